This design comes from an exercise in tuning for small area on the open sky130 flow, not from production work.
Only simulation tests tie the RTL to the original design; equivalence was not proved.
Order is by start time. A run may have started before the one above it ended, and the first run may already hold edits.
Some runs may be left out. An edit can pass the tests and still lose a function that they never use.
No activity file was given, so power comes from the tool's default toggle rates.

## design/flow/run.sh

```bash
#!/bin/bash
# synth_recipe.tcl (not shown) runs the flow's synth.tcl, then flattens the netlist and writes it again
# the make line also repeats each setting of config.mk as NAME=value (left out here)
make -C /OpenROAD-flow-scripts/flow DESIGN_CONFIG=/design/flow/config.mk WORK_HOME=/design/flow/orfs CLKGATE_MAP_FILE= SYNTH_SCRIPT=/design/flow/synth_recipe.tcl finish
```

## design/flow/config.mk

```make
export PLATFORM = sky130hd
export DESIGN_NAME = test_adt7420_driver
export DESIGN_NICKNAME = test_adt7420_driver
export VERILOG_FILES = /design/flow/design.v
export SDC_FILE = /design/flow/constraint.sdc
export NUM_CORES = 4
export LEC_CHECK = 0
export CAP_MARGIN = 20
export CORE_MARGIN = 2
export CORE_UTILIZATION = 40
export SLEW_MARGIN = 20
```

## design/flow/constraint.sdc

```tcl
create_clock -name core_clock -period 13.0 [get_ports {CLK100MHZ}]
set_input_delay 2.6000 -clock core_clock [delete_from_list [all_inputs] [get_ports {CLK100MHZ}]]
set_output_delay 2.6000 -clock core_clock [all_outputs]
set_load 0.01 [all_outputs]
```

## design/flow/design.v

```verilog
`timescale 1ns / 1ps
module clock_generator_200khz (
    input logic clk_100MHz,
    input logic rst,
    output logic clk_200kHz,
    output logic tick_200kHz
);
    logic [7:0] clk_200kHz_counter;
    logic clk_200kHz_reg;
    always_ff @(posedge clk_100MHz) begin
        if (rst) begin
            clk_200kHz_counter <= 8'd0;
            clk_200kHz_reg <= 1'b1;
        end else begin
            clk_200kHz_reg <= clk_200kHz_reg;
            if (clk_200kHz_counter == 249) begin
                clk_200kHz_counter <= 8'd0;
                clk_200kHz_reg <= ~clk_200kHz_reg;
            end else begin
                clk_200kHz_counter <= clk_200kHz_counter + 1;
            end
        end
    end
    assign clk_200kHz = clk_200kHz_reg;
    assign tick_200kHz = (clk_200kHz_counter == 249) && !clk_200kHz_reg;
endmodule
`timescale 1ns / 1ps
module clock_generator_10khz (
    input logic clk_100MHz,
    input logic rst,
    input logic tick_200kHz,
    output logic clk_10kHz
);
    logic [3:0] clk_10kHz_counter;
    logic clk_10kHz_reg;
    always_ff @(posedge clk_100MHz) begin
        if (rst) begin
            clk_10kHz_counter <= 4'd0;
            clk_10kHz_reg <= 1'b1;
        end else if (tick_200kHz) begin
            clk_10kHz_reg <= clk_10kHz_reg;
            if (clk_10kHz_counter == 9) begin
                clk_10kHz_counter <= 4'd0;
                clk_10kHz_reg <= ~clk_10kHz_reg;
            end else begin
                clk_10kHz_counter <= clk_10kHz_counter + 1;
            end
        end
    end
    assign clk_10kHz = clk_10kHz_reg;
endmodule
`timescale 1ns / 1ps
module adt7420_clock_generator (
    input logic clk_100MHz,
    input logic rst,
    output logic tick_200kHz,
    output logic clk_10kHz
);
    logic clk_200kHz;
    clock_generator_200khz clock_generator_200khz (
        .clk_100MHz(clk_100MHz),
        .rst(rst),
        .clk_200kHz(clk_200kHz),
        .tick_200kHz(tick_200kHz)
    );
    clock_generator_10khz clock_generator_10khz (
        .clk_100MHz(clk_100MHz),
        .rst(rst),
        .tick_200kHz(tick_200kHz),
        .clk_10kHz(clk_10kHz)
    );
endmodule
`timescale 1ns / 1ps
module adt7420_i2c_master #(
    parameter [11:0] POWER_UP_TIME = 12'd0
)(
    input logic clk_100MHz,
    input logic rst,
    input logic tick_200kHz,
    input logic sda_i,
    output logic sda_o,
    output logic sda_oe,
    output logic [7:0] temperature  
);
    localparam [7:0] SENSOR_ADDR = 7'h4B;  
    localparam RW = 1'b1;  
    localparam SENSOR_ADDR_PLUS_RW = {SENSOR_ADDR[6:0], RW};  
    localparam [4:0] S_POWER_UP      = 5'd0;
    localparam [4:0] S_START         = 5'd1;
    localparam [4:0] S_SEND_ADDR6    = 5'd2;
    localparam [4:0] S_SEND_ADDR5    = 5'd3;
    localparam [4:0] S_SEND_ADDR4    = 5'd4;
    localparam [4:0] S_SEND_ADDR3    = 5'd5;
    localparam [4:0] S_SEND_ADDR2    = 5'd6;
    localparam [4:0] S_SEND_ADDR1    = 5'd7;
    localparam [4:0] S_SEND_ADDR0    = 5'd8;
    localparam [4:0] S_SEND_RW       = 5'd9;
    localparam [4:0] S_RECEIVE_ACK   = 5'd10;
    localparam [4:0] S_RECEIVE_MSB7  = 5'd11;
    localparam [4:0] S_RECEIVE_MSB6  = 5'd12;
    localparam [4:0] S_RECEIVE_MSB5  = 5'd13;
    localparam [4:0] S_RECEIVE_MSB4  = 5'd14;
    localparam [4:0] S_RECEIVE_MSB3  = 5'd15;
    localparam [4:0] S_RECEIVE_MSB2  = 5'd16;
    localparam [4:0] S_RECEIVE_MSB1  = 5'd17;
    localparam [4:0] S_RECEIVE_MSB0  = 5'd18;
    localparam [4:0] S_SEND_ACK      = 5'd19;
    localparam [4:0] S_RECEIVE_LSB7  = 5'd20;
    localparam [4:0] S_RECEIVE_LSB6  = 5'd21;
    localparam [4:0] S_RECEIVE_LSB5  = 5'd22;
    localparam [4:0] S_RECEIVE_LSB4  = 5'd23;
    localparam [4:0] S_RECEIVE_LSB3  = 5'd24;
    localparam [4:0] S_RECEIVE_LSB2  = 5'd25;
    localparam [4:0] S_RECEIVE_LSB1  = 5'd26;
    localparam [4:0] S_RECEIVE_LSB0  = 5'd27;
    localparam [4:0] S_SEND_NACK     = 5'd28;
    logic [4:0] CS;
    logic [4:0] NS;
    logic [7:0] msb_reg;
    logic [7:0] lsb_reg;
    logic [7:0] temperature_reg;
    logic sda_out_reg;
    logic sda_in_reg;
    logic sda_direction;
    logic [11:0] clk_200kHz_counter;
    always_ff @(posedge clk_100MHz) begin
      if (rst) begin
        CS <= S_POWER_UP;
        msb_reg <= 8'b0;
        lsb_reg <= 8'b0;
        sda_out_reg <= 1'b1;
        clk_200kHz_counter <= 12'd0;
        temperature_reg <= 8'b0;
      end else if (tick_200kHz) begin
        NS = CS;
        msb_reg <= msb_reg;
        lsb_reg <= lsb_reg;
        sda_out_reg <= sda_out_reg;
        clk_200kHz_counter <= clk_200kHz_counter + 1;
        temperature_reg <= temperature_reg;
        CS <= CS;
        if (CS == S_SEND_NACK)
            temperature_reg <= {msb_reg[6:0], lsb_reg[7]};
        case (CS)
            S_POWER_UP: begin
                if (clk_200kHz_counter == (12'd1999 - POWER_UP_TIME)) 
                    NS = S_START;
            end
            S_START: begin
                if (clk_200kHz_counter == (12'd2004 - POWER_UP_TIME))
                    sda_out_reg <= 1'b0;
                if (clk_200kHz_counter == (12'd2013 - POWER_UP_TIME)) 
                    NS = S_SEND_ADDR6;
            end
            S_SEND_ADDR6: begin
                sda_out_reg <= SENSOR_ADDR_PLUS_RW[7];
                if (clk_200kHz_counter == (12'd2033 - POWER_UP_TIME)) 
                    NS = S_SEND_ADDR5;
            end
            S_SEND_ADDR5: begin
                sda_out_reg <= SENSOR_ADDR_PLUS_RW[6];
                if (clk_200kHz_counter == (12'd2053 - POWER_UP_TIME)) 
                    NS = S_SEND_ADDR4;
            end
            S_SEND_ADDR4: begin
                sda_out_reg <= SENSOR_ADDR_PLUS_RW[5];
                if (clk_200kHz_counter == (12'd2073 - POWER_UP_TIME)) 
                    NS = S_SEND_ADDR3;
            end
            S_SEND_ADDR3: begin
                sda_out_reg <= SENSOR_ADDR_PLUS_RW[4];
                if (clk_200kHz_counter == (12'd2093 - POWER_UP_TIME)) 
                    NS = S_SEND_ADDR2;
            end
            S_SEND_ADDR2: begin
                sda_out_reg <= SENSOR_ADDR_PLUS_RW[3];
                if (clk_200kHz_counter == (12'd2113 - POWER_UP_TIME)) 
                    NS = S_SEND_ADDR1;
            end
            S_SEND_ADDR1: begin
                sda_out_reg <= SENSOR_ADDR_PLUS_RW[2];
                if (clk_200kHz_counter == (12'd2133 - POWER_UP_TIME)) 
                    NS = S_SEND_ADDR0;
            end
            S_SEND_ADDR0: begin
                sda_out_reg <= SENSOR_ADDR_PLUS_RW[1];
                if (clk_200kHz_counter == (12'd2153 - POWER_UP_TIME)) 
                    NS = S_SEND_RW;
            end
            S_SEND_RW: begin
                sda_out_reg <= SENSOR_ADDR_PLUS_RW[0];
                if (clk_200kHz_counter == (12'd2169 - POWER_UP_TIME)) 
                    NS = S_RECEIVE_ACK;
            end
            S_RECEIVE_ACK: begin
                if (clk_200kHz_counter == (12'd2189 - POWER_UP_TIME))
                    NS = S_RECEIVE_MSB7;
            end
            S_RECEIVE_MSB7: begin
                if (clk_200kHz_counter == (12'd2209 - POWER_UP_TIME))
                    NS = S_RECEIVE_MSB6;
                else
                    msb_reg[7] <= sda_in_reg;    
            end
            S_RECEIVE_MSB6: begin
                if (clk_200kHz_counter == (12'd2229 - POWER_UP_TIME))
                    NS = S_RECEIVE_MSB5;
                else 
                    msb_reg[6] <= sda_in_reg;
            end
            S_RECEIVE_MSB5: begin
                if (clk_200kHz_counter == (12'd2249 - POWER_UP_TIME))
                    NS = S_RECEIVE_MSB4;
                else
                    msb_reg[5] <= sda_in_reg;
            end
            S_RECEIVE_MSB4: begin
                if (clk_200kHz_counter == (12'd2269 - POWER_UP_TIME))
                    NS = S_RECEIVE_MSB3;
                else
                    msb_reg[4] <= sda_in_reg;
            end
            S_RECEIVE_MSB3: begin
                if (clk_200kHz_counter == (12'd2289 - POWER_UP_TIME))
                    NS = S_RECEIVE_MSB2;
                else
                    msb_reg[3] <= sda_in_reg;
            end
            S_RECEIVE_MSB2: begin
                if (clk_200kHz_counter == (12'd2309 - POWER_UP_TIME))
                    NS = S_RECEIVE_MSB1;
                else
                    msb_reg[2] <= sda_in_reg;
            end
            S_RECEIVE_MSB1: begin
                if (clk_200kHz_counter == (12'd2329 - POWER_UP_TIME))
                    NS = S_RECEIVE_MSB0;
                else
                    msb_reg[1] <= sda_in_reg;
            end
            S_RECEIVE_MSB0: begin
                sda_out_reg <= 1'b0;
                if (clk_200kHz_counter == (12'd2349 - POWER_UP_TIME)) 
                    NS = S_SEND_ACK;
                else
                    msb_reg[0] <= sda_in_reg;
            end
            S_SEND_ACK: begin
                if (clk_200kHz_counter == (12'd2369 - POWER_UP_TIME)) 
                    NS = S_RECEIVE_LSB7;
            end
            S_RECEIVE_LSB7: begin
                if (clk_200kHz_counter == (12'd2389 - POWER_UP_TIME))
                    NS = S_RECEIVE_LSB6;
                else
                    lsb_reg[7] <= sda_in_reg;
            end
            S_RECEIVE_LSB6: begin
                if (clk_200kHz_counter == (12'd2409 - POWER_UP_TIME))
                    NS = S_RECEIVE_LSB5;
                else
                    lsb_reg[6] <= sda_in_reg;
            end
            S_RECEIVE_LSB5: begin
                if (clk_200kHz_counter == (12'd2429 - POWER_UP_TIME))
                    NS = S_RECEIVE_LSB4;
                else
                    lsb_reg[5] <= sda_in_reg;
            end
            S_RECEIVE_LSB4: begin
                if (clk_200kHz_counter == (12'd2449 - POWER_UP_TIME))
                    NS = S_RECEIVE_LSB3;
                else 
                    lsb_reg[4] <= sda_in_reg;
            end
            S_RECEIVE_LSB3: begin
                if (clk_200kHz_counter == (12'd2469 - POWER_UP_TIME))
                    NS = S_RECEIVE_LSB2;
                else
                    lsb_reg[3] <= sda_in_reg;
            end
            S_RECEIVE_LSB2: begin
                if (clk_200kHz_counter == (12'd2489 - POWER_UP_TIME))
                    NS = S_RECEIVE_LSB1;
                else
                    lsb_reg[2] <= sda_in_reg;
            end
            S_RECEIVE_LSB1: begin
                if (clk_200kHz_counter == (12'd2509 - POWER_UP_TIME))
                    NS = S_RECEIVE_LSB0;
                else
                    lsb_reg[1] <= sda_in_reg;
            end
            S_RECEIVE_LSB0: begin
                sda_out_reg <= 1'b1;
                if (clk_200kHz_counter == (12'd2529 - POWER_UP_TIME)) 
                    NS = S_SEND_NACK;
                else
                    lsb_reg[0] <= sda_in_reg;
            end
            S_SEND_NACK: begin
                if (clk_200kHz_counter == (12'd2559 - POWER_UP_TIME)) begin
                    clk_200kHz_counter <= (12'd2000 - POWER_UP_TIME);
                    NS = S_START;
                end
            end
            default: ;
        endcase
        CS <= NS;
      end
    end
    assign sda_in_reg = sda_i;
    assign sda_direction = (
        CS == S_POWER_UP || CS == S_START || 
        CS == S_SEND_ADDR6 || CS == S_SEND_ADDR5 || 
        CS == S_SEND_ADDR4 || CS == S_SEND_ADDR3 || 
        CS == S_SEND_ADDR2 || CS == S_SEND_ADDR1 || 
        CS == S_SEND_ADDR0 || CS == S_SEND_RW || 
        CS == S_SEND_ACK || CS == S_SEND_NACK
    ) ? 1'b1 : 1'b0;
    assign sda_o = sda_out_reg;
    assign sda_oe = sda_direction;
    assign temperature = temperature_reg;
endmodule
`timescale 1ns / 1ps
module temp_converter (
    input logic [7:0] temp_c,
    output logic [7:0] temp_f
);
    logic [15:0] temp_f_reg;
    always_comb begin
        temp_f_reg = temp_c * 9;
        temp_f_reg = temp_f_reg / 5;
        temp_f_reg = temp_f_reg + 32;
        temp_f = temp_f_reg[7:0];
    end
endmodule
`timescale 1ns / 1ps
module seg7_driver(
    input logic clk_100MHz,                
    input logic rst,                       
    input logic [7:0] c_data,              
    input logic [7:0] f_data,              
    output logic [6:0] seg,            
    output logic [7:0] an              
);
    logic [3:0] c_tens, c_ones;
    assign c_tens = c_data / 10;            
    assign c_ones = c_data % 10;            
    logic [3:0] f_tens, f_ones;
    assign f_tens = f_data / 10;            
    assign f_ones = f_data % 10;            
    localparam ZERO  = 7'b000_0001;   
    localparam ONE   = 7'b100_1111;   
    localparam TWO   = 7'b001_0010;   
    localparam THREE = 7'b000_0110;   
    localparam FOUR  = 7'b100_1100;   
    localparam FIVE  = 7'b010_0100;   
    localparam SIX   = 7'b010_0000;   
    localparam SEVEN = 7'b000_1111;   
    localparam EIGHT = 7'b000_0000;   
    localparam NINE  = 7'b000_0100;   
    localparam DEG   = 7'b001_1100;   
    localparam C     = 7'b011_0001;   
    localparam F     = 7'b011_1000;   
    localparam BLANK = 7'b111_1111;   
    logic [2:0] anode_select;          
    logic [16:0] anode_timer;          
    always @(posedge clk_100MHz) begin
        if(rst) begin
            anode_timer <= 0;
            anode_select <= 0;
        end
        else if(anode_timer == 99_999) begin          
            anode_timer <= 0;                    
            anode_select <=  anode_select + 1;
        end
        else
            anode_timer <=  anode_timer + 1;
    end
    always @(anode_select) begin
        case(anode_select) 
            3'o0 : an = 8'b1111_1110;
            3'o1 : an = 8'b1111_1101;
            3'o2 : an = 8'b1111_1011;
            3'o3 : an = 8'b1111_0111;
            3'o4 : an = 8'b1110_1111;
            3'o5 : an = 8'b1101_1111;
            3'o6 : an = 8'b1011_1111;
            3'o7 : an = 8'b0111_1111;
        endcase
    end
    always @*
        case(anode_select)
            3'o0 : seg = C;     
            3'o1 : seg = DEG;   
            3'o2 : begin        
                        case(c_ones)
                            4'b0000 : seg = ZERO;
                            4'b0001 : seg = ONE;
                            4'b0010 : seg = TWO;
                            4'b0011 : seg = THREE;
                            4'b0100 : seg = FOUR;
                            4'b0101 : seg = FIVE;
                            4'b0110 : seg = SIX;
                            4'b0111 : seg = SEVEN;
                            4'b1000 : seg = EIGHT;
                            4'b1001 : seg = NINE;
                            default : seg = BLANK;
                        endcase
                    end
            3'o3 : begin        
                        case(c_tens)
                            4'b0000 : seg = ZERO;
                            4'b0001 : seg = ONE;
                            4'b0010 : seg = TWO;
                            4'b0011 : seg = THREE;
                            4'b0100 : seg = FOUR;
                            4'b0101 : seg = FIVE;
                            4'b0110 : seg = SIX;
                            4'b0111 : seg = SEVEN;
                            4'b1000 : seg = EIGHT;
                            4'b1001 : seg = NINE;
                            default : seg = BLANK;
                        endcase
                    end
            3'o4 : seg = F;     
            3'o5 : seg = DEG;   
            3'o6 : begin        
                        case(f_ones)
                            4'b0000 : seg = ZERO;
                            4'b0001 : seg = ONE;
                            4'b0010 : seg = TWO;
                            4'b0011 : seg = THREE;
                            4'b0100 : seg = FOUR;
                            4'b0101 : seg = FIVE;
                            4'b0110 : seg = SIX;
                            4'b0111 : seg = SEVEN;
                            4'b1000 : seg = EIGHT;
                            4'b1001 : seg = NINE;
                            default : seg = BLANK;
                        endcase
                    end
            3'o7 : begin        
                        case(f_tens)
                            4'b0000 : seg = ZERO;
                            4'b0001 : seg = ONE;
                            4'b0010 : seg = TWO;
                            4'b0011 : seg = THREE;
                            4'b0100 : seg = FOUR;
                            4'b0101 : seg = FIVE;
                            4'b0110 : seg = SIX;
                            4'b0111 : seg = SEVEN;
                            4'b1000 : seg = EIGHT;
                            4'b1001 : seg = NINE;
                            default : seg = BLANK;
                        endcase
                    end             
        endcase  
endmodule
`timescale 1ns / 1ps
module test_adt7420_driver (
    input logic CLK100MHZ,
    input logic RST,
    input logic TMP_SDA_I,
    output logic TMP_SDA_O,
    output logic TMP_SDA_OE,
    output logic TMP_SCL,
    output logic [6:0] SEG,
    output logic [7:0] AN,
    output logic [15:0] LED
);
    localparam [11:0] POWER_UP_TIME = 12'd0;  
    logic tick_200kHz;
    logic [7:0] temperature_c_reg;
    logic [7:0] temperature_f_reg;
    adt7420_clock_generator clock_wizard (
        .clk_100MHz(CLK100MHZ),
        .rst(RST),
        .tick_200kHz(tick_200kHz),
        .clk_10kHz(TMP_SCL)
    );
    adt7420_i2c_master #(
        .POWER_UP_TIME(POWER_UP_TIME) 
    ) i2c_master (
        .clk_100MHz(CLK100MHZ),
        .rst(RST),
        .tick_200kHz(tick_200kHz),
        .sda_i(TMP_SDA_I),
        .sda_o(TMP_SDA_O),
        .sda_oe(TMP_SDA_OE),
        .temperature(temperature_c_reg)
    );
    temp_converter c2f (
        .temp_c(temperature_c_reg),
        .temp_f(temperature_f_reg)
    );
    seg7_driver seg7 (
        .clk_100MHz(CLK100MHZ),
        .rst(RST),
        .c_data(temperature_c_reg),
        .f_data(temperature_f_reg),
        .seg(SEG),
        .an(AN)
    );
    assign LED = {temperature_f_reg, temperature_c_reg};
endmodule
```

==> summary.txt, run 1 <==
Port Buffer Count 36; minimum setup slack among reg-to-reg paths approximately 9.4 ns; cell chosen for the clock root sky130_fd_sc_hd__clkbuf_16; net count after synthesis approximately 1,200; WHS Path Cells 2; flip-flop count of the largest register, all copies and words added 17; arrival time of data at the critical path endpoint about 9.9 ns; routed wire length ~22,000 um; part of the Yosys area used for sequential elements 18.5%; kind of cell adding the most delay to the critical path compound AO/OA/AOI/OAI gates; count of standard-cell rows 52; antenna cell count 0; # DRC 0; hold_buf cts 0; run status complete, no violations; Worst Path Class, Setup reg -> out; clock slew seen by the registers of the worst setup and hold paths roughly 0.05 ns; max_cap viols 0; most used flip-flop cell after synthesis sky130_fd_sc_hd__dfxtp_1; number of buffers added by the clock tree synthesis step 9; total overflow reported by the global router 0; Most flops, register seg7.anode_timer; Slew Viols, Final 0; critical path capture point type output port; CP dominant cell by count sky130_fd_sc_hd__ha_1; average wire per standard cell roughly 15 um; number of H-tree levels 3; number of global-route vias before repair approximately 7,600; wire length of the first global-routing pass approximately 36,000 um; Worst Skew 0.00663 ns; violation count after the first detailed-routing iteration about 700; Netlist cell types 100; final-stage net count 1,231; maximum cell stage delay along the critical path 0.55 ns; capture endpoint of the worst hold path i2c_master.temperature_reg[7]; fmax about 80 MHz; worst-case clock buffer depth 2; class of the tightest hold or removal check reg -> reg; maximum number of pins on one net before global-route repair 50; area of the core region a little over 0.02 mm2; asr flop ratio synth 0%; Post-Route Utilization a little under half; reg2reg end i2c_master.CS[3]; ratio of cells with drive above 1 in the final layout ~11%; total number of yosys warnings 5; library cell occupying the most area in the post-synthesis netlist sky130_fd_sc_hd__dfxtp_1; Detailed Routing Iterations Pass 1 6; top cells by area in the synthesized netlist sky130_fd_sc_hd__dfxtp_1, sky130_fd_sc_hd__ha_1, sky130_fd_sc_hd__nand2_1; worst reg2reg path startpoint i2c_master.clk_200kHz_counter[0]; Starting Density between 40% and 50%; via count approximately 8,500; Post-DP Area 0.00888 mm2; Synth top area share between 10% and 20%; total global-route track usage between 10% and 20%; R2R depth 11; number of synthesized flops with an enable pin 0; Die Y-Extent 148 um; # clock sinks 76; CTS tree yes; Seq cells post-synth between 70 and 80; Worst Min Path Start i2c_master.msb_reg[6]; layout overhead on the synthesized area 14.1%; estimated wirelength of the detail-placed design between 15,000 and 20,000 um; slowest library cell on the worst path sky130_fd_sc_hd__clkdlybuf4s50_1; Relative slew margins between 20% and 30%; worst-path fanout max 8; antenna viol nets, final 0; Largest regs seg7.anode_timer x17, i2c_master.clk_200kHz_counter x12; RePlAce Congestion ~0.94; clock period minus worst slack between 10 and 15 ns; Synth Instances approximately 1,100; antenna violations before repair 0; CP required ~10 ns; die outline area approximately 0.022 mm2; latest clock arrival within the worst-skew pair 0.33 ns; I/O pin count 37; final standard cell area without fillers ~0.0094 mm2; die width ~150 um; Setup violations, final 0; detail-routed via count per cell 5.89; crit share post-route 96.5%; number of hold violations in the final report 0; Startpoint Class register; combined area of all synthesized cells between 0.008 and 0.009 mm2; transition time at the pin with the least slew margin 1.10 ns; CP Buf/Inv Count 5; Syn Area/Cell 7.18 um2
-- cell families after synthesis --
logic type,Yosys count,synth area share (%)
fa+ha+maj,60,9.08
compound gates,349,30.5
flops,76,18.5
mux,12,1.53
buf+inv,110,5.41
xor+xnor,59,6.54
simple gates,481,28.4
-- per-stage QoR --
step / hold slack [ns] / instances / worst slack [ns] / setup TNS [ns]
global placement: 0.441 / 1419 / 0.555 / 0
global route: 0.475 / 1445 / -0.0496 / -0.140
CTS: 0.456 / 1433 / 0.0873 / 0
floorplan: 0.428 / 1147 / 0.913 / 0
detailed placement: 0.444 / 1419 / 0.374 / 0
finish: 0.455 / 1445 / 0.460 / 0
-- cell usage in the layout (no fill, tap or decap), types with 10 or more instances in the layout --
cell type | netlist | routed
sky130_fd_sc_hd__nand2_1 | 138 | 137
sky130_fd_sc_hd__nor2_1 | 117 | 117
sky130_fd_sc_hd__a21oi_1 | 82 | 81
sky130_fd_sc_hd__dfxtp_1 | 76 | 75
sky130_fd_sc_hd__o21ai_0 | 56 | 55
sky130_fd_sc_hd__ha_1 | 55 | 53
sky130_fd_sc_hd__nand3_1 | 51 | 51
sky130_fd_sc_hd__inv_1 | 47 | 47
sky130_fd_sc_hd__buf_4 | 1 | 39
sky130_fd_sc_hd__nor3_1 | 38 | 36
sky130_fd_sc_hd__clkdlybuf4s50_1 | 0 | 35
sky130_fd_sc_hd__xnor2_1 | 31 | 29
sky130_fd_sc_hd__xor2_1 | 25 | 25
sky130_fd_sc_hd__o211ai_1 | 17 | 17
sky130_fd_sc_hd__nand4_1 | 16 | 16
sky130_fd_sc_hd__a31oi_1 | 16 | 16
sky130_fd_sc_hd__nor4_1 | 18 | 16
sky130_fd_sc_hd__and3_1 | 16 | 15
sky130_fd_sc_hd__and2_1 | 14 | 14
sky130_fd_sc_hd__a211oi_1 | 12 | 11
sky130_fd_sc_hd__nand2b_1 | 11 | 11
sky130_fd_sc_hd__a21o_1 | 10 | 10
sky130_fd_sc_hd__o211a_1 | 10 | 10
sky130_fd_sc_hd__o21ai_1 | 10 | 10
-- layer usage --
layer  track usage, %  vias to the layer above  wire [um]
li1                 -                     4298          -
met2             31.6                      258      10200
met4             6.01                        0        355
met1             27.0                     3920      10400
met3             2.31                       36       1080
met5                0                        -          0
-- synth_stat cells (7+ instances only) --
library cell / n
sky130_fd_sc_hd__a211o_1: 8
sky130_fd_sc_hd__a211oi_1: 12
sky130_fd_sc_hd__a21o_1: 10
sky130_fd_sc_hd__a21oi_1: 82
sky130_fd_sc_hd__a221oi_1: 10
sky130_fd_sc_hd__a31oi_1: 16
sky130_fd_sc_hd__and2_1: 14
sky130_fd_sc_hd__and3_1: 16
sky130_fd_sc_hd__clkbuf_1: 47
sky130_fd_sc_hd__dfxtp_1: 76
sky130_fd_sc_hd__ha_1: 55
sky130_fd_sc_hd__inv_1: 47
sky130_fd_sc_hd__mux2i_1: 10
sky130_fd_sc_hd__nand2_1: 138
sky130_fd_sc_hd__nand2b_1: 11
sky130_fd_sc_hd__nand3_1: 51
sky130_fd_sc_hd__nand4_1: 16
sky130_fd_sc_hd__nor2_1: 117
sky130_fd_sc_hd__nor2b_1: 8
sky130_fd_sc_hd__nor3_1: 38
sky130_fd_sc_hd__nor4_1: 18
sky130_fd_sc_hd__o211a_1: 10
sky130_fd_sc_hd__o211ai_1: 17
sky130_fd_sc_hd__o21a_1: 7
sky130_fd_sc_hd__o21ai_0: 56
sky130_fd_sc_hd__o21ai_1: 10
sky130_fd_sc_hd__o22ai_1: 7
sky130_fd_sc_hd__o31ai_1: 9
sky130_fd_sc_hd__or2_2: 8
sky130_fd_sc_hd__or3_1: 9
sky130_fd_sc_hd__xnor2_1: 31
sky130_fd_sc_hd__xor2_1: 25
-- how the worst max path moves through the flow --
stage	end	slack (ns)	from	depth (start not counted)
detailed placement	SEG[0]	0.37	i2c_master.temperature_reg[4]	41
global placement	SEG[0]	0.55	i2c_master.temperature_reg[4]	40
global route	SEG[0]	-0.05	i2c_master.temperature_reg[1]	43
floorplan	SEG[2]	0.91	i2c_master.temperature_reg[1]	43
finish	SEG[5]	0.46	i2c_master.temperature_reg[1]	38
CTS	SEG[0]	0.09	i2c_master.temperature_reg[4]	40
-- worst register-to-register path, cell delays in order, from the launching register on --
cell	delay, ns
sky130_fd_sc_hd__dfxtp_1	0.42
sky130_fd_sc_hd__ha_1	0.24
sky130_fd_sc_hd__nor3b_1	0.61
sky130_fd_sc_hd__nand2_1	0.20
sky130_fd_sc_hd__o2111ai_1	0.35
sky130_fd_sc_hd__nand2_1	0.11
sky130_fd_sc_hd__a31oi_1	0.20
sky130_fd_sc_hd__nand4_1	0.14
sky130_fd_sc_hd__nor4_2	0.67
sky130_fd_sc_hd__nand2_1	0.13
sky130_fd_sc_hd__or3_1	0.33
sky130_fd_sc_hd__a21oi_1	0.14
-- what timing repair did --
| item | CTS | global route |
|---|---|---|
| pin swaps | 0 | 7 |
| buffers inserted | 0 | 12 |
| resized for setup | 1 | 27 |
| setup endpoints to repair | 1 | 7 |
-- final cells by class --
class	count	area [um2]
clock inverter	4	51.3
clock buffer	10	239
inverter	49	184
tap	270	338
fill	2043	10800
multi-input combinational	961	6420
timing repair buffer	75	648
sequential	76	1520
Power of run 1 is not shown: the default activity estimate is doubtful for this run.
==> inputs of run 2 (changes only) <==
==> design/flow/design.v (replaced) <==
`timescale 1ns / 1ps
module test_adt7420_driver (
    input  logic CLK100MHZ,
    input  logic RST,
    input  logic TMP_SDA_I,
    output logic TMP_SDA_O,
    output logic TMP_SDA_OE,
    output logic TMP_SCL,
    output logic [6:0] SEG,
    output logic [7:0] AN,
    output logic [15:0] LED
);
    logic [8:0] pre;
    logic [4:0] jc;                                
    logic       scl;
    logic [4:0] slot;
    logic [2:0] a5;
    logic [2:0] sel;
    logic       powered;
    logic [7:0] shreg;
    logic [7:0] temp_c;
    wire tick     = (pre == 9'd499);
    wire b10_wrap = jc[4] & ~jc[3];                
    wire b10_8    = jc[3] & ~jc[2];                
    wire b10_0    = ~jc[4] & ~jc[0];               
    wire b10_ge5  = jc[4];                         
    wire slot_end = b10_wrap & ~scl;               
    wire blk_end  = slot_end & slot[0];            
    wire a5_wrap  = (a5 == 3'd4);
    wire shift_slot = (slot <= 5'd17) | (slot == 5'd19) | (slot == 5'd27);
    wire sample     = scl & b10_8 & shift_slot;
    wire load       = powered & (slot == 5'd26) & ~scl & b10_0;
    always_ff @(posedge CLK100MHZ) begin
        if (RST) begin
            pre     <= 9'd0;
            jc      <= 5'd0;
            scl     <= 1'b1;
            slot    <= 5'd12;
            a5      <= 3'd0;
            sel     <= 3'd0;
            powered <= 1'b0;
            temp_c  <= 8'd0;
        end else begin
            pre <= tick ? 9'd0 : pre + 9'd1;
            if ((slot == 5'd0) & (sel == 3'd2))
                powered <= 1'b1;
            if (tick) begin
                jc <= {jc[3:0], ~jc[4]};
                if (b10_wrap)
                    scl <= ~scl;
                if (slot_end)
                    slot <= (slot == 5'd27) ? 5'd0 : slot + 5'd1;
                if (blk_end) begin
                    a5 <= a5_wrap ? 3'd0 : a5 + 3'd1;
                    if (a5_wrap)
                        sel <= sel + 3'd1;
                end
                if (load)
                    temp_c <= shreg;
            end
        end
    end
    always_ff @(posedge CLK100MHZ)
        if (tick & sample)
            shreg <= {shreg[6:0], TMP_SDA_I};
    wire late = ~scl & b10_ge5;                    
    logic oe_u, o_u;
    always_comb begin
        oe_u = 1'b0;
        o_u  = 1'b1;
        case (slot)
            5'd0:  begin oe_u = 1'b1; o_u = late | (scl & ~b10_ge5); end
            5'd1:  begin oe_u = 1'b1; o_u = ~late; end
            5'd2:  begin oe_u = 1'b1; o_u = 1'b0; end
            5'd3:  begin oe_u = 1'b1; o_u = late; end
            5'd4:  begin oe_u = 1'b1; o_u = ~late; end
            5'd5:  begin oe_u = 1'b1; o_u = late; end
            5'd6:  begin oe_u = 1'b1; o_u = 1'b1; end
            5'd7:  begin oe_u = 1'b1; o_u = 1'b1; end
            5'd8:  begin oe_u = scl;  o_u = 1'b1; end
            5'd17: begin oe_u = ~scl; o_u = 1'b0; end
            5'd18: begin oe_u = scl;  o_u = 1'b0; end
            5'd26: begin oe_u = ~scl; o_u = 1'b1; end
            5'd27: begin oe_u = 1'b1; o_u = 1'b1; end
            default: ;
        endcase
    end
    assign TMP_SDA_OE = ~powered | oe_u;
    assign TMP_SDA_O  = ~powered | o_u;
    assign TMP_SCL    = scl;
    logic [2:0] r5 [0:10];
    logic [9:0] q5;
    wire  [9:0] c4 = {temp_c, 2'b00};
    assign r5[0] = 3'd0;
    for (genvar i = 0; i < 10; i++) begin : g_div5
        always_comb begin
            case ({r5[i], c4[9-i]})
                4'd0: {q5[9-i], r5[i+1]} = {1'b0, 3'd0};
                4'd1: {q5[9-i], r5[i+1]} = {1'b0, 3'd1};
                4'd2: {q5[9-i], r5[i+1]} = {1'b0, 3'd2};
                4'd3: {q5[9-i], r5[i+1]} = {1'b0, 3'd3};
                4'd4: {q5[9-i], r5[i+1]} = {1'b0, 3'd4};
                4'd5: {q5[9-i], r5[i+1]} = {1'b1, 3'd0};
                4'd6: {q5[9-i], r5[i+1]} = {1'b1, 3'd1};
                4'd7: {q5[9-i], r5[i+1]} = {1'b1, 3'd2};
                4'd8: {q5[9-i], r5[i+1]} = {1'b1, 3'd3};
                4'd9: {q5[9-i], r5[i+1]} = {1'b1, 3'd4};
                default: {q5[9-i], r5[i+1]} = 4'bxxxx;
            endcase
        end
    end
    wire [7:0] temp_f = temp_c + q5[7:0] + 8'd32;
    assign LED = {temp_f, temp_c};
    wire [7:0] v     = sel[2] ? temp_f : temp_c;
    logic [3:0] r10 [0:8];
    logic [7:0] tens8;
    assign r10[0] = 4'd0;
    for (genvar i = 0; i < 8; i++) begin : g_div10
        wire [3:0] t = {r10[i][2:0], v[7-i]};
        assign tens8[7-i] = (r10[i] > 4'd4);
        assign r10[i+1]   = tens8[7-i] ? t - 4'd10 : t;
    end
    wire [3:0] ones = r10[8];
    wire [3:0] digit = sel[0] ? tens8[3:0] : ones;
    logic [6:0] dseg;
    always_comb begin
        case (digit)
            4'd0: dseg = 7'b000_0001;
            4'd1: dseg = 7'b100_1111;
            4'd2: dseg = 7'b001_0010;
            4'd3: dseg = 7'b000_0110;
            4'd4: dseg = 7'b100_1100;
            4'd5: dseg = 7'b010_0100;
            4'd6: dseg = 7'b010_0000;
            4'd7: dseg = 7'b000_1111;
            4'd8: dseg = 7'b000_0000;
            4'd9: dseg = 7'b000_0100;
            default: dseg = 7'b111_1111;
        endcase
    end
    always_comb begin
        if (sel[1])
            SEG = dseg;
        else if (sel[0])
            SEG = 7'b001_1100;                     
        else if (sel[2])
            SEG = 7'b011_1000;                     
        else
            SEG = 7'b011_0001;                     
    end
    assign AN = ~(8'd1 << sel);
endmodule
--- a/design/flow/config.mk
+++ b/design/flow/config.mk
@@ -5,7 +5,9 @@
 export SDC_FILE = /design/flow/constraint.sdc
 export NUM_CORES = 4
 export LEC_CHECK = 0
+export ABC_AREA = 1
 export CAP_MARGIN = 20
 export CORE_MARGIN = 2
-export CORE_UTILIZATION = 40
+export CORE_UTILIZATION = 60
+export CTS_BUF_LIST = sky130_fd_sc_hd__clkbuf_2 sky130_fd_sc_hd__clkbuf_4
 export SLEW_MARGIN = 20
==> run 2 against run 1 <==
Against the previous run: die area shrank 69%; worst setup slack gained 0.69 ns; routed wire length shrank 67%; highest routed layer unchanged.
==> summary.txt, run 2 <==
cell chosen for the clock root sky130_fd_sc_hd__clkbuf_4; kind of cell adding the most delay to the critical path simple AND/OR/NAND/NOR gates; worst-case clock buffer depth 2; library cell occupying the most area in the post-synthesis netlist sky130_fd_sc_hd__dfxtp_1; Worst Skew about 0.009 ns; Starting Density between 60% and 70%; Relative slew margins 55.4%; most common cell in the synthesized netlist sky130_fd_sc_hd__inv_1; number of synthesized flops with an enable pin 8; antenna cell count 0; die width between 80 and 90 um; most used flip-flop cell after synthesis sky130_fd_sc_hd__dfxtp_1; max_cap viols 0; clock period minus worst slack between 10 and 15 ns; synth cell count leaders sky130_fd_sc_hd__inv_1, sky130_fd_sc_hd__nand2_1, sky130_fd_sc_hd__nor2_1; estimated wirelength of the detail-placed design 5990 um; worst hold-check slack around 0.46 ns; ratio of cells with drive above 1 in the final layout about a tenth; asr flop ratio synth 0%; # DRC 0; Seq cells post-synth between 40 and 50; total number of yosys warnings 3; critical path capture point type output port; number of buffers added by the clock tree synthesis step 5; wire length of the first global-routing pass between 10,000 and 15,000 um; number of H-tree levels 2; CP Buf/Inv Count 13; total global-route track usage 22.7%; class of the tightest hold or removal check reg -> reg; Synth top area share 19.0%; most frequent cells in the layout sky130_fd_sc_hd__inv_1, sky130_fd_sc_hd__nand2_1, sky130_fd_sc_hd__nor2_1; latest clock arrival within the worst-skew pair roughly 0.34 ns; fmax ~84 MHz; crit share post-route between 90% and 100%; Post-Route Utilization 70.7%; # clock sinks between 40 and 50; post-CTS setup repair buffer count 0; clock slew seen by the registers of the worst setup and hold paths between 0.1 and 0.15 ns; Slew Viols, Final 0; Startpoint Class register; count of filler cells inserted in the layout roughly 520; top cells by area in the synthesized netlist sky130_fd_sc_hd__dfxtp_1, sky130_fd_sc_hd__ha_1, sky130_fd_sc_hd__inv_1; number of global-route vias before repair just under 3,000; via count ~3,400; count of standard-cell rows 28; Largest regs pre x9, shreg x8, temp_c x8; transition time at the pin with the least slew margin between 0.6 and 0.7 ns; final standard cell area without fillers around 0.0042 mm2; arrival time of data at the critical path endpoint slightly above 9 ns; Die Y-Extent 82.4 um; I/O pin count 37; final-stage net count slightly above 600; Port Buffer Count 36; net count after synthesis ~570; routed wire length 7380 um; antenna violations before repair 0; Syn Area/Cell ~7.0 um2; setup total negative slack 0 ns; Detailed Routing Iterations Pass 1 4; violation count after the first detailed-routing iteration 97; RePlAce Congestion slightly below 0.9; Post-DP Area 0.00411 mm2; most common cell after layout, fill and taps aside sky130_fd_sc_hd__inv_1; combined area of all synthesized cells around 0.0037 mm2; maximum number of pins on one net before global-route repair 21; average wire per standard cell around 12 um; slowest library cell on the worst path sky130_fd_sc_hd__clkdlybuf4s50_1; part of the Yosys area used for sequential elements about 26%; flip-flop count of the largest register, all copies and words added 9; CP dominant cell by count sky130_fd_sc_hd__nand2_1; antenna viol nets, final 0; area of the core region just under 0.006 mm2; detail-routed via count per cell 5.26; Setup violations, final 0; Worst Path Class, Setup reg -> out; Netlist cell types 45; layout overhead on the synthesized area 13.5%; Synth Instances approximately 530; number of hold violations in the final report 0; total overflow reported by the global router 0; CP required about 10 ns; CTS tree yes; Most flops, register pre; maximum cell stage delay along the critical path ~0.54 ns; worst-path fanout max 6; die outline area roughly 0.0068 mm2; unrepaired setup endpoints after global routing no; run status complete, no violations
[run 2: cell types whose count changed after synthesis, moves of 27 or more]
cell | previous run | this run
sky130_fd_sc_hd__dfxtp_1 | 76 | 35
sky130_fd_sc_hd__nand2_1 | 138 | 86
sky130_fd_sc_hd__xnor2_1 | 31 | 4
sky130_fd_sc_hd__nor2_1 | 117 | 50
sky130_fd_sc_hd__nor3_1 | 38 | 9
sky130_fd_sc_hd__a21oi_1 | 82 | 32
sky130_fd_sc_hd__clkbuf_1 | 47 | 5
sky130_fd_sc_hd__inv_1 | 47 | 96
[run 2: area by class of cell]
cell class / count / area [um2] / area share, %
Multi-Input combinational cell: 375 / 2340 / 56.0
Clock inverter: 2 / 12.5 / 0.299
Tap cell: 75 / 93.8 / 2.24
Clock buffer: 6 / 45.0 / 1.08
Timing Repair Buffer: 37 / 368 / 8.78
Inverter: 102 / 383 / 9.14
Sequential cell: 43 / 941 / 22.5
[run 2: worst paths after layout]
path | slack [ns] | start | endpoint | cells after the start
worst max-delay path | 1.15 | temp_c[7] | SEG[0] | 67
worst min-delay path | 0.46 | pre[0] | pre[0] | 1
worst max register to register | 10.22 | pre[0] | sel[1] | 14
worst min register to register | 0.46 | pre[0] | pre[0] | 1
[run 2: metrics by stage]
stage               std cells  setup WS [ns]
detailed placement        632           1.53
finish                    640           1.15
CTS                       640           1.12
floorplan                 527           2.82
global route              640         0.0224
global placement          632           1.92
[run 2: per-layer routing]
metal	GRT usage, %	routed length, um
met1	27.7	3340
met4	5.50	63
met3	3.15	203
met2	41.8	3770
met5	0	0
[run 2: logic make-up (layout without fill, tap and decap cells)]
kind of cell	after synthesis	after routing	share of synthesized area [%]
buf+inv	109	147	11.6
compound gates	97	97	15.4
flops	43	43	25.5
fa+ha+maj	43	43	14.8
simple gates	227	227	30.8
xor+xnor	8	8	1.90
[run 2: repair_timing]
action,CTS,global route
endpoints found under the hold margin,0,0
setup endpoints to repair,0,1
hold buffers,0,0
resized for setup,0,3
Power of run 2 is not shown: the default activity estimate is doubtful for this run.
==> inputs of run 3 (changes only) <==
--- a/design/flow/design.v
+++ b/design/flow/design.v
@@ -19,20 +19,19 @@
     logic       powered;
     logic [7:0] shreg;
     logic [7:0] temp_c;
-    wire tick     = (pre == 9'd499);
+    wire tick     = ~|{pre[8:6], pre[4:2], pre[0]};
     wire b10_wrap = jc[4] & ~jc[3];                
     wire b10_8    = jc[3] & ~jc[2];                
-    wire b10_0    = ~jc[4] & ~jc[0];               
     wire b10_ge5  = jc[4];                         
     wire slot_end = b10_wrap & ~scl;               
     wire blk_end  = slot_end & slot[0];            
     wire a5_wrap  = (a5 == 3'd4);
     wire shift_slot = (slot <= 5'd17) | (slot == 5'd19) | (slot == 5'd27);
     wire sample     = scl & b10_8 & shift_slot;
-    wire load       = powered & (slot == 5'd26) & ~scl & b10_0;
+    wire load       = powered & (slot == 5'd26) & ~scl;
     always_ff @(posedge CLK100MHZ) begin
         if (RST) begin
-            pre     <= 9'd0;
+            pre     <= 9'h010;
             jc      <= 5'd0;
             scl     <= 1'b1;
             slot    <= 5'd12;
@@ -41,7 +40,7 @@
             powered <= 1'b0;
             temp_c  <= 8'd0;
         end else begin
-            pre <= tick ? 9'd0 : pre + 9'd1;
+            pre <= tick ? 9'h010 : {pre[7:0], pre[8] ^ pre[4]};
             if ((slot == 5'd0) & (sel == 3'd2))
                 powered <= 1'b1;
             if (tick) begin
@@ -93,21 +92,9 @@
     wire  [9:0] c4 = {temp_c, 2'b00};
     assign r5[0] = 3'd0;
     for (genvar i = 0; i < 10; i++) begin : g_div5
-        always_comb begin
-            case ({r5[i], c4[9-i]})
-                4'd0: {q5[9-i], r5[i+1]} = {1'b0, 3'd0};
-                4'd1: {q5[9-i], r5[i+1]} = {1'b0, 3'd1};
-                4'd2: {q5[9-i], r5[i+1]} = {1'b0, 3'd2};
-                4'd3: {q5[9-i], r5[i+1]} = {1'b0, 3'd3};
-                4'd4: {q5[9-i], r5[i+1]} = {1'b0, 3'd4};
-                4'd5: {q5[9-i], r5[i+1]} = {1'b1, 3'd0};
-                4'd6: {q5[9-i], r5[i+1]} = {1'b1, 3'd1};
-                4'd7: {q5[9-i], r5[i+1]} = {1'b1, 3'd2};
-                4'd8: {q5[9-i], r5[i+1]} = {1'b1, 3'd3};
-                4'd9: {q5[9-i], r5[i+1]} = {1'b1, 3'd4};
-                default: {q5[9-i], r5[i+1]} = 4'bxxxx;
-            endcase
-        end
+        wire [3:0] t = {r5[i], c4[9-i]};
+        assign q5[9-i]  = (t >= 4'd5);
+        assign r5[i+1]  = q5[9-i] ? 3'(t - 4'd5) : t[2:0];
     end
     wire [7:0] temp_f = temp_c + q5[7:0] + 8'd32;
     assign LED = {temp_f, temp_c};
@@ -116,9 +103,9 @@
     logic [7:0] tens8;
     assign r10[0] = 4'd0;
     for (genvar i = 0; i < 8; i++) begin : g_div10
-        wire [3:0] t = {r10[i][2:0], v[7-i]};
-        assign tens8[7-i] = (r10[i] > 4'd4);
-        assign r10[i+1]   = tens8[7-i] ? t - 4'd10 : t;
+        wire [4:0] t = {r10[i], v[7-i]};
+        assign tens8[7-i] = (t >= 5'd10);
+        assign r10[i+1]   = tens8[7-i] ? 4'(t - 5'd10) : t[3:0];
     end
     wire [3:0] ones = r10[8];
     wire [3:0] digit = sel[0] ? tens8[3:0] : ones;
==> design/flow/flow/run.sh (new file) <==
#!/bin/bash
# Own layout flow: the standard flow, except that
#  - synthesis is the standard synthesis (synth_recipe.tcl) with a stronger,
#    area-oriented ABC script for the combinational logic (flow/area.abc) and no
#    separate adder mapping; registers are mapped exactly as in the standard run;
#  - port buffers are the smallest buffer cell.
set -euo pipefail
W=$(pwd)
F=$W/flow
cat > "$W/own_synth.tcl" <<EOS
proc abc {args} {
  set i [lsearch -exact \$args -script]
  if {\$i >= 0} { set args [lreplace \$args \$i [expr {\$i + 1}] -script $F/area.abc] }
  yosys abc {*}\$args
}
source $W/synth_recipe.tcl
EOS
sed -e "s#SYNTH_SCRIPT=[^ ]*#SYNTH_SCRIPT=$W/own_synth.tcl ADDER_MAP_FILE= 'BUFFER_PORTS_ARGS=-buffer_cell sky130_fd_sc_hd__buf_1'#" standard.sh > "$W/own.sh"
bash "$W/own.sh" synth > "$W/synth.log" 2>&1
bash "$W/own.sh" finish > "$W/layout.log" 2>&1
==> design/flow/flow/area.abc (new file) <==
strash
dc2
&get -n
&deepsyn -T 15
&put
dch -f
amap
strash
&get -n
&deepsyn -T 15
&put
dch -f
amap
strash
&get -n
&deepsyn -T 15
&put
dch -f
amap
topo
==> design/flow/standard.sh (new file) <==
#!/bin/bash
# synth_recipe.tcl (not shown) runs the flow's synth.tcl, then flattens the netlist and writes it again
# the make line also repeats each setting of config.mk as NAME=value (left out here)
make -C /OpenROAD-flow-scripts/flow DESIGN_CONFIG=/design/flow/config.mk WORK_HOME=/design/flow/orfs CLKGATE_MAP_FILE= SYNTH_SCRIPT=/design/flow/synth_recipe.tcl "${@:-finish}"
==> design/flow/config.mk (replaced) <==
export PLATFORM = sky130hd
export DESIGN_NAME = test_adt7420_driver
export DESIGN_NICKNAME = test_adt7420_driver
export VERILOG_FILES = /design/flow/design.v
export SDC_FILE = /design/flow/constraint.sdc
export NUM_CORES = 4
export LEC_CHECK = 0
export CAP_MARGIN = 20
export CORE_MARGIN = 2
export CORE_UTILIZATION = 60
export CTS_BUF_LIST = sky130_fd_sc_hd__clkbuf_4 sky130_fd_sc_hd__clkbuf_8
export SLEW_MARGIN = 20
removed: design/flow/run.sh
==> run 3 against run 2 <==
Against the previous run: synthesized cell count decreased by 40%; fmax decreased by 0.10%; die area decreased by 35%; still clean on timing, DRC and antenna.
==> summary.txt, run 3 <==
total number of yosys warnings 3; antenna cell count 0; Worst Path Class, Setup reg -> out; count of standard-cell rows 22; Worst IR Drop VDD approximately 0.095 mV; worst hold-check slack about 0.43 ns; die width about 67 um; routed wire length 5630 um; net count after synthesis 320; maximum cell stage delay along the critical path ~0.44 ns; transition time at the pin with the least slew margin between 1 and 1.5 ns; Startpoint Class register; Relative slew margins a little under a third; proportion of power drawn by the clock network between 40% and 50%; count of filler cells inserted in the layout 304; CP required 10.40 ns; crit share post-route approximately nine tenths; slowest library cell on the worst path sky130_fd_sc_hd__dfxtp_1; synth cell count leaders sky130_fd_sc_hd__nor2_1, sky130_fd_sc_hd__clkinv_1, sky130_fd_sc_hd__dfxtp_1; Setup violations, final 0; minimum setup slack among reg-to-reg paths 9.89 ns; via count around 2,400; total overflow reported by the global router 0; most common cell in the synthesized netlist sky130_fd_sc_hd__nor2_1; post-CTS resize count 0; flip-flop count of the largest register, all copies and words added 9; most frequent cells in the layout sky130_fd_sc_hd__nor2_1, sky130_fd_sc_hd__clkinv_1, sky130_fd_sc_hd__buf_1; CTS tree yes; clock slew seen by the registers of the worst setup and hold paths 0.09 ns; register share of total power about 51%; asr flop ratio synth 0%; top cells by area in the synthesized netlist sky130_fd_sc_hd__dfxtp_1, sky130_fd_sc_hd__nor2_1, sky130_fd_sc_hd__edfxtp_1; # DRC 0; Starting Density 63.5%; Comb power frac about 3.1%; area of the core region approximately 0.0037 mm2; Switching Share around a fifth; part of the Yosys area used for sequential elements between 30% and 40%; Syn Area/Cell around 7.4 um2; maximum number of pins on one net before global-route repair 20; critical path capture point type output port; Detailed Routing Iterations Pass 1 4; static leakage between 0.8 and 0.9 nW; fmax 84.3 MHz; Synth top area share between 20% and 30%; post-CTS setup repair buffer count 0; hold_buf cts 0; internal power of the cells between 0.2 and 0.25 mW; RePlAce Congestion roughly 0.93; worst-path fanout max 6; I/O pin count 37; Die Y-Extent between 60 and 70 um; # clock sinks 43; latest clock arrival within the worst-skew pair slightly above 0.3 ns; total global-route track usage 27.5%; estimated wirelength of the detail-placed design 4060 um; cell chosen for the clock root sky130_fd_sc_hd__clkbuf_8; P_sw 0.0565 mW; number of hold violations in the final report 0; max_cap viols 0; antenna violations before repair 0; library cell occupying the most area in the post-synthesis netlist sky130_fd_sc_hd__dfxtp_1; Largest regs pre x9, shreg x8, temp_c x8; most common cell after layout, fill and taps aside sky130_fd_sc_hd__nor2_1; run status complete, no violations; total power density per cell area between 100 and 150 mW/mm2; arrival time of data at the critical path endpoint roughly 9.3 ns; violation count after the first detailed-routing iteration 139; unrepaired setup endpoints after global routing no; number of global-route vias before repair ~2,200; setup total negative slack 0 ns; combined area of all synthesized cells around 0.0024 mm2; wire length of the first global-routing pass 9510 um; antenna viol nets, final 0; number of synthesized flops with an enable pin 8; clock period minus worst slack between 10 and 15 ns; number of buffers added by the clock tree synthesis step 5; number of H-tree levels 2; most used flip-flop cell after synthesis sky130_fd_sc_hd__dfxtp_1; Netlist cell types 36; class of the tightest hold or removal check reg -> reg; Seq cells post-synth 43; Port Buffer Count 36; detail-routed via count per cell slightly below 6; worst-case clock buffer depth 2; average wire per standard cell 13.8 um; Most flops, register pre; layout overhead on the synthesized area 14.5%; Slew Viols, Final 0; CP dominant cell by count sky130_fd_sc_hd__nor2_1; die outline area between 0.004 and 0.005 mm2; final-stage net count 363; Worst Skew roughly 0.014 ns; ratio of cells with drive above 1 in the final layout 2.77%; Synth Instances around 320
==> run 3: cell count changes in the layout (fill, tap and decap cells not counted), sizes merged, moves of 6 or more <==
cell | previous run | this run
buf | 1 | 37
o22ai | 1 | 17
clkinv | 3 | 57
a21oi | 32 | 10
o32ai | 0 | 6
ha | 42 | 0
inv | 100 | 1
nand3 | 46 | 8
nor2 | 51 | 65
a32o | 0 | 8
clkdlybuf4s50 | 36 | 0
nand2 | 106 | 20
o21ai | 42 | 13
nor3 | 9 | 16
==> run 3: cell families (layout without fill, tap and decap cells) <==
kind of cell | count (synthesis) | after routing | synth area share (%)
and+or+nand+nor | 127 | 127 | 23.5
AOI/OAI and AO/OA | 89 | 89 | 27.2
DFF | 43 | 43 | 39.9
buffers and inverters | 58 | 102 | 9.39
==> run 3: through the flow <==
step	cell area [um2]	setup slack, ns	util (%)	total power, mW	cells
floorplan	2360	2.62	-	0.148	317
global placement	2550	2.00	68.7	0.151	401
detailed placement	2550	1.72	68.7	0.151	401
CTS	2690	1.34	72.5	0.277	409
global route	2700	0.0373	72.7	0.283	409
finish	2700	1.14	72.7	0.276	409
==> run 3: area by class of cell <==
class | count | area (um2) | area share (%)
clock inverter | 3 | 71.3 | 2.64
tap | 48 | 60.1 | 2.22
timing repair buffer | 37 | 143 | 5.28
inverter | 57 | 214 | 7.92
sequential | 43 | 941 | 34.8
multi-input combinational | 216 | 1200 | 44.6
clock buffer | 5 | 68.8 | 2.55
==> run 3: worst paths after layout <==
check,from,endpoint,cells past startpoint
hold reg to reg,pre[6],pre[7],2
setup reg to reg,pre[2],temp_c[0],7
setup / recovery,temp_c[7],SEG[3],50
hold / removal,pre[6],pre[7],2
==> run 3: power groups by stage <==
stage	clock network, mW	registers, mW	logic [mW]
3_5_place_dp	0	0.143	0.00836
4_1_cts	0.128	0.140	0.00839
3_3_place_gp	0	0.143	0.00808
6_report	0.127	0.140	0.00844
5_1_grt	0.133	0.141	0.00955
2_1_floorplan	0	0.143	0.00553
==> run 3: metal layers <==
metal	global-route usage, %	wire, um	vias to the layer above
li1	-	-	1234
met1	34.5	2600	1108
met2	47.5	2720	63
met3	5.07	254	5
met4	8.93	55	0
met5	0	0	-
==> run 3: worst max-delay path, delay by kind of cell, from the launching register on <==
family          cells  cell delay (ns)
buf+inv            12             1.84
compound gates     16             3.53
simple gates       22             3.11
flops               1             0.44
==> inputs of run 4 (changes only) <==
==> design/flow/flow/run.sh (replaced) <==
#!/bin/bash
# Own layout flow: the standard flow (standard.sh), except that
#  - synthesis is the standard synthesis (synth_recipe.tcl) with a stronger,
#    area-oriented ABC script for the combinational logic (flow/area.abc) and no
#    separate adder mapping; registers are mapped exactly as in the standard run;
#  - port buffers use the smallest buffer cell;
#  - clock tree synthesis adds no dummy load cells.
set -euo pipefail
W=$(pwd)
F=$W/flow
cat > "$W/own_synth.tcl" <<EOS
proc abc {args} {
  set i [lsearch -exact \$args -script]
  if {\$i >= 0} { set args [lreplace \$args \$i [expr {\$i + 1}] -script $F/area.abc] }
  yosys abc {*}\$args
}
source $W/synth_recipe.tcl
EOS
CTS="CTS_ARGS=-sink_clustering_enable -repair_clock_nets -buf_list {sky130_fd_sc_hd__clkbuf_4 sky130_fd_sc_hd__clkbuf_8} -dont_use_dummy_load"
sed -e "s#SYNTH_SCRIPT=[^ ]*#SYNTH_SCRIPT=$W/own_synth.tcl ADDER_MAP_FILE= 'BUFFER_PORTS_ARGS=-buffer_cell sky130_fd_sc_hd__buf_1' '$CTS'#" standard.sh > "$W/own.sh"
bash "$W/own.sh" synth > "$W/synth.log" 2>&1
bash "$W/own.sh" finish > "$W/layout.log" 2>&1
--- a/design/flow/config.mk
+++ b/design/flow/config.mk
@@ -8,5 +8,4 @@
 export CAP_MARGIN = 20
 export CORE_MARGIN = 2
 export CORE_UTILIZATION = 60
-export CTS_BUF_LIST = sky130_fd_sc_hd__clkbuf_4 sky130_fd_sc_hd__clkbuf_8
 export SLEW_MARGIN = 20
==> run 4 against run 3 <==
Against the previous run: still clean on timing, DRC and antenna; global-route usage decreased by 2.4 points; fmax decreased by 4.3%; first-iteration DRC count increased by 1.4%; critical path type unchanged; largest cell class unchanged; largest power group unchanged; highest routed layer unchanged.
==> summary.txt, run 4 <==
run status complete, no violations; Worst Path Class, Setup reg -> out; Syn Area/Cell slightly above 7 um2; combined area of all synthesized cells 0.00238 mm2; net count after synthesis 333; worst-case clock buffer depth 2; Most flops, register pre; Setup violations, final 0; Port Buffer Count 36; total global-route track usage between 20% and 30%; Most Used Layer, Global Route met2; number of hold violations in the final report 0; wire length of the first global-routing pass 8760 um; worst-path fanout max 5; critical path capture point type output port; antenna viol nets, final 0; violation count after the first detailed-routing iteration 141; Worst Skew about 0.013 ns; antenna violations before repair 0; Worst IR Drop VDD slightly above 0.09 mV; layout overhead on the synthesized area 25.8%; routed wire length between 5000 and 6000 um; Starting Density approximately 64%; most frequent cells in the layout sky130_fd_sc_hd__nor2_1, sky130_fd_sc_hd__buf_1, sky130_fd_sc_hd__clkinv_1; most used flip-flop cell after synthesis sky130_fd_sc_hd__dfxtp_1; final-stage net count between 300 and 400; Relative slew margins slightly above 40%; slowest library cell on the worst path sky130_fd_sc_hd__o21ai_0; static leakage about 1.0 nW; Slew Viols, Final 0; most common cell after layout, fill and taps aside sky130_fd_sc_hd__nor2_1; number of H-tree levels 2; total power density per cell area 72.6 mW/mm2; WHS Path Cells 2; Seq cells post-synth 43; non-filler instance count after layout roughly 440; total overflow reported by the global router 0; number of synthesized flops with an enable pin 8; ratio of cells with drive above 1 in the final layout about a fifth; crit share post-route between 90% and 100%; Largest regs pre x9, shreg x8, temp_c x8; multi-input combinational cell area 0.00149 mm2; most common cell in the synthesized netlist sky130_fd_sc_hd__nor2_1; setup total negative slack 0 ns; GR met1 Demand/Resource 29.9%; # clock sinks 43; number of buffers added by the clock tree synthesis step 5; maximum cell stage delay along the critical path 0.42 ns; count of standard-cell rows 22; latest clock arrival within the worst-skew pair between 0.2 and 0.3 ns; fraction of met2 tracks used by global routing a little under half; Synth Instances 330; fmax roughly 80 MHz; library cell occupying the most area in the post-synthesis netlist sky130_fd_sc_hd__dfxtp_1; number of global-route vias before repair about 2,100; die outline area around 0.0045 mm2; total number of yosys warnings 3; flip-flop count of the largest register, all copies and words added 9; antenna cell count 0; average wire per standard cell between 10 and 15 um; R2R depth 11; via count around 2,500; maximum number of pins on one net before global-route repair 30; Startpoint Class register; Die Y-Extent around 67 um; estimated wirelength of the detail-placed design about 3800 um; clock slew seen by the registers of the worst setup and hold paths ~0.070 ns; synth cell count leaders sky130_fd_sc_hd__nor2_1, sky130_fd_sc_hd__clkinv_1, sky130_fd_sc_hd__dfxtp_1; CP dominant cell by count sky130_fd_sc_hd__a21oi_2; met3 capacity usage during global routing about 5.4%; die width roughly 67 um; RePlAce Congestion between 0.8 and 0.9; sequential cell area in the final layout ~940 um2; asr flop ratio synth 0%; # DRC 0; instance count after placement with tap cells included 420; clock period minus worst slack around 12 ns; max_cap viols 0; class of the tightest hold or removal check reg -> reg; area of the core region about 0.0037 mm2; count of filler cells inserted in the layout 273; Netlist cell types 31; CTS tree yes; Synth top area share 29.5%; cell chosen for the clock root sky130_fd_sc_hd__clkbuf_8; transition time at the pin with the least slew margin about 0.9 ns; Detailed Routing Iterations Pass 1 4; detail-routed via count per cell about 5.7; CP required 10.40 ns; top cells by area in the synthesized netlist sky130_fd_sc_hd__dfxtp_1, sky130_fd_sc_hd__nor2_1, sky130_fd_sc_hd__edfxtp_1; part of the Yosys area used for sequential elements approximately two fifths; arrival time of data at the critical path endpoint 9.79 ns; I/O pin count 37
==> run 4: final timing paths <==
path	start	end	slack (ns)
max	temp_c[6]	SEG[5]	0.61
min	pre[6]	pre[7]	0.43
max reg2reg	pre[2]	a5[2]	10.19
min reg2reg	pre[6]	pre[7]	0.43
==> run 4: cell families after synthesis <==
kind of cell	synth area share [%]
compound gates	28.6
buf+inv	6.63
flops	39.6
simple gates	25.2
==> run 4: layout make-up <==
type	count	area share, %
sequential	43	31.5
inverter	40	5.02
tap	48	2.01
clock buffer	5	2.30
multi-input combinational	246	49.8
timing repair buffer	55	9.33
==> run 4: power by group <==
group / switching (mW) / total [mW] / leakage (nW) / internal, mW
Sequential: 0.00102 / 0.138 / 0.357 / 0.137
Clock: 0.0380 / 0.0726 / 0.0359 / 0.0346
Combinational: 0.00433 / 0.00624 / 0.651 / 0.00191
Total: 0.0434 / 0.217 / 1.04 / 0.174
==> run 4: critical path, delay by kind of cell, from the launching register on <==
family / cells / cell delay (ns)
AOI/OAI and AO/OA: 27 / 4.29
and+or+nand+nor: 29 / 3.86
buffers and inverters: 9 / 0.96
DFF: 1 / 0.37
==> run 4: repair_timing <==
action | CTS | global route
buffers inserted | 3 | 9
hold endpoints to repair | 0 | 0
hold buffers | 0 | 0
pin swaps | 0 | 13
gates cloned | 0 | 0
setup endpoints to repair | 7 | 7
gates resized for setup | 10 | 62
==> run 4: per-layer routing <==
layer	routed length, um	vias to the layer above
li1	-	1303
met1	2620	1141
met2	2810	53
met3	212	7
met4	43	0
met5	0	-
==> run 4: through the flow <==
step           area, um2  hold WS (ns)  setup WS, ns  total power, mW  utilization, %
2_1_floorplan       2380         0.400         0.830            0.145               -
3_3_place_gp        2620         0.412         0.120            0.148            70.1
3_5_place_dp        2620         0.416        -0.190            0.148            70.1
4_1_cts             2750         0.429       0.00737            0.220            73.4
5_1_grt             2990         0.446        -0.339            0.226            79.9
6_report            2990         0.425         0.607            0.217            79.9
==> inputs of run 5 (changes only) <==
--- a/design/flow/design.v
+++ b/design/flow/design.v
@@ -26,9 +26,9 @@
     wire slot_end = b10_wrap & ~scl;               
     wire blk_end  = slot_end & slot[0];            
     wire a5_wrap  = (a5 == 3'd4);
-    wire shift_slot = (slot <= 5'd17) | (slot == 5'd19) | (slot == 5'd27);
+    wire shift_slot = ~slot[4] | (~slot[3] & ~slot[2] & (slot[0] | ~slot[1]));
     wire sample     = scl & b10_8 & shift_slot;
-    wire load       = powered & (slot == 5'd26) & ~scl;
+    wire load       = powered & slot[4] & slot[3] & slot[1] & ~slot[0] & ~scl;
     always_ff @(posedge CLK100MHZ) begin
         if (RST) begin
             pre     <= 9'h010;
@@ -41,7 +41,7 @@
             temp_c  <= 8'd0;
         end else begin
             pre <= tick ? 9'h010 : {pre[7:0], pre[8] ^ pre[4]};
-            if ((slot == 5'd0) & (sel == 3'd2))
+            if (~slot[4] & ~slot[3] & ~slot[2] & sel[1] & ~sel[0])
                 powered <= 1'b1;
             if (tick) begin
                 jc <= {jc[3:0], ~jc[4]};
==> run 5 against run 4 <==
Against the previous run: design area is 12% lower; sequential share of layout area increased by 4.1 points; clock power is essentially flat; hold slack gained 0.0057 ns.
==> summary.txt, run 5 <==
total global-route track usage about 26%; final-stage net count between 300 and 400; synth cell count leaders sky130_fd_sc_hd__nor2_1, sky130_fd_sc_hd__clkinv_1, sky130_fd_sc_hd__nand2_1; instance count after placement with tap cells included around 420; number of hold violations in the final report 0; # clock sinks 43; number of H-tree levels 2; antenna violations before repair 0; final standard cell area without fillers approximately 0.0026 mm2; ratio of cells with drive above 1 in the final layout 1.88%; arrival time of data at the critical path endpoint roughly 8.4 ns; total power density per cell area a little over 80 mW/mm2; Detailed Routing Iterations Pass 1 5; static leakage 0.893 nW; Startpoint Class register; latest clock arrival within the worst-skew pair just under 0.3 ns; estimated wirelength of the detail-placed design about 4200 um; cell chosen for the clock root sky130_fd_sc_hd__clkbuf_8; number of global-route vias before repair between 2,000 and 2,500; Die Y-Extent 66.8 um; clock period minus worst slack around 11 ns; library cell occupying the most area in the post-synthesis netlist sky130_fd_sc_hd__dfxtp_1; run status complete, no violations; CP required about 10 ns; Worst Slack Setup Final just under 2 ns; antenna cell count 0; CTS tree yes; Most flops, register pre; Port Buffer Count 36; Seq cells post-synth 43; die width 66.8 um; Worst IR Drop VDD around 0.10 mV; worst-case clock buffer depth 2; number of synthesized flops with an enable pin 8; Syn Area/Cell 7.15 um2; average wire per standard cell between 10 and 15 um; area of the core region 0.00372 mm2; unrepaired setup endpoints after global routing no; CP dominant cell by count sky130_fd_sc_hd__o21ai_0; fmax approximately 91 MHz; Worst Skew approximately 0.019 ns; Worst Path Class, Setup reg -> out; slowest library cell on the worst path sky130_fd_sc_hd__a21oi_1; critical path capture point type output port; antenna viol nets, final 0; max_cap viols 0; flip-flop count of the largest register, all copies and words added 9; part of the Yosys area used for sequential elements about two fifths; count of filler cells inserted in the layout ~330; setup total negative slack 0 ns; layout overhead on the synthesized area 11.5%; Setup violations, final 0; Starting Density 63.7%; clock slew seen by the registers of the worst setup and hold paths 0.08 ns; post-CTS setup repair buffer count 0; total overflow reported by the global router 0; routed wire length ~5500 um; violation count after the first detailed-routing iteration between 300 and 400; class of the tightest hold or removal check reg -> reg; # DRC 0; Relative slew margins a little over a third; Netlist cell types 36; asr flop ratio synth 0%; most frequent cells in the layout sky130_fd_sc_hd__nor2_1, sky130_fd_sc_hd__clkinv_1, sky130_fd_sc_hd__nand2_1; number of buffers added by the clock tree synthesis step 5; hold_buf cts 0; combined area of all synthesized cells ~0.0024 mm2; Synth Instances between 300 and 400; worst-path fanout max 8; RePlAce Congestion 0.962; count of standard-cell rows 22; maximum cell stage delay along the critical path around 0.5 ns; total number of yosys warnings 3; Synth top area share between 20 and 30%; post-placement worst setup slack around 2.6 ns; Post-DP Area approximately 0.0026 mm2; non-filler instance count after layout ~420; most used flip-flop cell after synthesis sky130_fd_sc_hd__dfxtp_1; Slew Viols, Final 0; transition time at the pin with the least slew margin ~0.95 ns; I/O pin count 37; net count after synthesis 334; most common cell after layout, fill and taps aside sky130_fd_sc_hd__nor2_1; post-CTS resize count 0; maximum number of pins on one net before global-route repair 22; most common cell in the synthesized netlist sky130_fd_sc_hd__nor2_1; detail-routed via count per cell 5.99; die outline area 0.00446 mm2; top cells by area in the synthesized netlist sky130_fd_sc_hd__dfxtp_1, sky130_fd_sc_hd__edfxtp_1, sky130_fd_sc_hd__nor2_1; wire length of the first global-routing pass about 9000 um; via count between 2,000 and 3,000; Largest regs pre x9, shreg x8, temp_c x8; crit share post-route a little over four fifths
[run 5: per-stage QoR]
stage               util [%]  power, mW  hold WS (ns)
detailed placement      69.1      0.148         0.417
CTS                     71.0      0.219         0.427
global placement        69.1      0.148         0.419
global route            71.0      0.226         0.467
finish                  71.0      0.218         0.431
floorplan                  -      0.145         0.400
[run 5: worst paths after layout]
path                                to      start  slack (ns)  depth (start not counted)
worst max-delay path            SEG[5]  temp_c[6]        1.98                         43
worst min register to register  pre[8]     pre[7]        0.43                          2
worst min-delay path            pre[8]     pre[7]        0.43                          2
worst max register to register  sel[2]     pre[2]       10.30                         12
[run 5: critical path, delay by kind of cell (launching register included)]
kind            cells  cell delay (ns)
compound gates     21             4.50
buf+inv             5             0.91
flops               1             0.47
simple gates       17             2.23
[run 5: report_power, final]
group | internal [mW] | switching, mW | leakage (nW)
logic | 0.00216 | 0.00435 | 0.502
clock network | 0.0346 | 0.0382 | 0.0359
registers | 0.137 | 0.000907 | 0.356
[run 5: layer usage]
metal,wire [um],GRT usage (%),up-vias,part of all wire [%]
li1,-,-,1267,-
met1,2480,33.9,1120,45
met2,2580,42.9,120,47
met3,354,4.22,15,6.4
met4,102,8.42,0,1.8
met5,0,0,-,0
[run 5: logic make-up (layout without fill, tap and decap cells)]
kind of cell           Yosys count  after routing  synth area share, %
AOI/OAI and AO/OA              107            107                 28.5
buffers and inverters           44             86                 7.14
DFF                             43             43                 39.8
and+or+nand+nor                137            137                 24.6
[run 5: layout make-up]
type                            instances  area, um2  area share, %
Clock buffer                            5       68.8           2.61
Inverter                               43        161           6.12
Multi-Input combinational cell        244       1260           47.6
Tap cell                               48       60.1           2.28
Sequential cell                        43        941           35.7
Timing Repair Buffer                   38        150           5.69
==> inputs of run 6 (changes only) <==
--- a/design/flow/flow/area.abc
+++ b/design/flow/flow/area.abc
@@ -18,3 +18,7 @@
 dch -f
 amap
 topo
+stime -c
+buffer -c
+upsize -c -D 6800
+dnsize -c -D 6800
==> run 6 against run 5 <==
Against the previous run: still clean; synthesized cell count is 5.4% higher; clock power about the same; non-clock buffer count unchanged; register-to-register slack barely moved; sequential power about the same; design area increased by 2.3%; critical endpoint is now SEG[3].
==> summary.txt, run 6 <==
routed wire length about 5800 um; clock period minus worst slack ~11 ns; latest clock arrival within the worst-skew pair about 0.30 ns; max_cap viols 0; number of hold violations in the final report 0; Startpoint Class register; maximum cell stage delay along the critical path around 0.79 ns; Seq cells post-synth 43; Detailed Routing Iterations Pass 1 4; internal power of the cells between 0.15 and 0.2 mW; synth cell count leaders sky130_fd_sc_hd__nor2_1, sky130_fd_sc_hd__inv_1, sky130_fd_sc_hd__dfxtp_1; most common cell after layout, fill and taps aside sky130_fd_sc_hd__nor2_1; number of global-route vias before repair around 2,200; Port Buffer Count 36; arrival time of data at the critical path endpoint 7.91 ns; number of synthesized flops with an enable pin 8; detail-routed via count per cell 5.89; most frequent cells in the layout sky130_fd_sc_hd__nor2_1, sky130_fd_sc_hd__inv_1, sky130_fd_sc_hd__buf_1; Setup violations, final 0; total power density per cell area 82.0 mW/mm2; P_sw 0.0453 mW; Most Used Layer, Global Route met2; ratio of cells with drive above 1 in the final layout a little under 3%; hold_buf cts 0; setup total negative slack 0 ns; Synth Instances 349; critical path capture point type output port; final-stage net count approximately 390; part of the Yosys area used for sequential elements 38.2%; asr flop ratio synth 0%; proportion of power drawn by the clock network 32.9%; most used flip-flop cell after synthesis sky130_fd_sc_hd__dfxtp_1; # DRC 0; register share of total power a little over three fifths; top cells by area in the synthesized netlist sky130_fd_sc_hd__dfxtp_1, sky130_fd_sc_hd__nor2_1, sky130_fd_sc_hd__edfxtp_1; total global-route track usage a little over a quarter; class of the tightest hold or removal check reg -> reg; Starting Density between 60% and 70%; # clock sinks 43; count of filler cells inserted in the layout between 300 and 400; layout overhead on the synthesized area 9.61%; flip-flop count of the largest register, all copies and words added 9; CP dominant cell by count sky130_fd_sc_hd__nor2_1; antenna violations before repair 0; most common cell in the synthesized netlist sky130_fd_sc_hd__nor2_1; Die Y-Extent 68.0 um; violation count after the first detailed-routing iteration between 150 and 200; run status complete, no violations; RePlAce Congestion 0.841; total number of yosys warnings 3; Worst Path Class, Setup reg -> out; die width between 60 and 70 um; Slew Viols, Final 0; antenna cell count 0; non-filler instance count after layout about 430; transition time at the pin with the least slew margin ~0.91 ns; post-CTS resize count 0; static leakage between 1 and 1.5 nW; number of H-tree levels 2; estimated wirelength of the detail-placed design about 4300 um; CTS tree yes; unrepaired setup endpoints after global routing no; overall power of the completed layout 0.221 mW; antenna viol nets, final 0; Post-Route Utilization between 60% and 70%; Syn Area/Cell 7.05 um2; cell chosen for the clock root sky130_fd_sc_hd__clkbuf_8; post-CTS setup repair buffer count 0; met3 capacity usage during global routing ~3.8%; Relative slew margins between 30% and 40%; net count after synthesis 352; Synth top area share between 20% and 30%; Worst IR Drop VDD approximately 0.13 mV; fmax 95.1 MHz; worst hold-check slack 0.417 ns; via count approximately 2,500; average wire per standard cell 13.5 um; Largest regs pre x9, shreg x8, temp_c x8; fraction of met2 tracks used by global routing ~44%; Most flops, register pre; worst-path fanout max 6; Comb power frac under 10%; area of the core region around 0.0040 mm2; clock slew seen by the registers of the worst setup and hold paths around 0.08 ns; number of buffers added by the clock tree synthesis step 5; wire length of the first global-routing pass a little over 9000 um; Switching Share around a fifth; slowest library cell on the worst path sky130_fd_sc_hd__a2111oi_0; maximum number of pins on one net before global-route repair 19; combined area of all synthesized cells 0.00246 mm2; CP required between 10 and 15 ns; GR met1 Demand/Resource between 30 and 40%; I/O pin count 37; crit share post-route 80.8%; worst-case clock buffer depth 2; count of standard-cell rows 23; total overflow reported by the global router 0; library cell occupying the most area in the post-synthesis netlist sky130_fd_sc_hd__dfxtp_1; Worst Skew 0.0207 ns; instance count after placement with tap cells included approximately 430; Netlist cell types 41; die outline area around 0.0046 mm2
run 6: final cells by class:
type                            instances  area, um2  share of cell area, %
Multi-Input combinational cell        244       1280                   47.6
Sequential cell                        43        941                   34.9
Inverter                               51        191                   7.10
Timing Repair Buffer                   38        150                   5.57
Clock buffer                            5       68.8                   2.55
Tap cell                               50       62.6                   2.32
run 6: metal layers:
layer	routed length [um]	share of wire [%]
met5	0	0
met4	110	1.9
met3	316	5.4
met2	2800	48
met1	2570	44
run 6: logic make-up after synthesis:
family,after synthesis,synth area share [%]
AOI/OAI and AO/OA,85,23.5
and+or+nand+nor,159,28.7
DFF,43,38.2
buffers and inverters,62,9.61
run 6: power by group through the flow:
| stage | combinational (mW) | sequential, mW | clock, mW |
|---|---|---|---|
| 2_1_floorplan | 0.00631 | 0.143 | 0 |
| 3_3_place_gp | 0.00816 | 0.143 | 0 |
| 3_5_place_dp | 0.00830 | 0.143 | 0 |
| 4_1_cts | 0.00834 | 0.140 | 0.0745 |
| 5_1_grt | 0.00928 | 0.140 | 0.0784 |
| 6_report | 0.00826 | 0.140 | 0.0728 |
run 6: final timing paths:
path                            depth (start not counted)     end  slack (ns)  startpoint
worst min-delay path                                    2  pre[7]        0.42      pre[6]
worst max-delay path                                   40  SEG[3]        2.49   temp_c[4]
worst min register to register                          2  pre[7]        0.42      pre[6]
worst max register to register                         11  sel[2]       10.31      pre[2]
run 6: stage by stage:
stage / cell area (um2) / worst slack [ns]
CTS: 2700 / 2.63
detailed placement: 2630 / 3.02
global route: 2700 / 1.51
finish: 2700 / 2.49
global placement: 2630 / 3.18
floorplan: 2460 / 3.88
run 6: worst max-delay path, delay by kind of cell (launching register included):
| kind | cells | cell delay (ns) |
|---|---|---|
| AO/OA/AOI/OAI | 18 | 4.25 |
| buffers and inverters | 6 | 0.78 |
| flip-flops | 1 | 0.45 |
| AND/OR/NAND/NOR | 16 | 2.14 |

re-timing with driven ports:
The results above use ideal ports. As a check the final layouts listed here were re-extracted and re-timed, cells and wires unchanged.
Step 1, drivers: a clkbuf_16 drives CLK100MHZ and a buf_2 each remaining input, both assumed.
Step 2 adds t to the input delays and takes it off the output delays; t is the mean of the earliest and latest rising clock arrival at the registers after step 1. Input paths then give back, and output paths get back, about the clock's delay inside the block.
Three values: ideal ports, drivers, drivers and shift; two values: the first two.
| run | t, ns | setup slack, ns | cell pins on the clock port's net |
|---|---|---|---|
| run 1 | 0.366 | 0.460 / 0.420 / 0.787 | 1 |
| run 2 | 0.358 | 1.154 / 1.130 / 1.489 | 1 |
| run 3 | 0.326 | 1.141 / 1.114 / 1.440 | 1 |
| run 4 | 0.305 | 0.607 / 0.584 / 0.889 | 1 |
| run 5 | 0.303 | 1.977 / 1.954 / 2.257 | 1 |
| run 6 | 0.314 | 2.490 / 2.462 / 2.775 | 1 |
After both steps setup and hold are still met in every run listed.
